What follows belongs to an exercise in optimizing a design on an open flow for small area and a short achievable clock period; a production flow would make more cautious choices. Only simulation tests tie the RTL to the original design; equivalence was not proved. Order is by start time. A run may have started before the one above it ended, and the first run may already hold edits. The series may have gaps, and a smaller design here may also do less where the tests do not look. Power and IR drop assume default switching activity.

### flow/design.v
module alu(
        input   wire    [31:0]  A,
        input   wire    [31:0]  B,       
        input   wire    [31:0]  imm,     
        input   wire            alu_src,
        input   wire            alu_sub,
        input   wire            sel_sum,
        input   wire            sel_and,
        input   wire            sel_or,
        input   wire            sel_slt,
        input   wire            sel_shl,
        input   wire            sel_shr,
        output  wire    [31:0]  Y
    );
    wire [31:0] b_op = alu_src ? imm : (alu_sub ? ~B : B);
    wire        cin  = ~alu_src & alu_sub;
    wire [32:0] sum  = {1'b0, A} + {1'b0, b_op} + {32'b0, cin};
    wire        ltu  = ~sum[32];
    wire [4:0]  sh = imm[4:0];
    reg  [31:0] a_rev, s_rev;
    integer k;
    always @(*)
        for (k = 0; k < 32; k = k + 1)
            a_rev[k] = A[31-k];
    wire [31:0] s_in  = sel_shr ? a_rev : A;
    wire [31:0] s_out = s_in << sh;
    always @(*)
        for (k = 0; k < 32; k = k + 1)
            s_rev[k] = s_out[31-k];
    assign Y = ({32{sel_sum}} & sum[31:0])
             | ({32{sel_and}} & (A & B))
             | ({32{sel_or}}  & (A | B))
             | {31'b0, sel_slt & ltu}
             | ({32{sel_shl}} & s_out)
             | ({32{sel_shr}} & s_rev);
endmodule  
module cu(
        input   wire    [5:0]   op,
        input   wire    [5:0]   funct,
        output  wire            reg_write,
        output  wire            reg_dst,
        output  wire            is_beq,
        output  wire            is_sw,
        output  wire            sel_sum,
        output  wire            sel_and,
        output  wire            sel_or,
        output  wire            sel_slt,
        output  wire            sel_shl,
        output  wire            sel_shr,
        output  wire            sel_mem,
        output  wire            alu_sub,
        output  wire            alu_src
    );
    wire r_type = (op == 6'b000000);
    wire addi   = (op == 6'b001000);
    wire sll    = (op == 6'b000010);
    wire srl    = (op == 6'b000011);
    wire lw     = (op == 6'b100011);
    wire f_add  = (funct == 6'b100000);
    wire f_sub  = (funct == 6'b100010);
    wire f_and  = (funct == 6'b100100);
    wire f_or   = (funct == 6'b100101);
    wire f_slt  = (funct == 6'b101010);
    assign is_beq    = (op == 6'b000100);
    assign is_sw     = (op == 6'b101011);
    assign reg_write = r_type | addi | sll | srl | lw;
    assign reg_dst   = r_type;
    assign sel_sum   = addi | (r_type & (f_add | f_sub));
    assign sel_and   = r_type & f_and;
    assign sel_or    = r_type & f_or;
    assign sel_slt   = r_type & f_slt;
    assign sel_shl   = sll;
    assign sel_shr   = srl;
    assign sel_mem   = lw;
    assign alu_sub   = f_sub | f_slt;
    assign alu_src   = ~r_type;
endmodule  
module rdsel(
        input   wire    [4:0]   addr,
        input   wire    [31:1]  valid,
        output  wire    [31:1]  sel
    );
    genvar i;
    generate
        for (i = 1; i < 32; i = i + 1) begin : g
            assign sel[i] = valid[i] & (addr == i);
        end
    endgenerate
endmodule  
module rdmux(
        input   wire    [991:0] d,
        input   wire    [31:1]  sel,
        output  reg     [31:0]  y
    );
    integer k;
    always @(*)
    begin
        y = 32'h0;
        for (k = 1; k < 32; k = k + 1)
            y = y | (d[32*(k-1) +: 32] & {32{sel[k]}});
    end
endmodule  
module wrdec(
        input   wire            we,
        input   wire    [4:0]   addr,
        output  wire    [31:1]  wsel
    );
    genvar i;
    generate
        for (i = 1; i < 32; i = i + 1) begin : g
            assign wsel[i] = we & (addr == i);
        end
    endgenerate
endmodule  
module terminal(
        input   wire            clk,
        input   wire            reset_n,
        input   wire            we,
        input   wire    [7:0]   data_write,
        output  reg     [7:0]   terminal_bus
);
    always @(posedge clk or negedge reset_n)
    begin
        if (!reset_n)
            terminal_bus <= 8'h0;
        else if (we)
            terminal_bus <= data_write;
    end
endmodule  
module agen(
        input   wire    [31:0]  ra,
        input   wire    [15:0]  imm,
        output  wire    [7:0]   addr,
        output  wire            hi_zero,
        output  wire            hi_one
    );
    wire [8:0]  lo = {1'b0, ra[7:0]} + {1'b0, imm[7:0]};
    assign addr = lo[7:0];
    wire        c8 = lo[8];
    wire [23:0] hx = ra[31:8];
    wire [23:0] hy = {{16{imm[15]}}, imm[15:8]};
    wire [23:0] hp = hx ^ hy;
    wire [23:0] ho = hx | hy;
    wire        hi_upper = &(hp[23:2] ~^ ho[22:1]);
    assign hi_zero = hi_upper & (hp[1] == ho[0]) & (hp[0] == c8);
    assign hi_one  = hi_upper & (hp[1] == (hx[0] & hy[0])) & (hp[0] != c8);
endmodule  
module crt4004(
	input   wire            clk,
	input   wire            reset_n,
    output  wire    [7:0]   terminal_bus,
    output  wire    [7:0]   imem_addr,
    input   wire    [31:0]  imem_data,
    output  wire            dmem_we,
    output  wire    [7:0]   dmem_addr,
    output  wire    [31:0]  dmem_wdata,
    input   wire    [31:0]  dmem_rdata
);
    reg  [7:0]  pc;
    assign imem_addr = pc;
    wire [31:0] instr = imem_data;
    wire [4:0]  rs    = instr[25:21];
    wire [4:0]  rt    = instr[20:16];
    wire [4:0]  rd    = instr[15:11];
    wire [15:0] imm   = instr[15:0];
    wire [31:0] simm  = {{16{imm[15]}}, imm};
    wire reg_write, reg_dst, is_beq, is_sw;
    wire sel_sum, sel_and, sel_or, sel_slt, sel_shl, sel_shr, sel_mem;
    wire alu_sub, alu_src;
    cu u_cu (
        .op         (instr[31:26]),
        .funct      (instr[5:0]),
        .reg_write  (reg_write),
        .reg_dst    (reg_dst),
        .is_beq     (is_beq),
        .is_sw      (is_sw),
        .sel_sum    (sel_sum),
        .sel_and    (sel_and),
        .sel_or     (sel_or),
        .sel_slt    (sel_slt),
        .sel_shl    (sel_shl),
        .sel_shr    (sel_shr),
        .sel_mem    (sel_mem),
        .alu_sub    (alu_sub),
        .alu_src    (alu_src)
    );
    wire [31:0] wd;
    wire [31:1] wsel;
    reg  [31:1] valid;
    wire [991:0] rf;
    wrdec u_wrdec (
        .we     (reg_write),
        .addr   (reg_dst ? rd : rt),
        .wsel   (wsel)
    );
    genvar i;
    generate
        for (i = 1; i < 32; i = i + 1) begin : g_reg
            reg [31:0] q;
            always @(posedge clk)
                if (wsel[i])
                    q <= wd;
            assign rf[32*(i-1) +: 32] = q;
        end
    endgenerate
    always @(posedge clk or negedge reset_n)
    begin
        if (!reset_n)
            valid <= 31'b0;
        else
            valid <= valid | wsel;
    end
    wire [31:1] sel_a, sel_b;
    wire [31:0] ra, rb;
    rdsel u_sel_a (.addr(rs), .valid(valid), .sel(sel_a));
    rdsel u_sel_b (.addr(rt), .valid(valid), .sel(sel_b));
    rdmux u_rd_a  (.d(rf), .sel(sel_a), .y(ra));
    rdmux u_rd_b  (.d(rf), .sel(sel_b), .y(rb));
    wire [31:0] alu_y;
    alu u_alu (
        .A          (ra),
        .B          (rb),
        .imm        (simm),
        .alu_src    (alu_src),
        .alu_sub    (alu_sub),
        .sel_sum    (sel_sum),
        .sel_and    (sel_and),
        .sel_or     (sel_or),
        .sel_slt    (sel_slt),
        .sel_shl    (sel_shl),
        .sel_shr    (sel_shr),
        .Y          (alu_y)
    );
    assign wd = sel_mem ? dmem_rdata : alu_y;
    wire hi_zero, hi_one;
    agen u_agen (
        .ra         (ra),
        .imm        (imm),
        .addr       (dmem_addr),
        .hi_zero    (hi_zero),
        .hi_one     (hi_one)
    );
    assign dmem_we    = reset_n & is_sw & hi_zero;
    assign dmem_wdata = rb;
    terminal u_terminal (
        .clk            (clk),
        .reset_n        (reset_n),
        .we             (is_sw & hi_one),
        .data_write     (rb[7:0]),
        .terminal_bus   (terminal_bus)
    );
    wire [7:0] pc1  = pc + 8'd1;
    wire [7:0] pcbr = pc1 + imm[7:0];
    wire       taken = is_beq & (ra == rb);
    always @(posedge clk or negedge reset_n)
    begin
        if (!reset_n)
            pc <= 8'h0;
        else
            pc <= taken ? pcbr : pc1;
    end
endmodule  
### flow/run.sh
#!/bin/bash
# synth_recipe.tcl (not shown) runs the flow's synth.tcl, then flattens the netlist and writes it again
# the make line also repeats each setting of config.mk as NAME=value (left out here)
make -C /OpenROAD-flow-scripts/flow DESIGN_CONFIG=/design/flow/config.mk WORK_HOME=/design/flow/orfs CLKGATE_MAP_FILE= SYNTH_SCRIPT=/design/flow/synth_recipe.tcl finish
### flow/config.mk
export PLATFORM = sky130hd
export DESIGN_NAME = crt4004
export DESIGN_NICKNAME = crt4004
export VERILOG_FILES = /design/flow/design.v
export SDC_FILE = /design/flow/constraint.sdc
export NUM_CORES = 8
export LEC_CHECK = 0
export CAP_MARGIN = 20
export CORE_MARGIN = 2
export CORE_UTILIZATION = 40
export SETUP_SLACK_MARGIN = 5
export SLEW_MARGIN = 20
export SYNTH_HIERARCHICAL = 1
### flow/constraint.sdc
create_clock -name core_clock -period 15.0 [get_ports {clk}]
set_input_delay 3.0000 -clock core_clock [delete_from_list [all_inputs] [get_ports {clk}]]
set_output_delay 3.0000 -clock core_clock [all_outputs]
set_load 0.01 [all_outputs]
==> results of run 1 <==
## area by class of cell
cell class                 instances  share of cell area
inverter                          56            0.003631
multi-input combinational       2418              0.3272
sequential                      1039              0.5348
timing repair buffer             245             0.03968
tap                             1650             0.03566
clock buffer                     123             0.04690
clock inverter                    68             0.01202
antenna                            1          0.00004322
## cells by family after synthesis
group / share of synthesized area
AO/OA/AOI/OAI: 0.2021
flip-flops: 0.6096
AND/OR/NAND/NOR: 0.08415
buffers and inverters: 0.02614
multiplexers: 0.03641
XOR/XNOR: 0.02224
adder cells (fa/ha/maj): 0.01931
## repair_timing
item,in CTS,in global routing
pin swaps,11,10
buffers inserted,5,3
gates resized for setup,71,34
endpoints found under the setup margin,39,129
hold endpoints to repair,0,0
## state kept, by name, indices dropped and copies added, names as in the netlist
signal and count:
g.q 992, pc 8, u_terminal.terminal_bus 8, valid 31
## per-module statistics from Yosys, one instance, submodules excluded
module | flops+latches | cells inside
crt4004 | 1031 | 1213
alu | 0 | 771
rdmux | 0 | 733
agen | 0 | 126
terminal | 8 | 17
rdsel | 0 | 47
wrdec | 0 | 46
cu | 0 | 30
## critical path, cell delays in order
cell and delay (ns):
clkdlybuf4s15_2 0.25, and3b_2 0.28, and3_1 0.20, buf_8 0.20, a222oi_1 0.40, nand3_1 0.19, or4_4 0.58, ha_2 0.22
fa_2 0.38, a211oi_2 0.23, o21ai_1 0.12, a221oi_2 0.26, xnor2_1 0.12, nor3_2 0.18, and3_1 0.18, clkdlybuf4s15_1 0.24
## how the worst max path moves through the flow
stage	end	slack (ns)	cells after the start	from
floorplan	dmem_we	5.62	15	imem_data[22]
global placement	dmem_we	3.91	16	imem_data[23]
detailed placement	dmem_we	3.82	16	imem_data[23]
CTS	dmem_we	4.95	16	imem_data[23]
global route	dmem_we	4.81	17	imem_data[23]
finish	dmem_we	4.93	16	imem_data[23]
## per-layer routing
layer  global-route usage  part of all wire  routed length (um)
met4               0.1488             0.055               11050
met2               0.4551              0.44               88610
met1               0.3935              0.38               75800
met5                    0           0.00028                  57
met3              0.07324              0.13               25120
## power by group
| part | internal (mW) | total, mW | switching, mW |
|---|---|---|---|
| Sequential | 3.17 | 3.19 | 0.0217 |
| Clock | 1.50 | 2.64 | 1.14 |
| Combinational | 0.260 | 0.669 | 0.409 |
## per-stage QoR
stage	utilization	cells	cell area (um2)
2_1_floorplan	-	3763	50790
3_3_place_gp	0.4298	5400	54110
3_5_place_dp	0.4298	5400	54110
4_1_cts	0.4588	5596	57760
5_1_grt	0.4598	5599	57890
6_report	0.4599	5600	57900
## placed cells by master (no fill, tap or decap), drive strengths merged, types with 18 or more instances in the layout
cell type	netlist	routed
edfxtp	992	992
a22oi	780	780
nand4	145	145
nand3	145	145
buf	51	124
clkbuf	199	123
nand2	112	112
clkdlybuf4s50	0	108
o21ai	100	100
xnor2	98	98
nor2	95	95
a222oi	82	82
a221oi	78	78
mux2	76	76
and3	73	73
ha	72	72
a22o	70	70
or4	66	66
mux2i	61	61
inv	56	58
clkinv	0	52
a21oi	48	48
dfrtp	47	47
a21o	42	42
or2	35	35
xor2	31	31
nor2b	18	18
nor3	18	18
==> run_results.csv, run 1 <==
group,metric,value,unit
outcome,outcome,"no timing/DRC/antenna violations",
drt,avgRoutedWirePerCell,35.83,um
timing,clock.fmax,0.09930,GHz
synthesis,mappedNetlistArea,50790,um2
placed_design,routabilityCongestion,0.9737,
global_routing,grt_pass1_wl,277700,um
synthesis,synth.distinct_cells,88,
synthesis,synthMostInstantiatedCell,"edfxtp_1",
floorplanning,core_area,125900,um2
final_layout,area_growth,13.99,%
synthesis,yosys_warnings,10,
critical_path,endpoint_kind,"output port",
clock_network,cts_max_level,3,
power_and_ir_drop,cellPowerDensity,112.3,nW/um2
floorplanning,die-area,129800,um2
synthesis,synth_area_per_cell,13.50,um2
global_routing,antenna_found_initial,13,
synthesis,synth.top_cells.by_count,"992 x edfxtp_1, 780 x a22oi_1, 199 x clkbuf_1, 145 x nand4_1, 144 x nand3_1",
drt,drc,0,
timing,period_share,0.6714,
critical_path,required,12.00,ns
critical_path,crit_arrival,7.07,ns
critical_path,critical_path_peak_fanout,32,
critical_path,setup.worst_path.start_class,"input pin",
timing,hold_slack,0.4885,ns
synthesis,netlist_top_cells_area,"edfxtp_1 59%, a22oi_1 12%, dfrtp_1 2.3%",
critical_path,reg2reg_slack,8.10,ns
floorplanning,io_pins,123,
global_routing,grt_max_degree,67,
synthesis,synth.largest_area_cell,"edfxtp_1",
drt,routed_wl,200600,um
drt,vias,39310,
placed_design,io_buffers,122,
timing,fin_tns_setup,0,ns
critical_path,reg2regPathDepth,19,
synthesis,synth_nets,3905,
global_routing,grt_util_all_layers,0.2972,
synthesis,synthArstFlopShare,0.04524,
clock_network,path_clk_slew,0.06,ns
final_layout,seq_area,30960,um2
synthesis,synth_seq_cells,1039,
clock_network,clk_latency,0.72,ns
critical_path,r2r-start,"valid[1]$_DFF_PN0_",
placed_design,place_ws,3.823,ns
timing,rsz0062_at_grt,"yes",
timing,slew_headroom,0.3099,
clock_network,cts_sinks,1039,
clock_network,hold_buffers,0,
critical_path,rr_endpoint,"g_reg[11].q[28]$_DFFE_PP_",
synthesis,synth_edf_count,992,
synthesis,synthCells,3763,
floorplanning,start_util,0.4034,
floorplanning,die_height,360.3,um
hold_path,min_to,"valid[30]$_DFF_PN0_",
hold_path,hold_path_depth,1,
power_and_ir_drop,total_power,6.501,mW
timing,timing.final.ws_setup,4.929,ns
timing,fin_skew,0.03571,ns
synthesis,ys.flop_type,"edfxtp_1",
timing,setup_violations,0,
timing,final_hold_viol_count,0,
placed_design,dp_hpwl,123700,um
timing,tightest_slew,1.022,ns
synthesis,yosysSeqAreaShare,0.6096,
power_and_ir_drop,ir_worst_vdd,0.00009429,V
drt,first_pass_iters,8,
final_layout,layout-drive-gt1-share,0.1509,
drt,vias_per_cell,7.020,
clock_network,cts_buffer_depth,3,
clock_network,cts_buffers,102,
floorplanning,rows,130,
power_and_ir_drop,p_leak,19.84,nW
final_layout,fin_nets,4004,
hold_path,min_from,"valid[30]$_DFF_PN0_",
global_routing,grt_overflow,0,
final_layout,fill_cells,11099,
synthesis,post-synth-top-area-fraction,0.5865,
floorplanning,die_w,360.3,um
drt,first_iter_violations,6756,
clock_network,cts_tree,"built",
global_routing,grt_pass1_vias,37235,
final_layout,multi_input_area,18950,um2
drt,drtAntennaViolNets,0,
timing,slew_viol_final,0,
hold_path,hold_path_class,"reg -> reg",
flow_run,maxCapViolCount,0,
timing,min_period,10.07,ns
clock_network,cts-root-buf,"clkbuf_16",
critical_path,crit_type,"in -> out",
==> run 2, diff against run 1 <==
--- a/flow/config.mk
+++ b/flow/config.mk
@@ -7,7 +7,9 @@
 export LEC_CHECK = 0
 export CAP_MARGIN = 20
 export CORE_MARGIN = 2
-export CORE_UTILIZATION = 40
+export CORE_UTILIZATION = 65
+export CTS_CLUSTER_DIAMETER = 80
+export CTS_CLUSTER_SIZE = 25
 export SETUP_SLACK_MARGIN = 5
 export SLEW_MARGIN = 20
 export SYNTH_HIERARCHICAL = 1
==> run_results.csv, run 2 <==
group,metric,value,unit
synthesis,synth.top_cells.by_count,"992 x edfxtp_1, 780 x a22oi_1, 199 x clkbuf_1, 145 x nand4_1, 144 x nand3_1",
synthesis,synth_nets,3905,
timing,slew_headroom,0.2528,
critical_path,critical_path_peak_fanout,32,
timing,fin_skew,0.04301,ns
drt,first_iter_violations,8233,
flow_run,maxCapViolCount,0,
synthesis,synthCells,3763,
critical_path,required,15.26,ns
clock_network,cts-root-buf,"clkbuf_16",
placed_design,place_ws,3.844,ns
synthesis,synth_area_per_cell,13.50,um2
global_routing,grt_pass1_wl,277700,um
timing,fin_tns_setup,0,ns
floorplanning,rows,102,
clock_network,cts_buffers,50,
final_layout,seq_area,30960,um2
drt,drtAntennaViolNets,0,
clock_network,cts_sinks,1039,
hold_path,hold_path_depth,1,
critical_path,slowest_delay,0.84,ns
clock_network,clk_latency,0.65,ns
critical_path,critPathTopFamily,"compound AO/OA/AOI/OAI gates",
synthesis,yosysSeqAreaShare,0.6096,
power_and_ir_drop,cellPowerDensity,98.34,nW/um2
critical_path,endpoint_kind,"flop",
critical_path,rr_endpoint,"g_reg[2].q[30]$_DFFE_PP_",
synthesis,ys.flop_type,"edfxtp_1",
clock_network,cts_buffer_depth,3,
synthesis,synth.distinct_cells,88,
final_layout,largest_register,"g.q",
placed_design,dp_hpwl,124300,um
timing,setup_violations,0,
floorplanning,core_area,77470,um2
synthesis,synth_seq_cells,1039,
drt,drc,0,
final_layout,instances_no_fill,4887,
hold_path,min_to,"valid[5]$_DFF_PN0_",
drt,vias,40704,
timing,period_share,0.6670,
drt,avgRoutedWirePerCell,40.26,um
drt,vias_per_cell,8.329,
critical_path,r2r-start,"valid[2]$_DFF_PN0_",
final_layout,largestRegisters,"g.q (992), valid (31)",
synthesis,post-synth-top-area-fraction,0.5865,
global_routing,grt_pass1_vias,39263,
critical_path,setup.worst_path.start_class,"input pin",
timing,rsz0062_at_grt,"no",
critical_path,crit_path_top_delay_cell,"or4_1",
global_routing,grt_max_degree,67,
global_routing,grt_util_all_layers,0.4796,
timing,min_period,10.00,ns
placed_design,post-place-cells,4791,
timing,hold_slack,0.4887,ns
hold_path,min_from,"valid[5]$_DFF_PN0_",
global_routing,grt_overflow,0,
final_layout,final_common_cell,"edfxtp_1",
final_layout,fin_nets,3955,
final_layout,fill_cells,5068,
floorplanning,die_w,283.5,um
floorplanning,io_pins,123,
timing,tightest_slew,1.121,ns
timing,slew_viol_final,0,
synthesis,netlist_top_cells_area,"edfxtp_1 59%, a22oi_1 12%, dfrtp_1 2.3%",
final_layout,layout-drive-gt1-share,0.1275,
outcome,outcome,"no timing/DRC/antenna violations",
drt,first_pass_iters,14,
drt,routed_wl,196700,um
final_layout,layout_common_cells,"992 x edfxtp_1, 778 x a22oi_1, 145 x nand4_1, 138 x nand3_1, 111 x nand2_1",
floorplanning,start_util,0.6557,
final_layout,area_growth,8.578,%
placed_design,io_buffers,122,
clock_network,cts_max_level,2,
final_layout,largest_reg_flops,992,
power_and_ir_drop,p_leak,18.93,nW
clock_network,cts_tree,"built",
synthesis,yosys_warnings,10,
critical_path,path_cells,"dlymetal6s2s_1 -> nor2b_1 -> and3_1 -> buf_4 -> a222oi_1 -> nand3_1 -> or4_1 -> xnor2_1 -> o21ai_0 -> fa_1 -> inv_1 -> fa_1 -> nor2b_1 -> o31a_1 -> o21ai_1 -> o41ai_4 -> a31oi_2 -> o311a_1 -> a211o_1 -> a221o_1 -> mux2_2",
floorplanning,die_height,283.5,um
synthesis,mappedNetlistArea,50790,um2
timing,final_hold_viol_count,0,
synthesis,synth.largest_area_cell,"edfxtp_1",
floorplanning,die-area,80390,um2
critical_path,reg2regPathDepth,20,
critical_path,cp_num_buf_inv,3,
timing,clock.fmax,0.09995,GHz
timing,timing.final.ws_setup,4.995,ns
synthesis,synthMostInstantiatedCell,"edfxtp_1",
critical_path,reg2reg_slack,7.91,ns
critical_path,crit_arrival,10.26,ns
placed_design,routabilityCongestion,1.005,
final_layout,multi_input_area,18950,um2
power_and_ir_drop,ir_worst_vdd,0.0001126,V
critical_path,crit_type,"in -> reg",
synthesis,synth_edf_count,992,
clock_network,path_clk_slew,0.10,ns
clock_network,hold_buffers,0,
hold_path,hold_path_class,"reg -> reg",
global_routing,antenna_found_initial,19,
synthesis,synthArstFlopShare,0.04524,
power_and_ir_drop,total_power,5.423,mW
==> run 2: cell count changes in the layout (fill, tap and decap cells not counted), sizes merged <==
cell and change:
clkdlybuf4s15 -6, clkbuf -50, clkinvlp -2, diode +10, clkinv -51, buf +3
inv +6, dlymetal6s2s -1, bufinv -12
==> run 2: worst max path at each step <==
stage	start	endpoint	slack (ns)	cells past startpoint
after detailed placement	imem_data[23]	dmem_we	3.84	17
after floorplan	imem_data[22]	dmem_we	5.62	15
after global placement	imem_data[23]	dmem_we	3.89	17
final	imem_data[20]	g_reg[2].q[30]$_DFFE_PP_	5.00	21
after global routing	imem_data[23]	dmem_we	5.00	17
after CTS	imem_data[23]	dmem_we	4.93	17
==> run 2: per-module statistics from Yosys (local to each module, per instance) <==
module    flops+latches  cells
crt4004            1031   1213
alu                   0    771
rdmux                 0    733
agen                  0    126
terminal              8     17
rdsel                 0     47
wrdec                 0     46
cu                    0     30
==> run 2: metal layers <==
metal,vias to the layer above,routed length [um],global-route usage
li1,15818,-,-
met1,19587,61980,0.5956
met2,4238,84130,0.7111
met3,1035,35750,0.2091
met4,26,14590,0.2589
met5,-,287,0
==> run 2: power by group <==
part	total [mW]	switching (mW)	internal (mW)
logic	0.684	0.425	0.260
registers	3.19	0.0221	3.17
clock network	1.55	0.907	0.642
total	5.42	1.35	4.07
==> run 2: cell families (layout without fill, tap and decap cells) <==
kind of cell,Yosys count,count (layout),share of synthesized area
other,0,11,0
xor gates and xnor gates,129,129,0.02224
and+or+nand+nor,763,763,0.08415
adders and majority gates,76,76,0.01931
muxes,152,152,0.03641
DFF,1039,1039,0.6096
buffers and inverters,306,379,0.02614
AOI/OAI and AO/OA,1298,1298,0.2021
==> run 2: cell type report <==
type	count	area share
Sequential cell	1039	0.5615
Multi-Input combinational cell	2418	0.3436
Timing Repair Buffer	248	0.04088
Clock buffer	66	0.02416
Tap cell	1040	0.02360
Inverter	56	0.003812
Clock inverter	9	0.001997
Antenna cell	11	0.0004991
==> run 2: stage by stage <==
step,utilization,instance area (um2)
detailed placement,0.6889,53370
global placement,0.6881,53300
global route,0.7115,55120
finish,0.7119,55150
floorplan,-,50790
CTS,0.7107,55060
==> run 2: timing repair <==
item                                    4_1_cts  5_1_grt
pin swaps                                    10       13
endpoints found under the setup margin      101      267
setup buffers                                 7        3
gates resized for setup                      61       33
==> run 3, diff against run 2 <==
--- a/flow/design.v
+++ b/flow/design.v
@@ -1,6 +1,38 @@
+module cla32(
+        input   wire    [31:0]  a_n,
+        input   wire    [31:0]  b,
+        input   wire            cin,
+        output  wire    [32:1]  c,
+        output  wire    [31:0]  g,
+        output  wire    [31:0]  t
+    );
+    wire [31:0] a = ~a_n;
+    assign g = a & b;
+    assign t = a | b;
+    reg  [31:0] gg [0:5];
+    reg  [31:0] tt [0:5];
+    integer i, l, j;
+    always @(*) begin
+        gg[0] = g;
+        tt[0] = t;
+        gg[0][0] = g[0] | (t[0] & cin);
+        for (l = 1; l <= 5; l = l + 1)
+            for (i = 0; i < 32; i = i + 1) begin
+                j = ((i >> (l - 1)) << (l - 1)) - 1;
+                if (((i >> (l - 1)) & 1) == 1) begin
+                    gg[l][i] = gg[l-1][i] | (tt[l-1][i] & gg[l-1][j]);
+                    tt[l][i] = tt[l-1][i] & tt[l-1][j];
+                end else begin
+                    gg[l][i] = gg[l-1][i];
+                    tt[l][i] = tt[l-1][i];
+                end
+            end
+    end
+    assign c = gg[5];
+endmodule  
 module alu(
-        input   wire    [31:0]  A,
-        input   wire    [31:0]  B,       
+        input   wire    [31:0]  A_n,     
+        input   wire    [31:0]  B_n,     
         input   wire    [31:0]  imm,     
         input   wire            alu_src,
         input   wire            alu_sub,
@@ -12,27 +44,30 @@
         input   wire            sel_shr,
         output  wire    [31:0]  Y
     );
-    wire [31:0] b_op = alu_src ? imm : (alu_sub ? ~B : B);
+    wire [31:0] b_op = alu_src ? imm : (alu_sub ? B_n : ~B_n);
     wire        cin  = ~alu_src & alu_sub;
-    wire [32:0] sum  = {1'b0, A} + {1'b0, b_op} + {32'b0, cin};
-    wire        ltu  = ~sum[32];
-    wire [4:0]  sh = imm[4:0];
-    reg  [31:0] a_rev, s_rev;
+    wire [32:1] c;
+    wire [31:0] g, t;
+    cla32 u_c (.a_n(A_n), .b(b_op), .cin(cin), .c(c), .g(g), .t(t));
+    wire [31:0] sum  = ~A_n ^ b_op ^ {c[31:1], cin};
+    wire        ltu  = ~c[32];
+    wire [4:0]  n   = imm[4:0];
+    wire [4:0]  r   = sel_shr ? (5'd0 - n) : n;
+    wire [31:0] r0  = r[0] ? {A_n[30:0], A_n[31]}   : A_n;
+    wire [31:0] r1  = r[1] ? {r0[29:0], r0[31:30]} : r0;
+    wire [31:0] r2  = r[2] ? {r1[27:0], r1[31:28]} : r1;
+    wire [31:0] r3  = r[3] ? {r2[23:0], r2[31:24]} : r2;
+    wire [31:0] rot_n = r[4] ? {r3[15:0], r3[31:16]} : r3;
+    reg  [31:0] m;
     integer k;
     always @(*)
         for (k = 0; k < 32; k = k + 1)
-            a_rev[k] = A[31-k];
-    wire [31:0] s_in  = sel_shr ? a_rev : A;
-    wire [31:0] s_out = s_in << sh;
-    always @(*)
-        for (k = 0; k < 32; k = k + 1)
-            s_rev[k] = s_out[31-k];
-    assign Y = ({32{sel_sum}} & sum[31:0])
-             | ({32{sel_and}} & (A & B))
-             | ({32{sel_or}}  & (A | B))
+            m[k] = (sel_shl & (k >= n)) | (sel_shr & ((31 - k) >= n));
+    assign Y = ({32{sel_sum}} & sum)
+             | ({32{sel_and}} & g)
+             | ({32{sel_or}}  & t)
              | {31'b0, sel_slt & ltu}
-             | ({32{sel_shl}} & s_out)
-             | ({32{sel_shr}} & s_rev);
+             | (m & ~rot_n);
 endmodule  
 module cu(
         input   wire    [5:0]   op,
@@ -75,43 +110,134 @@
     assign alu_sub   = f_sub | f_slt;
     assign alu_src   = ~r_type;
 endmodule  
+module pd2(
+        input   wire    [1:0]   a,
+        output  wire    [3:0]   y
+    );
+    assign y[0] = ~a[1] & ~a[0];
+    assign y[1] = ~a[1] &  a[0];
+    assign y[2] =  a[1] & ~a[0];
+    assign y[3] =  a[1] &  a[0];
+endmodule  
+module pd3(
+        input   wire    [2:0]   a,
+        output  wire    [7:0]   y
+    );
+    genvar i;
+    generate
+        for (i = 0; i < 8; i = i + 1) begin : g
+            assign y[i] = (a == i);
+        end
+    endgenerate
+endmodule  
+module and3m(
+        input   wire            a,
+        input   wire            b,
+        input   wire            c,
+        output  wire            y
+    );
+    assign y = a & b & c;
+endmodule  
+module ao3n(
+        input   wire    [2:0]   d,
+        input   wire    [2:0]   s,
+        output  wire            y
+    );
+    assign y = ~((d[0] & s[0]) | (d[1] & s[1]) | (d[2] & s[2]));
+endmodule  
+module nand2m(
+        input   wire            a,
+        input   wire            b,
+        output  wire            y
+    );
+    assign y = ~(a & b);
+endmodule  
+module nand3m(
+        input   wire            a,
+        input   wire            b,
+        input   wire            c,
+        output  wire            y
+    );
+    assign y = ~(a & b & c);
+endmodule  
+module nand4m(
+        input   wire    [3:0]   a,
+        output  wire            y
+    );
+    assign y = ~&a;
+endmodule  
+module nor3m(
+        input   wire            a,
+        input   wire            b,
+        input   wire            c,
+        output  wire            y
+    );
+    assign y = ~(a | b | c);
+endmodule  
 module rdsel(
         input   wire    [4:0]   addr,
         input   wire    [31:1]  valid,
         output  wire    [31:1]  sel
     );
+    wire [3:0] lo;
+    wire [7:0] hi;
+    pd2 u_lo (.a(addr[1:0]), .y(lo));
+    pd3 u_hi (.a(addr[4:2]), .y(hi));
     genvar i;
     generate
         for (i = 1; i < 32; i = i + 1) begin : g
-            assign sel[i] = valid[i] & (addr == i);
+            and3m u_s (.a(lo[i % 4]), .b(hi[i / 4]), .c(valid[i]), .y(sel[i]));
         end
     endgenerate
 endmodule  
 module rdmux(
         input   wire    [991:0] d,
         input   wire    [31:1]  sel,
-        output  reg     [31:0]  y
+        output  wire    [31:0]  y_n
     );
-    integer k;
-    always @(*)
-    begin
-        y = 32'h0;
-        for (k = 1; k < 32; k = k + 1)
-            y = y | (d[32*(k-1) +: 32] & {32{sel[k]}});
-    end
+    genvar b, k;
+    generate
+        for (b = 0; b < 32; b = b + 1) begin : g_bit
+            wire [10:0] n;
+            for (k = 0; k < 10; k = k + 1) begin : g_grp
+                ao3n u_ao (
+                    .d ({d[32*(3*k+2) + b], d[32*(3*k+1) + b], d[32*(3*k) + b]}),
+                    .s (sel[3*k+3 : 3*k+1]),
+                    .y (n[k])
+                );
+            end
+            nand2m u_n31 (.a(d[32*30 + b]), .b(sel[31]), .y(n[10]));
+            wire p0, p1, p2;
+            nand4m u_p0 (.a(n[3:0]), .y(p0));
+            nand4m u_p1 (.a(n[7:4]), .y(p1));
+            nand3m u_p2 (.a(n[8]), .b(n[9]), .c(n[10]), .y(p2));
+            nor3m  u_y  (.a(p0), .b(p1), .c(p2), .y(y_n[b]));
+        end
+    endgenerate
 endmodule  
 module wrdec(
         input   wire            we,
         input   wire    [4:0]   addr,
-        output  wire    [31:1]  wsel
+        output  wire    [31:1]  wsel,
+        output  wire    [31:1]  wsel_n
     );
     genvar i;
     generate
         for (i = 1; i < 32; i = i + 1) begin : g
-            assign wsel[i] = we & (addr == i);
+            assign wsel[i]   = we & (addr == i);
+            assign wsel_n[i] = ~(we & (addr == i));
         end
     endgenerate
 endmodule  
+module wrbit(
+        input   wire            q,
+        input   wire            d,
+        input   wire            we,
+        input   wire            we_n,
+        output  wire            y
+    );
+    assign y = (q | we) & (d | we_n);
+endmodule  
 module terminal(
         input   wire            clk,
         input   wire            reset_n,
@@ -127,23 +253,144 @@
             terminal_bus <= data_write;
     end
 endmodule  
+module nor2bm(input wire a_n, input wire b, output wire y);    
+    assign y = ~a_n & b;
+endmodule
+module nand2bm(input wire a_n, input wire b, output wire y);   
+    assign y = ~a_n | b;
+endmodule
+module a21oim(input wire a1, input wire a2, input wire b1, output wire y);
+    assign y = ~((a1 & a2) | b1);
+endmodule
+module a21om(input wire a1, input wire a2, input wire b1, output wire y);
+    assign y = (a1 & a2) | b1;
+endmodule
+module o21aim(input wire a1, input wire a2, input wire b1, output wire y);
+    assign y = ~((a1 | a2) & b1);
+endmodule
+module nor2m(input wire a, input wire b, output wire y);
+    assign y = ~(a | b);
+endmodule
+module invm(input wire a, output wire y);
+    assign y = ~a;
+endmodule
+module xnor2m(input wire a, input wire b, output wire y);
+    assign y = ~(a ^ b);
+endmodule
+module mux2m(input wire a0, input wire a1, input wire s, output wire y);
+    assign y = s ? a1 : a0;
+endmodule
+module pfx8(
+        input   wire    [7:0]   a_n,
+        input   wire    [7:0]   b,
+        output  wire    [8:1]   cn
+    );
+    wire [7:0] g0, t0;                   
+    wire [7:0] g1n, t1n;                 
+    wire [7:0] g2, t2;                   
+    wire       g1_1;
+    wire [3:2] g2n;
+    genvar i;
+    generate
+        for (i = 0; i < 8; i = i + 1) begin : l0
+            nor2bm  u_g (.a_n(a_n[i]), .b(b[i]), .y(g0[i]));
+            nand2bm u_t (.a_n(a_n[i]), .b(b[i]), .y(t0[i]));
+        end
+        invm u_g1n0 (.a(g0[0]), .y(g1n[0]));
+        for (i = 1; i < 8; i = i + 1) begin : l1
+            a21oim u_g (.a1(t0[i]), .a2(g0[i-1]), .b1(g0[i]), .y(g1n[i]));
+            if (i >= 2) begin : t
+                nand2m u_t (.a(t0[i]), .b(t0[i-1]), .y(t1n[i]));
+            end
+        end
+        a21om u_g1_1 (.a1(t0[1]), .a2(g0[0]), .b1(g0[1]), .y(g1_1));
+        for (i = 2; i < 8; i = i + 1) begin : l2
+            o21aim u_g (.a1(t1n[i]), .a2(g1n[i-2]), .b1(g1n[i]), .y(g2[i]));
+            if (i >= 4) begin : t
+                nor2m u_t (.a(t1n[i]), .b(t1n[i-2]), .y(t2[i]));
+            end
+        end
+        for (i = 4; i < 8; i = i + 1) begin : l3
+            a21oim u_g (.a1(t2[i]), .a2(i == 4 ? g0[0] : (i == 5 ? g1_1 : g2[i-4])), .b1(g2[i]), .y(cn[i+1]));
+        end
+        invm u_c3 (.a(g2[2]), .y(cn[3]));
+        invm u_c4 (.a(g2[3]), .y(cn[4]));
+    endgenerate
+    assign cn[1] = g1n[0];
+    assign cn[2] = g1n[1];
+endmodule  
+module eqm(
+        input   wire            x_n,     
+        input   wire            y,       
+        input   wire            xl_n,    
+        input   wire            yl,      
+        output  wire            e
+    );
+    assign e = (~x_n ^ y) == (~xl_n | yl);
+endmodule
+module eq1m(
+        input   wire            x_n,
+        input   wire            y,
+        input   wire            xl_n,
+        input   wire            yl,
+        output  wire            e
+    );
+    assign e = (~x_n ^ y) == (~xl_n & yl);
+endmodule
+module xor2m(input wire a, input wire b, output wire y);
+    assign y = a ^ b;
+endmodule
 module agen(
-        input   wire    [31:0]  ra,
+        input   wire    [31:0]  ra_n,    
         input   wire    [15:0]  imm,
+        input   wire            en,      
         output  wire    [7:0]   addr,
-        output  wire            hi_zero,
-        output  wire            hi_one
+        output  wire            we_ram,
+        output  wire            we_term
     );
-    wire [8:0]  lo = {1'b0, ra[7:0]} + {1'b0, imm[7:0]};
-    assign addr = lo[7:0];
-    wire        c8 = lo[8];
-    wire [23:0] hx = ra[31:8];
-    wire [23:0] hy = {{16{imm[15]}}, imm[15:8]};
-    wire [23:0] hp = hx ^ hy;
-    wire [23:0] ho = hx | hy;
-    wire        hi_upper = &(hp[23:2] ~^ ho[22:1]);
-    assign hi_zero = hi_upper & (hp[1] == ho[0]) & (hp[0] == c8);
-    assign hi_one  = hi_upper & (hp[1] == (hx[0] & hy[0])) & (hp[0] != c8);
+    wire [8:1] cn;
+    pfx8 u_c (.a_n(ra_n[7:0]), .b(imm[7:0]), .cn(cn));
+    wire [7:0] p;
+    genvar i;
+    generate
+        for (i = 0; i < 8; i = i + 1) begin : g_sum
+            xnor2m u_p (.a(ra_n[i]), .b(imm[i]), .y(p[i]));     
+            if (i == 0) begin : b0
+                assign addr[0] = p[0];
+            end else begin : bi
+                xnor2m u_s (.a(p[i]), .b(cn[i]), .y(addr[i]));
+            end
+        end
+    endgenerate
+    wire [23:0] xn = ra_n[31:8];
+    wire [23:0] y  = {{16{imm[15]}}, imm[15:8]};
+    wire [23:1] e;                       
+    wire        e1o;                     
+    generate
+        for (i = 1; i < 24; i = i + 1) begin : g_e
+            eqm u_e (.x_n(xn[i]), .y(y[i]), .xl_n(xn[i-1]), .yl(y[i-1]), .e(e[i]));
+        end
+    endgenerate
+    eq1m u_e1o (.x_n(xn[1]), .y(y[1]), .xl_n(xn[0]), .yl(y[0]), .e(e1o));
+    wire [5:0] m_n;
+    nand4m u_m0 (.a(e[5:2]),   .y(m_n[0]));
+    nand4m u_m1 (.a(e[9:6]),   .y(m_n[1]));
+    nand4m u_m2 (.a(e[13:10]), .y(m_n[2]));
+    nand4m u_m3 (.a(e[17:14]), .y(m_n[3]));
+    nand4m u_m4 (.a(e[21:18]), .y(m_n[4]));
+    nand3m u_m5 (.a(e[22]), .b(e[23]), .c(en), .y(m_n[5]));
+    wire u0, u1;
+    nor3m u_u0 (.a(m_n[0]), .b(m_n[1]), .c(m_n[2]), .y(u0));
+    nor3m u_u1 (.a(m_n[3]), .b(m_n[4]), .c(m_n[5]), .y(u1));
+    wire vz_n, vo_n;                     
+    nand3m u_vz (.a(u0), .b(u1), .c(e[1]), .y(vz_n));
+    nand3m u_vo (.a(u0), .b(u1), .c(e1o),  .y(vo_n));
+    wire hp0, d_n, d;
+    xnor2m u_hp0 (.a(xn[0]), .b(y[0]), .y(hp0));    
+    xnor2m u_d_n (.a(hp0), .b(cn[8]), .y(d_n));     
+    xor2m  u_d   (.a(hp0), .b(cn[8]), .y(d));       
+    nor2m  u_wr  (.a(vz_n), .b(d_n), .y(we_ram));
+    nor2m  u_wt  (.a(vo_n), .b(d),   .y(we_term));
 endmodule  
 module crt4004(
 	input   wire            clk,
@@ -185,21 +432,26 @@
         .alu_src    (alu_src)
     );
     wire [31:0] wd;
-    wire [31:1] wsel;
+    wire [31:1] wsel, wsel_n;
     reg  [31:1] valid;
     wire [991:0] rf;
     wrdec u_wrdec (
         .we     (reg_write),
         .addr   (reg_dst ? rd : rt),
-        .wsel   (wsel)
+        .wsel   (wsel),
+        .wsel_n (wsel_n)
     );
     genvar i;
     generate
         for (i = 1; i < 32; i = i + 1) begin : g_reg
-            reg [31:0] q;
+            reg  [31:0] q;
+            wire [31:0] nxt;
+            genvar b;
+            for (b = 0; b < 32; b = b + 1) begin : g_bit
+                wrbit u_w (.q(q[b]), .d(wd[b]), .we(wsel[i]), .we_n(wsel_n[i]), .y(nxt[b]));
+            end
             always @(posedge clk)
-                if (wsel[i])
-                    q <= wd;
+                q <= nxt;
             assign rf[32*(i-1) +: 32] = q;
         end
     endgenerate
@@ -211,15 +463,15 @@
             valid <= valid | wsel;
     end
     wire [31:1] sel_a, sel_b;
-    wire [31:0] ra, rb;
+    wire [31:0] ra_n, rb_n;
     rdsel u_sel_a (.addr(rs), .valid(valid), .sel(sel_a));
     rdsel u_sel_b (.addr(rt), .valid(valid), .sel(sel_b));
-    rdmux u_rd_a  (.d(rf), .sel(sel_a), .y(ra));
-    rdmux u_rd_b  (.d(rf), .sel(sel_b), .y(rb));
+    rdmux u_rd_a  (.d(rf), .sel(sel_a), .y_n(ra_n));
+    rdmux u_rd_b  (.d(rf), .sel(sel_b), .y_n(rb_n));
     wire [31:0] alu_y;
     alu u_alu (
-        .A          (ra),
-        .B          (rb),
+        .A_n        (ra_n),
+        .B_n        (rb_n),
         .imm        (simm),
         .alu_src    (alu_src),
         .alu_sub    (alu_sub),
@@ -232,26 +484,26 @@
         .Y          (alu_y)
     );
     assign wd = sel_mem ? dmem_rdata : alu_y;
-    wire hi_zero, hi_one;
+    wire we_term;
     agen u_agen (
-        .ra         (ra),
+        .ra_n       (ra_n),
         .imm        (imm),
+        .en         (reset_n & is_sw),
         .addr       (dmem_addr),
-        .hi_zero    (hi_zero),
-        .hi_one     (hi_one)
+        .we_ram     (dmem_we),
+        .we_term    (we_term)
     );
-    assign dmem_we    = reset_n & is_sw & hi_zero;
-    assign dmem_wdata = rb;
+    assign dmem_wdata = ~rb_n;
     terminal u_terminal (
         .clk            (clk),
         .reset_n        (reset_n),
-        .we             (is_sw & hi_one),
-        .data_write     (rb[7:0]),
+        .we             (we_term),
+        .data_write     (~rb_n[7:0]),
         .terminal_bus   (terminal_bus)
     );
     wire [7:0] pc1  = pc + 8'd1;
     wire [7:0] pcbr = pc1 + imm[7:0];
-    wire       taken = is_beq & (ra == rb);
+    wire       taken = is_beq & (ra_n == rb_n);
     always @(posedge clk or negedge reset_n)
     begin
         if (!reset_n)
==> flow/flow/run.sh (new file) <==
#!/bin/bash
set -euo pipefail
sed -E 's/SETUP_SLACK_MARGIN=[0-9.]+/SETUP_SLACK_MARGIN=6.5/' standard.sh > standard_margin.sh
grep -q 'SETUP_SLACK_MARGIN=6.5' standard_margin.sh
bash standard_margin.sh > orfs_flow.log 2>&1
==> flow/standard.sh (new file) <==
#!/bin/bash
# synth_recipe.tcl (not shown) runs the flow's synth.tcl, then flattens the netlist and writes it again
# the make line also repeats each setting of config.mk as NAME=value (left out here)
make -C /OpenROAD-flow-scripts/flow DESIGN_CONFIG=/design/flow/config.mk WORK_HOME=/design/flow/orfs CLKGATE_MAP_FILE= SYNTH_SCRIPT=/design/flow/synth_recipe.tcl "${@:-finish}"
--- a/flow/config.mk
+++ b/flow/config.mk
@@ -13,3 +13,4 @@
 export SETUP_SLACK_MARGIN = 5
 export SLEW_MARGIN = 20
 export SYNTH_HIERARCHICAL = 1
+export TNS_END_PERCENT = 0
removed: flow/run.sh
==> run_results.csv, run 3 <==
group,metric,value,unit
outcome,outcome,"no timing/DRC/antenna violations",
clock_network,cts-root-buf,"clkbuf_16",
flow_run,maxCapViolCount,0,
floorplanning,die_height,275.9,um
synthesis,yosys_warnings,12,
final_layout,multi_input_area,27080,um2
clock_network,hold_buffers,0,
floorplanning,die_w,275.9,um
timing,tightest_slew,1.239,ns
floorplanning,io_pins,123,
synthesis,synthMostInstantiatedCell,"o22a_1",
global_routing,grt_util_all_layers,0.5616,
floorplanning,rows,99,
critical_path,setup.worst_path.start_class,"input pin",
timing,final_hold_viol_count,0,
synthesis,yosysSeqAreaShare,0.4379,
synthesis,synth.top_cells.by_count,"994 x o22a_1, 992 x dfxtp_1, 671 x a222oi_1, 172 x nand2_1, 148 x nand4_1",
synthesis,netlist_top_cells_area,"dfxtp_1 41%, o22a_1 18%, a222oi_1 14%",
timing,setup_violations,0,
final_layout,area_growth,14.47,%
drt,first_iter_violations,13839,
drt,vias,50708,
global_routing,grt_pass1_vias,45751,
placed_design,routabilityCongestion,1.024,
power_and_ir_drop,ir_worst_vdd,0.0001236,V
global_routing,grt_use_met1,0.6643,
power_and_ir_drop,cellPowerDensity,107.0,nW/um2
power_and_ir_drop,p_leak,20.09,nW
synthesis,post-synth-top-area-fraction,0.4134,
hold_path,hold_path_class,"reg -> reg",
drt,avgRoutedWirePerCell,39.56,um
global_routing,grt_max_degree,52,
drt,drtAntennaViolNets,0,
synthesis,synth_top_family_by_area,"compound AO/OA/AOI/OAI gates",
global_routing,antenna_found_initial,13,
synthesis,synth_fa_ha_area_frac,0.006876,
critical_path,endpoint_kind,"output port",
timing,slew_viol_final,0,
timing,slew_headroom,0.1719,
synthesis,synthSimpleGateAreaFrac,0.1077,
timing,fin_skew,0.07714,ns
synthesis,synth_edf_count,0,
synthesis,synth_area_per_cell,11.10,um2
synthesis,ys.flop_type,"dfxtp_1",
final_layout,layout_common_cells,"994 x o22a_1, 992 x dfxtp_1, 671 x a222oi_1, 194 x buf_4, 172 x nand2_1",
critical_path,critical_path_peak_fanout,20,
drt,vias_per_cell,8.954,
clock_network,path_clk_slew,0.10,ns
synthesis,synth_seq_cells,1039,
drt,routed_wl,224000,um
timing,rsz0062_at_grt,"yes",
synthesis,synthArstFlopShare,0.04524,
placed_design,io_buffers,122,
final_layout,fin_nets,4763,
global_routing,top_usage_layer,"met2",
final_layout,layout-drive-gt1-share,0.1429,
timing,min_period,9.863,ns
final_layout,largestRegisters,"g.q (992), valid (31)",
timing,fin_tns_setup,0,ns
global_routing,grt_use_met2,0.7792,
clock_network,cts_buffer_depth,3,
clock_network,cts_sinks,1039,
synthesis,synth.largest_area_cell,"dfxtp_1",
final_layout,final_common_cell,"o22a_1",
clock_network,cts_buffers,49,
synthesis,synth.distinct_cells,88,
clock_network,cts_tree,"built",
floorplanning,core_area,73080,um2
final_layout,largest_register,"g.q",
clock_network,cts_max_level,2,
global_routing,grtUsageMet3,0.2880,
drt,first_pass_iters,30,
final_layout,seq_area,21040,um2
synthesis,muxShareOfSynthArea,0.04308,
clock_network,clk_latency,0.72,ns
floorplanning,start_util,0.6573,
synthesis,synth_compound_area_frac,0.3515,
synthesis,synthCells,4328,
final_layout,fill_cells,5170,
final_layout,largest_reg_flops,992,
timing,clock.fmax,0.1014,GHz
critical_path,crit_type,"in -> out",
global_routing,grt_overflow,0,
final_layout,final_util,0.7524,
drt,drc,0,
timing,period_share,0.6575,
synthesis,synth_nets,4409,
synthesis,mappedNetlistArea,48040,um2
critical_path,crit_arrival,6.86,ns
critical_path,required,12.00,ns
synthesis,synth-xor-area-share,0.03774,
placed_design,dp_hpwl,127100,um
floorplanning,die-area,76090,um2
global_routing,grt_pass1_wl,313400,um
run 3: where the power goes:
part	internal (mW)	switching, mW
Clock	0.628	0.940
Sequential	3.14	0.306
Combinational	0.470	0.400
Total	4.24	1.65
run 3: layout make-up:
class / count / share of cell area
Sequential cell: 1039 / 0.3825
Clock inverter: 9 / 0.002822
Antenna cell: 7 / 0.0003186
Timing Repair Buffer: 377 / 0.07072
Clock buffer: 57 / 0.02285
Inverter: 94 / 0.006417
Tap cell: 959 / 0.02182
Multi-Input combinational cell: 3121 / 0.4925
run 3: critical path: stages:
cell	delay, ns
buf_12	0.11
buf_4	0.13
nor3_2	0.60
and3_4	0.53
buf_4	0.41
a222oi_1	0.13
nand4_1	0.47
nor3_4	0.05
buf_6	0.15
xor2_1	0.15
xnor2_1	0.22
nand4_1	0.18
nor3_4	0.30
nand3_1	0.13
nor2_1	0.09
buf_2	0.16
run 3: modules after synthesis (local to each module, per instance), excerpt:
module	flip-flops and latches	cells inside	cell area (um2)
a21oim	0	1	8.758
ao3n	0	1	10.01
nor2bm	0	1	13.76
alu	0	567	4609
nor3m	0	1	10.01
pd3	0	8	65.06
terminal	8	17	331.6
nor2m	0	1	3.754
eq1m	0	3	23.77
wrdec	0	96	491.7
invm	0	1	3.754
nand3m	0	1	5.005
and3m	0	1	6.256
run 3: logic make-up (layout without fill, tap and decap cells):
family	Yosys count	count (layout)
multiplexers	122	125
adder cells (fa/ha/maj)	28	28
other	0	7
XOR/XNOR	207	207
buffers and inverters	173	537
flip-flops	1039	1039
AND/OR/NAND/NOR	875	877
AO/OA/AOI/OAI	1884	1884
run 3: worst paths after layout:
path                                startpoint                                endpoint  slack (ns)  depth (start not counted)
max                              imem_data[24]                                 dmem_we        5.14                         16
min                        valid[17]$_DFF_PN0_                     valid[17]$_DFF_PN0_        0.50                          1
min reg2reg                valid[17]$_DFF_PN0_                     valid[17]$_DFF_PN0_        0.50                          1
max reg2reg                 valid[1]$_DFF_PN0_                  g_reg[8].q[31]$_DFF_P_        7.85                         22
max in group asynchronous              reset_n  u_terminal.terminal_bus[1]$_DFFE_PN0P_       11.99                          2
min in group asynchronous              reset_n  u_terminal.terminal_bus[3]$_DFFE_PN0P_        2.44                          2
run 3: metal layers:
| layer | vias to the layer above | share of wire | wire length, um |
|---|---|---|---|
| met5 | - | 0.0019 | 434 |
| met1 | 24066 | 0.32 | 70590 |
| met3 | 1638 | 0.19 | 43140 |
| met4 | 14 | 0.10 | 23240 |
| li1 | 19632 | - | - |
| met2 | 5358 | 0.39 | 86620 |
run 3: what timing repair did:
action	in CTS	in global routing
resized for setup	161	25
endpoints found under the setup margin	940	940
setup buffers	78	25
pin swaps	101	25
gates cloned	12	3
run 3: metrics by stage:
| step | cells | power (mW) | cell area (um2) | setup slack, ns | hold WS (ns) |
|---|---|---|---|---|---|
| floorplan | 4328 | 4.014 | 48190 | 6.503 | 0.4449 |
| global placement | 5457 | 4.239 | 51440 | 4.116 | 0.4633 |
| detailed placement | 5461 | 4.296 | 51530 | 4.143 | 0.4630 |
| CTS | 5617 | 5.797 | 54340 | 5.804 | 0.4876 |
| global route | 5658 | 6.042 | 54980 | 5.304 | 0.4998 |
| finish | 5663 | 5.882 | 54990 | 5.137 | 0.4959 |
==> run 4, diff against run 3 <==
==> flow/run.sh (new file) <==
#!/bin/bash
# synth_recipe.tcl (not shown) runs the flow's synth.tcl, then flattens the netlist and writes it again
# the make line also repeats each setting of config.mk as NAME=value (left out here)
make -C /OpenROAD-flow-scripts/flow DESIGN_CONFIG=/design/flow/config.mk WORK_HOME=/design/flow/orfs CLKGATE_MAP_FILE= SYNTH_SCRIPT=/design/flow/synth_recipe.tcl finish
--- a/flow/config.mk
+++ b/flow/config.mk
@@ -13,4 +13,3 @@
 export SETUP_SLACK_MARGIN = 5
 export SLEW_MARGIN = 20
 export SYNTH_HIERARCHICAL = 1
-export TNS_END_PERCENT = 0
removed: flow/flow/run.sh
removed: flow/standard.sh
==> run_results.csv, run 4 <==
group,metric,value,unit
timing,tightest_slew,1.265,ns
clock_network,cts_max_level,2,
drt,vias,49572,
outcome,outcome,"no timing/DRC/antenna violations",
critical_path,required,12.00,ns
placed_design,io_buffers,122,
synthesis,synth.distinct_cells,88,
drt,first_iter_violations,13578,
power_and_ir_drop,cellPowerDensity,109.2,nW/um2
drt,vias_per_cell,8.885,
power_and_ir_drop,total_power,5.860,mW
global_routing,grt_pass1_vias,44960,
floorplanning,die-area,76090,um2
final_layout,largest_register,"g.q",
final_layout,fin_nets,4683,
flow_run,maxCapViolCount,0,
clock_network,cts_buffers,49,
final_layout,layout-drive-gt1-share,0.1261,
placed_design,place_ws,3.902,ns
clock_network,hold_buffers,0,
hold_path,hold_path_class,"reg -> reg",
final_layout,largest_reg_flops,992,
clock_network,path_clk_slew,0.09,ns
synthesis,synthCells,4328,
final_layout,area_growth,11.67,%
clock_network,cts_tree,"built",
synthesis,synth.top_cells.by_count,"994 x o22a_1, 992 x dfxtp_1, 671 x a222oi_1, 172 x nand2_1, 148 x nand4_1",
timing,fin_skew,0.06326,ns
synthesis,synth.largest_area_cell,"dfxtp_1",
synthesis,synth_nets,4409,
timing,final_hold_viol_count,0,
global_routing,grt_overflow,0,
timing,slew_viol_final,0,
critical_path,crit_arrival,7.13,ns
clock_network,clk_latency,0.73,ns
floorplanning,core_area,73080,um2
drt,drtAntennaViolNets,0,
floorplanning,die_w,275.9,um
placed_design,dp_hpwl,132100,um
synthesis,synth_area_per_cell,11.10,um2
drt,first_pass_iters,30,
drt,routed_wl,214900,um
synthesis,ys.flop_type,"dfxtp_1",
critical_path,endpoint_kind,"output port",
floorplanning,die_height,275.9,um
timing,rsz0062_at_grt,"no",
synthesis,synth_edf_count,0,
floorplanning,io_pins,123,
power_and_ir_drop,p_leak,19.38,nW
timing,clock.fmax,0.09874,GHz
clock_network,cts_sinks,1039,
timing,setup_violations,0,
synthesis,synth_seq_cells,1039,
global_routing,antenna_found_initial,7,
critical_path,crit_type,"in -> out",
final_layout,final_common_cell,"o22a_1",
placed_design,post-place-cells,5472,
timing,period_share,0.6752,
critical_path,critical_path_peak_fanout,22,
critical_path,setup.worst_path.start_class,"input pin",
clock_network,cts_buffer_depth,3,
synthesis,synthArstFlopShare,0.04524,
synthesis,synthMostInstantiatedCell,"o22a_1",
placed_design,routabilityCongestion,1.018,
final_layout,layout_common_cells,"994 x o22a_1, 992 x dfxtp_1, 671 x a222oi_1, 172 x nand2_1, 150 x buf_4",
synthesis,post-synth-top-area-fraction,0.4134,
drt,drc,0,
timing,timing.final.ws_setup,4.872,ns
timing,hold_slack,0.5049,ns
synthesis,yosysSeqAreaShare,0.4379,
floorplanning,start_util,0.6573,
floorplanning,rows,99,
synthesis,mappedNetlistArea,48040,um2
global_routing,grt_max_degree,67,
final_layout,instances_no_fill,5579,
final_layout,largestRegisters,"g.q (992), valid (31)",
timing,slew_headroom,0.1547,
synthesis,netlist_top_cells_area,"dfxtp_1 41%, o22a_1 18%, a222oi_1 14%",
global_routing,grt_util_all_layers,0.5404,
drt,avgRoutedWirePerCell,38.52,um
clock_network,cts-root-buf,"clkbuf_16",
global_routing,grt_pass1_wl,303000,um
timing,min_period,10.13,ns
synthesis,yosys_warnings,12,
timing,fin_tns_setup,0,ns
power_and_ir_drop,ir_worst_vdd,0.0001276,V
## run 4: area by class of cell
class / instances / area [um2]
clock buffers: 57 / 1256
well taps: 959 / 1200
repair buffers: 301 / 2844
inverters: 94 / 352.8
multi-input cells: 3117 / 26810
diodes: 3 / 7.507
flip-flops and latches: 1039 / 21040
fillers: 5482 / 19440
clock inverters: 9 / 140.1
## run 4: kinds of logic after synthesis
kind of cell	count (synthesis)	share of synthesized area
adder cells (fa/ha/maj)	28	0.006876
AO/OA/AOI/OAI	1884	0.3515
flip-flops	1039	0.4379
XOR/XNOR	207	0.03774
multiplexers	122	0.04308
AND/OR/NAND/NOR	875	0.1077
buffers and inverters	173	0.01513
## run 4: metal layers
metal  wire (um)  up-vias  track usage
met5         384        -      0.02381
met4       20770       14       0.3871
met3       39690     1416       0.2455
met2       84720     5082       0.7578
met1       69370    23627       0.6519
li1            -    19433            -
## run 4: stage by stage
stage                     instance area, um2    util
after floorplan                        48040       -
after global placement                 51360  0.7028
after detailed placement               51510  0.7049
after CTS                              53320  0.7296
after global routing                   53640  0.7339
final                                  53640  0.7340
## run 4: worst paths after layout
kind	from	end	slack, ns	depth (start not counted)
worst max-delay path	imem_data[16]	dmem_wdata[22]	4.87	9
max in group asynchronous	reset_n	valid[3]$_DFF_PN0_	11.99	2
worst min register to register	g_reg[31].q[24]$_DFF_P_	g_reg[31].q[24]$_DFF_P_	0.50	1
worst min-delay path	g_reg[31].q[24]$_DFF_P_	g_reg[31].q[24]$_DFF_P_	0.50	1
min in group asynchronous	reset_n	u_terminal.terminal_bus[2]$_DFFE_PN0P_	2.43	2
worst max register to register	valid[16]$_DFF_PN0_	g_reg[31].q[18]$_DFF_P_	7.65	21
## run 4: timing repair
item,4_1_cts,5_1_grt
cloned,0,1
endpoints found under the setup margin,8,433
buffers inserted,26,3
gates resized for setup,55,30
pin swaps,33,22
## run 4: power by group
part	switching (mW)	internal [mW]
Sequential	0.328	3.14
Clock	0.940	0.613
Combinational	0.385	0.457
## run 4: critical path, stage by stage
cell and delay [ns]:
clkdlybuf4s50_1 0.54, and2_2 0.34, and3_2 0.36, buf_4 0.32, a222oi_1 0.46, nand4_1 0.58, nor3_2 0.89, inv_1 0.09
clkdlybuf4s50_1 0.51
## run 4: modules after synthesis, one instance, submodules excluded, excerpt
| module | copies in the design | cell area (um2) | flops+latches | cells |
|---|---|---|---|---|
| nand2m | 70 | 3.754 | 0 | 1 |
| cu | 1 | 180.2 | 0 | 30 |
| eq1m | 1 | 23.77 | 0 | 3 |
| terminal | 1 | 331.6 | 8 | 17 |
| o21aim | 6 | 5.005 | 0 | 1 |
| invm | 3 | 3.754 | 0 | 1 |
| nor2m | 6 | 3.754 | 0 | 1 |
| ao3n | 640 | 10.01 | 0 | 1 |
| eqm | 23 | 23.77 | 0 | 3 |
| nor2bm | 8 | 13.76 | 0 | 1 |
==> run 5, diff against run 4 <==
==> flow/flow/run.sh (new file) <==
#!/bin/bash
set -euo pipefail
sed -E 's/SETUP_SLACK_MARGIN=[0-9.]+/SETUP_SLACK_MARGIN=6.5/' standard.sh > standard_margin.sh
grep -q 'SETUP_SLACK_MARGIN=6.5' standard_margin.sh
bash standard_margin.sh > orfs_flow.log 2>&1
==> flow/standard.sh (new file) <==
#!/bin/bash
# synth_recipe.tcl (not shown) runs the flow's synth.tcl, then flattens the netlist and writes it again
# the make line also repeats each setting of config.mk as NAME=value (left out here)
make -C /OpenROAD-flow-scripts/flow DESIGN_CONFIG=/design/flow/config.mk WORK_HOME=/design/flow/orfs CLKGATE_MAP_FILE= SYNTH_SCRIPT=/design/flow/synth_recipe.tcl "${@:-finish}"
--- a/flow/config.mk
+++ b/flow/config.mk
@@ -7,9 +7,10 @@
 export LEC_CHECK = 0
 export CAP_MARGIN = 20
 export CORE_MARGIN = 2
-export CORE_UTILIZATION = 65
+export CORE_UTILIZATION = 58
 export CTS_CLUSTER_DIAMETER = 80
 export CTS_CLUSTER_SIZE = 25
 export SETUP_SLACK_MARGIN = 5
 export SLEW_MARGIN = 20
 export SYNTH_HIERARCHICAL = 1
+export TNS_END_PERCENT = 0
removed: flow/run.sh
==> run_results.csv, run 5 <==
group,metric,value,unit
critical_path,endpoint_kind,"output port",
timing,setup_violations,0,
critical_path,path_depth,14,
critical_path,crit_path_top_delay_cell,"nor3_2",
hold_path,hold_path_class,"reg -> reg",
critical_path,setup.worst_path.start_class,"input pin",
critical_path,crit_type,"in -> out",
clock_network,clk_latency,0.69,ns
placed_design,routabilityCongestion,0.9947,
critical_path,cp_num_buf_inv,3,
power_and_ir_drop,cellPowerDensity,107.6,nW/um2
placed_design,dp_hpwl,131200,um
drt,vias,48707,
timing,fin_skew,0.05637,ns
timing,rsz0062_at_grt,"yes",
flow_run,maxCapViolCount,0,
drt,first_iter_violations,11102,
drt,first_pass_iters,14,
outcome,outcome,"no timing/DRC/antenna violations",
synthesis,synthCells,4328,
synthesis,post-synth-top-area-fraction,0.4134,
floorplanning,core_area,81980,um2
critical_path,path_cells,"buf_6 -> nor3_2 -> and3_1 -> buf_4 -> a222oi_1 -> nand4_1 -> nor3_4 -> xor2_1 -> xnor2_1 -> nand4_1 -> nor3_4 -> nand3_2 -> nor2_2 -> buf_2",
timing,min_period,9.682,ns
floorplanning,die_height,291.8,um
clock_network,cts_sinks,1039,
clock_network,cts_buffer_depth,3,
timing,clock.fmax,0.1033,GHz
timing,tightest_slew,1.264,ns
synthesis,synth.top_cells.by_count,"994 x o22a_1, 992 x dfxtp_1, 671 x a222oi_1, 172 x nand2_1, 148 x nand4_1",
critical_path,endpoint,"dmem_we",
global_routing,grt_pass1_vias,44220,
synthesis,synthMostInstantiatedCell,"o22a_1",
critical_path,critPathTopFamily,"simple AND/OR/NAND/NOR gates",
global_routing,grt_util_all_layers,0.4913,
synthesis,synth.largest_area_cell,"dfxtp_1",
critical_path,crit_arrival,6.68,ns
timing,slew_headroom,0.1557,
critical_path,reg2reg_slack,7.87,ns
floorplanning,die-area,85140,um2
synthesis,ys.flop_type,"dfxtp_1",
final_layout,largestRegisters,"g.q (992), valid (31)",
floorplanning,rows,105,
timing,slew_viol_final,0,
timing,hold_slack,0.4925,ns
final_layout,final_util,0.6696,
synthesis,synth_area_per_cell,11.10,um2
critical_path,slowest_delay,0.60,ns
placed_design,io_buffers,122,
timing,fin_tns_setup,0,ns
critical_path,rr_endpoint,"g_reg[26].q[31]$_DFF_P_",
synthesis,synth_edf_count,0,
global_routing,grt_overflow,0,
final_layout,layout-drive-gt1-share,0.1406,
synthesis,synth_seq_cells,1039,
synthesis,mappedNetlistArea,48040,um2
drt,avgRoutedWirePerCell,38.54,um
power_and_ir_drop,p_leak,19.97,nW
floorplanning,io_pins,123,
critical_path,r2r-start,"valid[13]$_DFF_PN0_",
clock_network,cts_max_level,2,
clock_network,cts-root-buf,"clkbuf_16",
timing,period_share,0.6455,
final_layout,layout_common_cells,"994 x o22a_1, 992 x dfxtp_1, 671 x a222oi_1, 181 x buf_4, 172 x nand2_1",
final_layout,fill_cells,6614,
critical_path,required,12.00,ns
critical_path,reg2regPathDepth,23,
floorplanning,die_w,291.8,um
floorplanning,start_util,0.5860,
clock_network,hold_buffers,0,
global_routing,antenna_found_initial,6,
global_routing,grt_pass1_wl,310200,um
synthesis,yosysSeqAreaShare,0.4379,
clock_network,cts_buffers,50,
final_layout,largest_reg_flops,992,
synthesis,synth_nets,4409,
drt,drtAntennaViolNets,0,
synthesis,yosys_warnings,12,
timing,final_hold_viol_count,0,
final_layout,final_common_cell,"o22a_1",
final_layout,fin_nets,4743,
clock_network,path_clk_slew,0.10,ns
drt,routed_wl,221700,um
global_routing,grt_max_degree,67,
synthesis,synthArstFlopShare,0.04524,
final_layout,largest_register,"g.q",
synthesis,netlist_top_cells_area,"dfxtp_1 41%, o22a_1 18%, a222oi_1 14%",
power_and_ir_drop,ir_worst_vdd,0.0001052,V
critical_path,critical_path_peak_fanout,32,
synthesis,synth.distinct_cells,88,
drt,drc,0,
final_layout,area_growth,14.28,%
drt,vias_per_cell,8.469,
clock_network,cts_tree,"built",
critical_path,startpoint,"imem_data[25]",
==> run 5: routing by layer <==
metal  vias up  GRT usage  share of wire
met3      1006     0.2033           0.17
met5         -   0.005672        0.00017
li1      19581          -              -
met4         6     0.3264          0.083
met2      4472     0.7001           0.40
met1     23642     0.6066           0.34
==> run 5: cells by family (layout without fill, tap and decap cells) <==
kind of cell | Yosys count | in the layout | share of synthesized area
fa+ha+maj | 28 | 28 | 0.006876
buf+inv | 173 | 520 | 0.01513
mux | 122 | 125 | 0.04308
simple gates | 875 | 877 | 0.1077
other cells | 0 | 1 | 0
xor+xnor | 207 | 207 | 0.03774
compound gates | 1884 | 1884 | 0.3515
flops | 1039 | 1039 | 0.4379
==> run 5: metrics by stage <==
stage	setup slack [ns]	instances	power (mW)	instance area [um2]
after global routing	5.415	5750	6.091	54890
after detailed placement	4.059	5574	4.299	51760
after global placement	4.116	5566	4.255	51570
after CTS	5.595	5712	5.856	54220
after floorplan	6.503	4328	4.014	48190
final	5.318	5751	5.909	54900
==> run 5: how the worst min path moves through the flow <==
stage	from	to	slack, ns	depth (start not counted)
detailed placement	valid[18]$_DFF_PN0_	valid[18]$_DFF_PN0_	0.46	1
global placement	valid[24]$_DFF_PN0_	valid[24]$_DFF_PN0_	0.46	1
finish	valid[18]$_DFF_PN0_	valid[18]$_DFF_PN0_	0.49	1
CTS	valid[18]$_DFF_PN0_	valid[18]$_DFF_PN0_	0.49	1
global route	valid[20]$_DFF_PN0_	valid[20]$_DFF_PN0_	0.52	1
floorplan	valid[1]$_DFF_PN0_	valid[1]$_DFF_PN0_	0.44	1
==> run 5: modules after synthesis (local to each module, per instance), excerpt <==
module	area, um2	flops+latches
terminal	331.6	8
a21oim	8.758	0
xnor2m	8.758	0
alu	4609	0
invm	3.754	0
nand3m	5.005	0
xor2m	8.758	0
and3m	6.256	0
nand2m	3.754	0
nand4m	6.256	0
wrbit	8.758	0
==> run 5: power breakdown <==
part	internal (mW)	switching [mW]	total, mW	leakage [nW]
registers	3.14	0.304	3.44	8.78
logic	0.463	0.387	0.850	10.5
clock network	0.668	0.948	1.62	0.730
total	4.27	1.64	5.91	20.0
==> run 5: cell type report <==
type	count	area, um2	share of cell area
multi-input combinational	3121	27030	0.4924
sequential	1039	21040	0.3832
timing repair buffer	356	3637	0.06626
clock buffer	60	1341	0.02443
tap	1070	1339	0.02439
inverter	94	352.8	0.006427
clock inverter	10	156.4	0.002849
antenna	1	2.502	0.00004559
==> run 5: timing repair <==
item,in CTS,in global routing
setup endpoints to repair,1002,940
setup buffers,60,25
gates cloned,8,5
gates resized for setup,124,53
pin swaps,73,43
==> run 6, diff against run 5 <==
--- a/flow/config.mk
+++ b/flow/config.mk
@@ -7,7 +7,7 @@
 export LEC_CHECK = 0
 export CAP_MARGIN = 20
 export CORE_MARGIN = 2
-export CORE_UTILIZATION = 58
+export CORE_UTILIZATION = 45
 export CTS_CLUSTER_DIAMETER = 80
 export CTS_CLUSTER_SIZE = 25
 export SETUP_SLACK_MARGIN = 5
==> run_results.csv, run 6 <==
group,metric,value,unit
timing,final_hold_viol_count,0,
clock_network,clk_latency,0.72,ns
synthesis,synth.distinct_cells,88,
final_layout,layout-drive-gt1-share,0.1522,
synthesis,yosys_warnings,12,
final_layout,fin_nets,4774,
placed_design,dp_hpwl,137400,um
floorplanning,die_height,330.7,um
critical_path,critical_path_peak_fanout,16,
timing,rsz0062_at_grt,"yes",
global_routing,grt_pass1_wl,320000,um
clock_network,cts_max_level,2,
floorplanning,start_util,0.4550,
synthesis,ys.flop_type,"dfxtp_1",
hold_path,hold_path_depth,1,
floorplanning,core_area,105600,um2
clock_network,cts_sinks,1039,
drt,drtAntennaViolNets,0,
global_routing,grt_overflow,0,
final_layout,largest_reg_flops,992,
critical_path,required,12.00,ns
timing,timing.final.ws_setup,5.448,ns
timing,setup_violations,0,
synthesis,synth_edf_count,0,
final_layout,layout_common_cells,"994 x o22a_1, 992 x dfxtp_1, 671 x a222oi_1, 192 x buf_4, 170 x nand2_1",
final_layout,largestRegisters,"g.q (992), valid (31)",
timing,clock.fmax,0.1047,GHz
drt,avgRoutedWirePerCell,37.74,um
global_routing,grt_pass1_vias,43431,
synthesis,yosysSeqAreaShare,0.4379,
drt,vias_per_cell,7.883,
timing,tightest_slew,1.258,ns
timing,fin_tns_setup,0,ns
synthesis,synth_nets,4409,
clock_network,path_clk_slew,0.11,ns
power_and_ir_drop,ir_worst_vdd,0.00009049,V
synthesis,synthArstFlopShare,0.04524,
timing,slew_headroom,0.1595,
placed_design,place_ws,3.991,ns
critical_path,crit_arrival,6.55,ns
timing,period_share,0.6368,
power_and_ir_drop,p_leak,20.27,nW
synthesis,synth_area_per_cell,11.10,um2
synthesis,synth_seq_cells,1039,
global_routing,grt_max_degree,67,
synthesis,synth.top_cells.by_count,"994 x o22a_1, 992 x dfxtp_1, 671 x a222oi_1, 172 x nand2_1, 148 x nand4_1",
timing,fin_skew,0.05523,ns
critical_path,reg2reg_slack,7.82,ns
drt,routed_wl,230600,um
floorplanning,rows,119,
clock_network,cts-root-buf,"clkbuf_16",
final_layout,area_growth,16.53,%
clock_network,cts_buffer_depth,3,
timing,hold_slack,0.4873,ns
drt,drc,0,
synthesis,synth.largest_area_cell,"dfxtp_1",
placed_design,routabilityCongestion,0.9910,
critical_path,setup.worst_path.start_class,"input pin",
global_routing,antenna_found_initial,4,
drt,vias,48157,
flow_run,maxCapViolCount,0,
critical_path,startpoint,"imem_data[22]",
critical_path,r2r-start,"valid[1]$_DFF_PN0_",
clock_network,cts_tree,"built",
drt,first_iter_violations,10149,
critical_path,reg2regPathDepth,23,
drt,first_pass_iters,12,
timing,slew_viol_final,0,
outcome,outcome,"no timing/DRC/antenna violations",
floorplanning,die-area,109400,um2
timing,min_period,9.552,ns
placed_design,io_buffers,122,
final_layout,final_common_cell,"o22a_1",
synthesis,mappedNetlistArea,48040,um2
global_routing,grt_util_all_layers,0.4020,
final_layout,largest_register,"g.q",
floorplanning,die_w,330.7,um
critical_path,endpoint_kind,"output port",
floorplanning,io_pins,123,
power_and_ir_drop,cellPowerDensity,106.8,nW/um2
critical_path,crit_type,"in -> out",
critical_path,rr_endpoint,"g_reg[13].q[31]$_DFF_P_",
hold_path,hold_path_class,"reg -> reg",
synthesis,synthCells,4328,
clock_network,cts_buffers,51,
synthesis,synthMostInstantiatedCell,"o22a_1",
synthesis,post-synth-top-area-fraction,0.4134,
synthesis,netlist_top_cells_area,"dfxtp_1 41%, o22a_1 18%, a222oi_1 14%",
critical_path,endpoint,"dmem_we",
run 6: routing by layer:
metal | track usage | share of wire
met1 | 0.5232 | 0.37
met2 | 0.5735 | 0.41
met3 | 0.1441 | 0.15
met4 | 0.2296 | 0.068
met5 | 0 | 0.00012
run 6: Yosys stat by module, one instance, submodules excluded, excerpt:
module  area [um2]  cells inside  copies in the design  flops+latches
a21om        7.507             1                     1              0
agen         7.507             1                     1              0
alu           4609           567                     1              0
and3m        6.256             1                    62              0
ao3n         10.01             1                   640              0
eq1m         23.77             3                     1              0
eqm          23.77             3                    23              0
nand2m       3.754             1                    70              0
nand4m       6.256             1                   133              0
pd2          26.28             4                     2              0
pd3          65.06             8                     2              0
wrbit        8.758             1                   992              0
wrdec        491.7            96                     1              0
xnor2m       8.758             1                    17              0
xor2m        8.758             1                     1              0
run 6: repair_timing:
| item | CTS | global route |
|---|---|---|
| gates cloned | 8 | 2 |
| buffers inserted | 80 | 31 |
| endpoints found under the setup margin | 971 | 971 |
| gates resized for setup | 168 | 89 |
| pin swaps | 93 | 70 |
| hold buffers | 0 | 0 |
| endpoints found under the hold margin | 0 | 0 |
run 6: power breakdown:
part | internal (mW) | switching [mW]
combinational | 0.469 | 0.388
sequential | 3.14 | 0.293
clock | 0.707 | 0.985
run 6: logic make-up after synthesis:
kind of cell,share of synthesized area
compound gates,0.3515
xor+xnor,0.03774
mux,0.04308
buf+inv,0.01513
simple gates,0.1077
fa+ha+maj,0.006876
flops,0.4379
run 6: layout make-up:
type                       count  area [um2]
fill                        9574       49590
multi-input combinational   3118       27140
sequential                  1039       21040
timing repair buffer         389        4121
tap                         1391        1740
clock buffer                  63        1384
inverter                      94       352.8
clock inverter                14       198.9
antenna                        1       2.502
run 6: worst min path at each step:
| stage | to | startpoint | slack [ns] |
|---|---|---|---|
| floorplan | valid[1]$_DFF_PN0_ | valid[1]$_DFF_PN0_ | 0.44 |
| CTS | valid[22]$_DFF_PN0_ | valid[22]$_DFF_PN0_ | 0.49 |
| finish | valid[22]$_DFF_PN0_ | valid[22]$_DFF_PN0_ | 0.49 |
| global route | valid[22]$_DFF_PN0_ | valid[22]$_DFF_PN0_ | 0.51 |
| global placement | valid[27]$_DFF_PN0_ | valid[27]$_DFF_PN0_ | 0.46 |
| detailed placement | valid[18]$_DFF_PN0_ | valid[18]$_DFF_PN0_ | 0.46 |
run 6: per-stage QoR:
step                  util  total power, mW  cell area (um2)  instances
finish              0.5303            5.980            55980       6109
global route        0.5302            6.190            55970       6108
CTS                 0.5230            5.949            55210       6067
detailed placement  0.4954            4.294            52300       5902
global placement    0.4929            4.259            52030       5891
floorplan                -            4.014            48190       4328
run 6: worst max-delay path: stages:
cell      delay [ns]
buf_8           0.11
nor2b_4         0.16
and3_4          0.21
buf_12          0.16
a222oi_1        0.61
nand4_1         0.58
nor3_4          0.46
xor2_1          0.21
xnor2_1         0.16
nand4_1         0.18
nor3_4          0.29
nand3_1         0.10
nor2_1          0.12
buf_4           0.16
==> run 7, diff against run 6 <==
--- a/flow/config.mk
+++ b/flow/config.mk
@@ -7,7 +7,7 @@
 export LEC_CHECK = 0
 export CAP_MARGIN = 20
 export CORE_MARGIN = 2
-export CORE_UTILIZATION = 45
+export CORE_UTILIZATION = 40
 export CTS_CLUSTER_DIAMETER = 80
 export CTS_CLUSTER_SIZE = 25
 export SETUP_SLACK_MARGIN = 5
==> run_results.csv, run 7 <==
group,metric,value,unit
final_layout,instances_no_fill,6308,
drt,vias_per_cell,7.641,
synthesis,synth_nets,4409,
clock_network,cts_max_level,2,
timing,slew_headroom,0.1731,
synthesis,mappedNetlistArea,48040,um2
critical_path,crit_path_top_delay_cell,"nand4_1",
synthesis,muxShareOfSynthArea,0.04308,
placed_design,io_buffers,122,
placed_design,routabilityCongestion,1.005,
timing,clock.fmax,0.1050,GHz
final_layout,layout-drive-gt1-share,0.1437,
synthesis,yosysSeqAreaShare,0.4379,
synthesis,synth-xor-area-share,0.03774,
floorplanning,core_area,119500,um2
final_layout,layout_common_cells,"994 x o22a_1, 992 x dfxtp_1, 671 x a222oi_1, 179 x buf_4, 172 x nand2_1",
final_layout,largest_register,"g.q",
timing,timing.final.ws_setup,5.473,ns
floorplanning,die_height,350.5,um
drt,avgRoutedWirePerCell,36.96,um
power_and_ir_drop,ir_worst_vdd,0.00009944,V
critical_path,endpoint_kind,"output port",
critical_path,setup.worst_path.start_class,"input pin",
critical_path,slowest_delay,0.56,ns
drt,first_pass_iters,14,
synthesis,netlist_top_cells_area,"dfxtp_1 41%, o22a_1 18%, a222oi_1 14%",
drt,drc,0,
final_layout,largest_reg_flops,992,
synthesis,yosys_warnings,12,
floorplanning,io_pins,123,
timing,fin_tns_setup,0,ns
clock_network,cts_tree,"built",
synthesis,synthCells,4328,
timing,min_period,9.527,ns
clock_network,hold_buffers,0,
clock_network,clk_latency,0.71,ns
global_routing,antenna_found_initial,8,
final_layout,final_common_cell,"o22a_1",
power_and_ir_drop,cellPowerDensity,108.7,nW/um2
synthesis,synth_edf_count,0,
global_routing,grt_pass1_vias,43811,
synthesis,synth_seq_cells,1039,
synthesis,synthSimpleGateAreaFrac,0.1077,
synthesis,post-synth-top-area-fraction,0.4134,
power_and_ir_drop,p_leak,20.04,nW
drt,first_iter_violations,10495,
synthesis,synth.distinct_cells,88,
critical_path,path_cells,"buf_12 -> and3b_2 -> and3_4 -> buf_12 -> a222oi_1 -> nand4_1 -> nor3_4 -> xor2_1 -> xnor2_1 -> nand4_1 -> nor3_4 -> nand3_2 -> nor2_2 -> buf_2",
placed_design,post-place-cells,6124,
synthesis,synthArstFlopShare,0.04524,
clock_network,cts_sinks,1039,
critical_path,required,12.00,ns
hold_path,hold_path_class,"reg -> reg",
final_layout,area_growth,16.03,%
placed_design,place_ws,4.085,ns
final_layout,fin_nets,4741,
clock_network,path_clk_slew,0.10,ns
timing,final_hold_viol_count,0,
floorplanning,rows,127,
drt,vias,48197,
timing,tightest_slew,1.237,ns
drt,routed_wl,233100,um
timing,fin_skew,0.05360,ns
clock_network,cts_buffers,54,
synthesis,synth_top_family_by_area,"compound AO/OA/AOI/OAI gates",
drt,drtAntennaViolNets,0,
synthesis,synth_compound_area_frac,0.3515,
timing,rsz0062_at_grt,"yes",
clock_network,cts_buffer_depth,3,
synthesis,ys.flop_type,"dfxtp_1",
synthesis,synth.largest_area_cell,"dfxtp_1",
global_routing,grt_overflow,0,
timing,hold_slack,0.5048,ns
global_routing,grt_pass1_wl,323700,um
outcome,outcome,"no timing/DRC/antenna violations",
final_layout,largestRegisters,"g.q (992), valid (31)",
critical_path,crit_type,"in -> out",
floorplanning,die-area,122900,um2
clock_network,cts-root-buf,"clkbuf_16",
floorplanning,start_util,0.4020,
global_routing,grt_util_all_layers,0.3613,
synthesis,synth_fa_ha_area_frac,0.006876,
timing,slew_viol_final,0,
synthesis,synth.top_cells.by_count,"994 x o22a_1, 992 x dfxtp_1, 671 x a222oi_1, 172 x nand2_1, 148 x nand4_1",
floorplanning,die_w,350.5,um
synthesis,synth_area_per_cell,11.10,um2
timing,period_share,0.6352,
timing,setup_violations,0,
flow_run,maxCapViolCount,0,
synthesis,synthMostInstantiatedCell,"o22a_1",
global_routing,grt_max_degree,67,
critical_path,crit_arrival,6.53,ns
critical_path,critical_path_peak_fanout,8,
placed_design,dp_hpwl,137200,um
[run 7: area by class of cell]
type | instances | area (um2)
Antenna cell | 5 | 12.51
Clock buffer | 65 | 1486
Clock inverter | 22 | 274.0
Fill cell | 11255 | 63760
Inverter | 94 | 352.8
Multi-Input combinational cell | 3122 | 27150
Sequential cell | 1039 | 21040
Tap cell | 1612 | 2017
Timing Repair Buffer | 349 | 3412
[run 7: repair_timing]
action	CTS	global route
gates resized for setup	174	27
endpoints found under the setup margin	1002	971
gates cloned	10	0
pin swaps	94	27
buffers inserted	68	6
[run 7: Yosys stat by module (local to each module, per instance), excerpt]
module	flip-flops and latches	cells inside	times used	area, um2
o21aim	0	1	6	5.005
nand4m	0	1	133	6.256
wrdec	0	96	1	491.7
cu	0	30	1	180.2
ao3n	0	1	640	10.01
alu	0	567	1	4609
a21oim	0	1	11	8.758
xor2m	0	1	1	8.758
nor2m	0	1	6	3.754
pd2	0	4	2	26.28
nand3m	0	1	67	5.005
agen	0	1	1	7.507
xnor2m	0	1	17	8.758
terminal	8	17	1	331.6
eq1m	0	3	1	23.77
nand2bm	0	1	7	6.256
[run 7: critical path, delay by kind of cell]
kind            cells  cell delay [ns]
buf+inv             3             0.44
simple gates        8             2.27
compound gates      1             0.45
xor+xnor            2             0.35
[run 7: kinds of logic (layout without fill, tap and decap cells)]
group / Yosys count / after routing
AO/OA/AOI/OAI: 1884 / 1884
flip-flops: 1039 / 1039
buffers and inverters: 173 / 530
XOR/XNOR: 207 / 207
AND/OR/NAND/NOR: 875 / 877
multiplexers: 122 / 126
adder cells (fa/ha/maj): 28 / 28
other: 0 / 5
[run 7: layer usage]
metal | global-route usage | wire length, um | vias up
li1 | - | - | 19590
met1 | 0.4701 | 87040 | 23911
met2 | 0.5165 | 94490 | 3915
met3 | 0.1165 | 34140 | 775
met4 | 0.2236 | 17420 | 6
met5 | 0 | 34 | -
[run 7: path summary, 6_finish.rpt]
check | from | endpoint | slack [ns] | depth (start not counted)
max in group asynchronous | reset_n | valid[7]$_DFF_PN0_ | 12.00 | 2
hold reg to reg | valid[23]$_DFF_PN0_ | valid[23]$_DFF_PN0_ | 0.50 | 1
min in group asynchronous | reset_n | u_terminal.terminal_bus[0]$_DFFE_PN0P_ | 2.43 | 2
setup reg to reg | valid[7]$_DFF_PN0_ | g_reg[15].q[31]$_DFF_P_ | 7.79 | 22
hold / removal | valid[23]$_DFF_PN0_ | valid[23]$_DFF_PN0_ | 0.50 | 1
setup / recovery | imem_data[24] | dmem_we | 5.47 | 14
[run 7: where the power goes]
part           internal (mW)  total [mW]  leakage, nW  switching (mW)
registers               3.14        3.44         8.78           0.299
clock network          0.751        1.77        0.856            1.02
logic                  0.465       0.855         10.4           0.390
total                   4.35        6.06         20.0            1.71
[run 7: metrics by stage]
stage	instance area [um2]	util	power, mW
after floorplan	48190	-	4.014
after global placement	52360	0.4382	4.264
after detailed placement	52450	0.4389	4.300
after CTS	55450	0.4641	6.034
after global routing	55730	0.4663	6.264
final	55740	0.4664	6.061
==> run 8, diff against run 7 <==
--- a/flow/config.mk
+++ b/flow/config.mk
@@ -7,7 +7,7 @@
 export LEC_CHECK = 0
 export CAP_MARGIN = 20
 export CORE_MARGIN = 2
-export CORE_UTILIZATION = 40
+export CORE_UTILIZATION = 50
 export CTS_CLUSTER_DIAMETER = 80
 export CTS_CLUSTER_SIZE = 25
 export SETUP_SLACK_MARGIN = 5
==> run_results.csv, run 8 <==
group,metric,value,unit
floorplanning,io_pins,123,
timing,period_share,0.6362,
clock_network,cts_max_level,2,
placed_design,placed_area,52170,um2
clock_network,cts-root-buf,"clkbuf_16",
critical_path,path_depth,14,
synthesis,post-synth-top-area-fraction,0.4134,
hold_path,hold_path_depth,1,
final_layout,seq_area,21040,um2
placed_design,dp_hpwl,138000,um
critical_path,required,12.00,ns
synthesis,yosys_warnings,12,
synthesis,ys.flop_type,"dfxtp_1",
timing,slew_headroom,0.2026,
critical_path,startpoint,"imem_data[22]",
synthesis,synth-xor-area-share,0.03774,
synthesis,synth_compound_area_frac,0.3515,
final_layout,largest_reg_flops,992,
critical_path,r2r-start,"valid[13]$_DFF_PN0_",
timing,fin_skew,0.04491,ns
drt,met2_wirelength,96520,um
floorplanning,core_area,95150,um2
drt,drtAntennaViolNets,0,
final_layout,area_growth,16.24,%
final_layout,largestRegisters,"g.q (992), valid (31)",
synthesis,synth_fa_ha_area_frac,0.006876,
critical_path,reg2regPathDepth,23,
critical_path,slowest_delay,0.62,ns
synthesis,yosysSeqAreaShare,0.4379,
critical_path,cp_num_buf_inv,3,
synthesis,netlist_top_cells_area,"dfxtp_1 41%, o22a_1 18%, a222oi_1 14%",
floorplanning,start_util,0.5048,
final_layout,stdcell_area,55840,um2
global_routing,grt_util_all_layers,0.4486,
clock_network,cts_sinks,1039,
final_layout,largest_register,"g.q",
final_layout,multi_input_area,27130,um2
power_and_ir_drop,p_leak,20.31,nW
floorplanning,rows,113,
drt,routed_wl,237300,um
critical_path,critical_path_peak_fanout,16,
global_routing,antenna_found_initial,10,
critical_path,crit_path_top_delay_cell,"nand4_1",
timing,final_hold_viol_count,0,
global_routing,grt_pass1_wl,323200,um
synthesis,synth.largest_area_cell,"dfxtp_1",
timing,clock.fmax,0.1048,GHz
final_layout,final_util,0.5868,
synthesis,synthMostInstantiatedCell,"o22a_1",
drt,wl_met1,84860,um
final_layout,fill_cells,8298,
global_routing,grt_pass1_vias,44126,
power_and_ir_drop,ir_worst_vdd,0.00008855,V
synthesis,mappedNetlistArea,48040,um2
drt,vias_per_cell,8.188,
synthesis,synth_seq_cells,1039,
timing,min_period,9.542,ns
synthesis,synth_nets,4409,
power_and_ir_drop,cellPowerDensity,106.8,nW/um2
timing,timing.final.ws_setup,5.458,ns
hold_path,hold_path_class,"reg -> reg",
drt,drc,0,
floorplanning,die-area,98570,um2
synthesis,synth.distinct_cells,88,
critical_path,reg2reg_slack,8.03,ns
synthesis,synth_top_family_by_area,"compound AO/OA/AOI/OAI gates",
clock_network,path_clk_slew,0.11,ns
clock_network,cts_tree,"built",
global_routing,grt_overflow,0,
synthesis,synthArstFlopShare,0.04524,
clock_network,clk_latency,0.71,ns
global_routing,grt_max_degree,52,
critical_path,endpoint_kind,"output port",
critical_path,critPathTopFamily,"simple AND/OR/NAND/NOR gates",
timing,rsz0062_at_grt,"yes",
floorplanning,die_w,314.0,um
critical_path,crit_arrival,6.54,ns
drt,avgRoutedWirePerCell,39.54,um
outcome,outcome,"no timing/DRC/antenna violations",
drt,first_pass_iters,17,
flow_run,maxCapViolCount,0,
synthesis,synth.top_cells.by_count,"994 x o22a_1, 992 x dfxtp_1, 671 x a222oi_1, 172 x nand2_1, 148 x nand4_1",
critical_path,crit_type,"in -> out",
final_layout,layout_common_cells,"994 x o22a_1, 992 x dfxtp_1, 671 x a222oi_1, 213 x buf_4, 172 x nand2_1",
synthesis,synthSimpleGateAreaFrac,0.1077,
placed_design,io_buffers,122,
critical_path,path_cells,"buf_4 -> and2_4 -> and3_4 -> buf_12 -> a222oi_1 -> nand4_1 -> nor3_4 -> xor2_1 -> xnor2_1 -> nand4_1 -> nor3_4 -> nand3_1 -> nor2_1 -> buf_2",
clock_network,hold_buffers,0,
placed_design,routabilityCongestion,0.9888,
clock_network,cts_buffers,51,
placed_design,place_ws,4.155,ns
critical_path,setup.worst_path.start_class,"input pin",
critical_path,endpoint,"dmem_we",
drt,highest-signal-layer,"met5",
drt,route.met3.wl,37770,um
timing,tightest_slew,1.193,ns
final_layout,fin_nets,4794,
synthesis,muxShareOfSynthArea,0.04308,
synthesis,synthCells,4328,
final_layout,layout-drive-gt1-share,0.1530,
synthesis,synth_area_per_cell,11.10,um2
final_layout,final_common_cell,"o22a_1",
drt,first_iter_violations,11065,
timing,slew_viol_final,0,
critical_path,rr_endpoint,"g_reg[21].q[14]$_DFF_P_",
synthesis,synth_edf_count,0,
floorplanning,die_height,314.0,um
timing,fin_tns_setup,0,ns
timing,setup_violations,0,
clock_network,cts_buffer_depth,3,
drt,vias,49147,
-- run 8: cell types whose count changed in the layout (fill, tap and decap cells not counted), moves of 7 or more --
cell	before	now
and3_1	56	48
buf_12	15	28
buf_4	179	213
clkbuf_16	57	64
-- run 8: per-module statistics from Yosys, one instance, submodules excluded, excerpt --
module | area, um2 | copies in the design
invm | 3.754 | 3
pd2 | 26.28 | 2
wrdec | 491.7 | 1
nand2bm | 6.256 | 7
crt4004 | 22450 | 1
pd3 | 65.06 | 2
-- run 8: through the flow --
stage	instances	power, mW	hold slack, ns
2_1_floorplan	4328	4.014	0.4449
3_3_place_gp	5778	4.262	0.4653
4_1_cts	5938	5.925	0.4933
3_5_place_dp	5787	4.294	0.4656
6_report	6002	5.963	0.4943
5_1_grt	5998	6.156	0.5126
-- run 8: cells by family after synthesis --
kind of cell,Yosys count
AOI/OAI and AO/OA,1884
DFF,1039
and+or+nand+nor,875
xor gates and xnor gates,207
buffers and inverters,173
muxes,122
adders and majority gates,28
-- run 8: layout make-up --
type,instances,area share
well taps,1265,0.02835
multi-input cells,3121,0.4858
clock buffers,59,0.02431
diodes,4,0.0001793
flip-flops and latches,1039,0.3767
inverters,94,0.006319
repair buffers,406,0.07520
clock inverters,14,0.003092
-- run 8: power by group --
group          switching [mW]  internal (mW)
Sequential              0.298           3.14
Clock                   0.989          0.680
Combinational           0.388          0.470
Total                    1.67           4.29
-- run 8: worst min path at each step --
stage / slack [ns] / startpoint / end
final: 0.49 / valid[27]$_DFF_PN0_ / valid[27]$_DFF_PN0_
after global routing: 0.51 / valid[21]$_DFF_PN0_ / valid[21]$_DFF_PN0_
after CTS: 0.49 / valid[3]$_DFF_PN0_ / valid[3]$_DFF_PN0_
after detailed placement: 0.47 / valid[20]$_DFF_PN0_ / valid[20]$_DFF_PN0_
after global placement: 0.47 / valid[20]$_DFF_PN0_ / valid[20]$_DFF_PN0_
after floorplan: 0.44 / valid[1]$_DFF_PN0_ / valid[1]$_DFF_PN0_
-- run 8: layer usage --
| metal | GRT usage | vias up |
|---|---|---|
| met3 | 0.1532 | 891 |
| met4 | 0.2749 | 6 |
| li1 | - | 19681 |
| met1 | 0.5746 | 24288 |
| met5 | 0 | - |
| met2 | 0.6497 | 4281 |
-- run 8: repair_timing --
item / 4_1_cts / 5_1_grt
pin swaps: 105 / 44
resized for setup: 161 / 82
endpoints found under the setup margin: 1002 / 961
gates cloned: 5 / 14
setup buffers: 73 / 41
==> run 9, diff against run 8 <==
==> flow/flow/run.sh (replaced) <==
#!/bin/bash
set -euo pipefail
sed -E 's/SETUP_SLACK_MARGIN=[0-9.]+/SETUP_SLACK_MARGIN=7.5/' standard.sh > standard_margin.sh
grep -q 'SETUP_SLACK_MARGIN=7.5' standard_margin.sh
bash standard_margin.sh > orfs_flow.log 2>&1
==> run_results.csv, run 9 <==
group,metric,value,unit
final_layout,seq_area,21040,um2
power_and_ir_drop,ir_worst_vdd,0.00008360,V
placed_design,io_buffers,122,
floorplanning,die_height,314.0,um
critical_path,startpoint,"imem_data[22]",
timing,final_hold_viol_count,0,
clock_network,cts-root-buf,"clkbuf_16",
floorplanning,core_area,95150,um2
floorplanning,start_util,0.5048,
critical_path,endpoint,"dmem_we",
clock_network,cts_tree,"built",
clock_network,cts_buffers,50,
final_layout,area_growth,15.69,%
timing,tightest_slew,1.272,ns
drt,vias_per_cell,8.224,
clock_network,cts_sinks,1039,
hold_path,hold_path_class,"reg -> reg",
timing,timing.final.ws_setup,5.472,ns
final_layout,largest_register,"g.q",
drt,first_pass_iters,13,
floorplanning,rows,113,
power_and_ir_drop,total_power,5.952,mW
timing,fin_tns_setup,0,ns
flow_run,maxCapViolCount,0,
global_routing,grt_overflow,0,
synthesis,synthCells,4328,
final_layout,layout_common_cells,"994 x o22a_1, 992 x dfxtp_1, 671 x a222oi_1, 197 x buf_4, 163 x nand2_1",
synthesis,synthMostInstantiatedCell,"o22a_1",
final_layout,final_util,0.5840,
timing,setup_violations,0,
critical_path,endpoint_kind,"output port",
timing,rsz0062_at_grt,"yes",
synthesis,synthArstFlopShare,0.04524,
power_and_ir_drop,p_clk_frac,0.275,
critical_path,required,12.00,ns
power_and_ir_drop,p_leak,20.10,nW
final_layout,final_common_cell,"o22a_1",
synthesis,synth_area_per_cell,11.10,um2
final_layout,fin_nets,4778,
final_layout,fill_cells,8281,
clock_network,cts_max_level,2,
critical_path,rr_endpoint,"g_reg[11].q[25]$_DFF_P_",
power_and_ir_drop,combPwrFrac,0.146,
critical_path,critical_path_peak_fanout,10,
global_routing,grt_util_all_layers,0.4542,
final_layout,largestRegisters,"g.q (992), valid (31)",
synthesis,synth_seq_cells,1039,
critical_path,reg2regPathDepth,22,
outcome,outcome,"no timing/DRC/antenna violations",
timing,fin_skew,0.04088,ns
global_routing,grt_pass1_wl,326900,um
timing,slew_viol_final,0,
global_routing,antenna_found_initial,7,
synthesis,synth.top_cells.by_count,"994 x o22a_1, 992 x dfxtp_1, 671 x a222oi_1, 172 x nand2_1, 148 x nand4_1",
floorplanning,die-area,98570,um2
global_routing,grt_max_degree,67,
placed_design,dp_hpwl,137500,um
synthesis,synth_edf_count,0,
synthesis,post-synth-top-area-fraction,0.4134,
placed_design,place_ws,3.967,ns
timing,clock.fmax,0.1050,GHz
critical_path,crit_type,"in -> out",
clock_network,cts_buffer_depth,3,
drt,first_iter_violations,11366,
timing,slew_headroom,0.1501,
final_layout,largest_reg_flops,992,
final_layout,multi_input_area,27630,um2
timing,period_share,0.6352,
drt,avgRoutedWirePerCell,40.11,um
floorplanning,io_pins,123,
placed_design,routabilityCongestion,0.9553,
power_and_ir_drop,p_sw,1.690,mW
power_and_ir_drop,cellPowerDensity,107.1,nW/um2
critical_path,crit_arrival,6.53,ns
power_and_ir_drop,p_sw_frac,0.2839,
critical_path,reg2reg_slack,7.77,ns
drt,routed_wl,240200,um
critical_path,r2r-start,"valid[9]$_DFF_PN0_",
critical_path,setup.worst_path.start_class,"input pin",
synthesis,synth.largest_area_cell,"dfxtp_1",
global_routing,grt_pass1_vias,44101,
drt,drtAntennaViolNets,0,
synthesis,ys.flop_type,"dfxtp_1",
synthesis,netlist_top_cells_area,"dfxtp_1 41%, o22a_1 18%, a222oi_1 14%",
power_and_ir_drop,p_seq_frac,0.580,
synthesis,synth.distinct_cells,88,
clock_network,path_clk_slew,0.10,ns
synthesis,yosys_warnings,12,
drt,drc,0,
timing,min_period,9.528,ns
power_and_ir_drop,p_int,4.262,mW
drt,vias,49254,
synthesis,yosysSeqAreaShare,0.4379,
final_layout,layout-drive-gt1-share,0.1581,
synthesis,mappedNetlistArea,48040,um2
clock_network,clk_latency,0.73,ns
synthesis,synth_nets,4409,
floorplanning,die_w,314.0,um
[run 9: kinds of logic after synthesis]
family                     synth area share
muxes                               0.04308
xor gates and xnor gates            0.03774
buffers and inverters               0.01513
adders and majority gates          0.006876
and+or+nand+nor                      0.1077
AOI/OAI and AO/OA                    0.3515
DFF                                  0.4379
[run 9: worst max-delay path, cell delays in order]
cell,delay (ns)
buf_12,0.11
nor2b_4,0.20
and3_4,0.29
a222oi_1,0.44
nand4_1,0.54
nor3_4,0.67
nor2b_4,0.26
xnor2_1,0.13
nand4_1,0.18
nor3_4,0.31
nand3_2,0.12
nor2_2,0.09
buf_2,0.15
[run 9: per-stage QoR]
| stage | instances | cell area, um2 | hold WS (ns) |
|---|---|---|---|
| 2_1_floorplan | 4328 | 48320 | 0.4449 |
| 3_3_place_gp | 5734 | 51790 | 0.4669 |
| 3_5_place_dp | 5739 | 51920 | 0.4639 |
| 4_1_cts | 5938 | 54940 | 0.4890 |
| 5_1_grt | 5984 | 55560 | 0.5163 |
| 6_report | 5989 | 55570 | 0.5079 |
[run 9: modules after synthesis (local to each module, per instance), excerpt]
| module | flops+latches | area [um2] | copies in the design |
|---|---|---|---|
| nand2bm | 0 | 6.256 | 7 |
| cla32 | 0 | 1146 | 1 |
| wrbit | 0 | 8.758 | 992 |
| crt4004 | 1031 | 22450 | 1 |
| xor2m | 0 | 8.758 | 1 |
| nand2m | 0 | 3.754 | 70 |
| o21aim | 0 | 5.005 | 6 |
| and3m | 0 | 6.256 | 62 |
| nor3m | 0 | 10.01 | 66 |
| eq1m | 0 | 23.77 | 1 |
| ao3n | 0 | 10.01 | 640 |
| agen | 0 | 7.507 | 1 |
| pd2 | 0 | 26.28 | 2 |
| alu | 0 | 4609 | 1 |
[run 9: worst min-delay path by stage]
stage / end / cells past startpoint / startpoint / slack (ns)
after floorplan: valid[11]$_DFF_PN0_ / 1 / valid[11]$_DFF_PN0_ / 0.44
after global placement: valid[23]$_DFF_PN0_ / 1 / valid[23]$_DFF_PN0_ / 0.47
after detailed placement: valid[26]$_DFF_PN0_ / 1 / valid[26]$_DFF_PN0_ / 0.46
after CTS: valid[20]$_DFF_PN0_ / 1 / valid[20]$_DFF_PN0_ / 0.49
after global routing: g_reg[14].q[17]$_DFF_P_ / 1 / g_reg[14].q[17]$_DFF_P_ / 0.52
final: valid[31]$_DFF_PN0_ / 1 / valid[31]$_DFF_PN0_ / 0.51
[run 9: layer usage]
metal / routed length (um) / global-route usage / share of wire
met3: 38290 / 0.1660 / 0.16
met4: 16520 / 0.2417 / 0.069
met1: 88920 / 0.6048 / 0.37
met2: 96480 / 0.6387 / 0.40
met5: 30 / 0 / 0.00012
[run 9: timing repair]
| action | CTS | global route |
|---|---|---|
| pin swaps | 99 | 60 |
| gates cloned | 24 | 14 |
| setup buffers | 101 | 27 |
| hold endpoints to repair | 0 | 0 |
| hold buffers | 0 | 0 |
| setup endpoints to repair | 1049 | 1041 |
| gates resized for setup | 157 | 51 |
[run 9: power groups by stage]
stage	clock, mW	sequential (mW)	combinational, mW
floorplan	0	3.42	0.599
global placement	0	3.47	0.787
detailed placement	0	3.48	0.808
CTS	1.64	3.43	0.840
global route	1.73	3.49	0.927
finish	1.63	3.45	0.866
[run 9: final cells by class]
type,instances,share of cell area
multi-input combinational,3152,0.4972
sequential,1039,0.3785
timing repair buffer,360,0.06277
tap,1265,0.02848
clock buffer,60,0.02355
inverter,94,0.006349
clock inverter,14,0.002949
antenna,5,0.0002251
==> run 10, diff against run 9 <==
==> flow/flow/run.sh (replaced) <==
#!/bin/bash
set -euo pipefail
echo 'export BUFFER_PORTS_ARGS = -buffer_cell sky130_fd_sc_hd__buf_1' >> config.mk
sed -E 's/SETUP_SLACK_MARGIN=[0-9.]+/SETUP_SLACK_MARGIN=6.5/' standard.sh > standard_margin.sh
grep -q 'SETUP_SLACK_MARGIN=6.5' standard_margin.sh
bash standard_margin.sh > orfs_flow.log 2>&1
--- a/flow/config.mk
+++ b/flow/config.mk
@@ -14,3 +14,4 @@
 export SLEW_MARGIN = 20
 export SYNTH_HIERARCHICAL = 1
 export TNS_END_PERCENT = 0
+export BUFFER_PORTS_ARGS = -buffer_cell sky130_fd_sc_hd__buf_1
==> run_results.csv, run 10 <==
group,metric,value,unit
outcome,outcome,"no timing/DRC/antenna violations",
final_layout,layout-drive-gt1-share,0.1494,
power_and_ir_drop,p_leak,19.71,nW
global_routing,grt_use_met2,0.6412,
synthesis,synth_seq_cells,1039,
drt,first_pass_iters,13,
critical_path,reg2reg_slack,7.66,ns
critical_path,required,12.00,ns
timing,slew_headroom,0.1633,
floorplanning,core_area,95150,um2
final_layout,final_common_cell,"o22a_1",
critical_path,slowest_delay,0.57,ns
critical_path,endpoint_kind,"output port",
floorplanning,die_w,314.0,um
timing,fin_tns_setup,0,ns
timing,period_share,0.6371,
flow_run,maxCapViolCount,0,
final_layout,instances_no_fill,5971,
global_routing,grt_overflow,0,
floorplanning,io_pins,123,
synthesis,netlist_top_cells_area,"dfxtp_1 41%, o22a_1 18%, a222oi_1 14%",
drt,drc,0,
critical_path,r2r-start,"valid[1]$_DFF_PN0_",
hold_path,hold_path_class,"reg -> reg",
synthesis,synth_edf_count,0,
global_routing,top_usage_layer,"met2",
synthesis,synth.distinct_cells,88,
timing,rsz0062_at_grt,"yes",
drt,vias,48270,
timing,clock.fmax,0.1046,GHz
power_and_ir_drop,cellPowerDensity,107.9,nW/um2
synthesis,synth_area_per_cell,11.10,um2
synthesis,post-synth-top-area-fraction,0.4134,
floorplanning,rows,113,
global_routing,grt_pass1_vias,43232,
placed_design,post-place-cells,5767,
synthesis,mappedNetlistArea,48040,um2
floorplanning,start_util,0.5048,
final_layout,layout_common_cells,"994 x o22a_1, 992 x dfxtp_1, 671 x a222oi_1, 198 x buf_4, 171 x nand2_1",
timing,fin_skew,0.06705,ns
synthesis,synth_top_family_by_area,"compound AO/OA/AOI/OAI gates",
timing,final_hold_viol_count,0,
synthesis,synthArstFlopShare,0.04524,
critical_path,rr_endpoint,"g_reg[12].q[25]$_DFF_P_",
critical_path,reg2regPathDepth,21,
critical_path,crit_path_top_delay_cell,"nand4_1",
timing,setup_violations,0,
drt,avgRoutedWirePerCell,38.26,um
drt,routed_wl,228400,um
global_routing,antenna_found_initial,9,
floorplanning,die_height,314.0,um
final_layout,largest_reg_flops,992,
synthesis,synth.top_cells.by_count,"994 x o22a_1, 992 x dfxtp_1, 671 x a222oi_1, 172 x nand2_1, 148 x nand4_1",
placed_design,dp_hpwl,136000,um
synthesis,ys.flop_type,"dfxtp_1",
synthesis,synth.largest_area_cell,"dfxtp_1",
placed_design,io_buffers,122,
clock_network,cts-root-buf,"clkbuf_16",
clock_network,path_clk_slew,0.10,ns
hold_path,hold_path_depth,1,
final_layout,area_growth,13.66,%
drt,vias_per_cell,8.084,
synthesis,muxShareOfSynthArea,0.04308,
timing,min_period,9.557,ns
clock_network,clk_latency,0.73,ns
clock_network,cts_max_level,2,
global_routing,grt_max_degree,67,
final_layout,largest_register,"g.q",
global_routing,grtUsageMet3,0.1496,
synthesis,synthCells,4328,
clock_network,cts_tree,"built",
critical_path,critical_path_peak_fanout,8,
synthesis,synth_compound_area_frac,0.3515,
final_layout,final_util,0.5738,
placed_design,routabilityCongestion,0.9608,
critical_path,crit_arrival,6.56,ns
synthesis,yosysSeqAreaShare,0.4379,
synthesis,synth-xor-area-share,0.03774,
clock_network,cts_buffer_depth,3,
final_layout,fin_nets,4761,
timing,slew_viol_final,0,
critical_path,path_cells,"buf_12 -> nor3b_4 -> and3_4 -> buf_12 -> buf_4 -> buf_4 -> a222oi_1 -> nand4_1 -> nor3_4 -> nor2b_1 -> xnor2_1 -> nand4_1 -> nor3_4 -> nand3_2 -> nor2_2 -> buf_2",
drt,first_iter_violations,10832,
drt,drtAntennaViolNets,0,
critical_path,setup.worst_path.start_class,"input pin",
synthesis,synthMostInstantiatedCell,"o22a_1",
synthesis,synth_fa_ha_area_frac,0.006876,
global_routing,grt_pass1_wl,318900,um
clock_network,cts_sinks,1039,
global_routing,grt_util_all_layers,0.4414,
final_layout,largestRegisters,"g.q (992), valid (31)",
synthesis,synthSimpleGateAreaFrac,0.1077,
hold_path,min_to,"g_reg[31].q[3]$_DFF_P_",
synthesis,synth_nets,4409,
power_and_ir_drop,ir_worst_vdd,0.00009621,V
synthesis,yosys_warnings,12,
hold_path,min_from,"g_reg[31].q[3]$_DFF_P_",
global_routing,grt_use_met1,0.5759,
clock_network,cts_buffers,50,
floorplanning,die-area,98570,um2
timing,tightest_slew,1.252,ns
critical_path,crit_type,"in -> out",
-- run 10: critical path: cells and delay by family --
family	cells	cell delay (ns)
and+or+nand+nor	9	2.21
buffers and inverters	5	0.71
AOI/OAI and AO/OA	1	0.47
xor gates and xnor gates	1	0.14
-- run 10: how the worst max path moves through the flow --
stage                              from                 endpoint  slack [ns]  depth (start not counted)
after floorplan           imem_data[22]                  dmem_we        6.50                         11
after global placement    imem_data[17]  g_reg[12].q[14]$_DFF_P_        4.61                         24
after detailed placement  imem_data[17]  g_reg[27].q[14]$_DFF_P_        4.53                         24
after CTS                 imem_data[23]                  dmem_we        5.64                         16
after global routing      imem_data[23]                  dmem_we        5.46                         14
final                     imem_data[23]                  dmem_we        5.44                         16
-- run 10: per-layer routing --
layer | share of wire | up-vias
li1 | - | 19632
met1 | 0.37 | 24061
met2 | 0.41 | 3867
met3 | 0.15 | 702
met4 | 0.066 | 8
met5 | 0.00021 | -
-- run 10: per-module statistics from Yosys (local to each module, per instance), a selection --
| module | copies in the design | cell area (um2) | flops+latches | cells inside |
|---|---|---|---|---|
| pd2 | 2 | 26.28 | 0 | 4 |
| nor3m | 66 | 10.01 | 0 | 1 |
| eqm | 23 | 23.77 | 0 | 3 |
| invm | 3 | 3.754 | 0 | 1 |
| eq1m | 1 | 23.77 | 0 | 3 |
| wrdec | 1 | 491.7 | 0 | 96 |
| o21aim | 6 | 5.005 | 0 | 1 |
-- run 10: kinds of logic (layout without fill, tap and decap cells) --
| kind of cell | count (synthesis) | count (layout) |
|---|---|---|
| flip-flops | 1039 | 1039 |
| AND/OR/NAND/NOR | 875 | 880 |
| buffers and inverters | 173 | 538 |
| adder cells (fa/ha/maj) | 28 | 28 |
| multiplexers | 122 | 124 |
| AO/OA/AOI/OAI | 1884 | 1884 |
| other | 0 | 6 |
| XOR/XNOR | 207 | 207 |
-- run 10: repair_timing --
action	CTS	global route
setup buffers	79	27
pin swaps	70	36
hold buffers	0	0
gates resized for setup	111	29
endpoints found under the setup margin	906	971
gates cloned	13	1
-- run 10: area by class of cell --
| class | instances | area, um2 |
|---|---|---|
| Sequential cell | 1039 | 21040 |
| Inverter | 94 | 352.8 |
| Tap cell | 1265 | 1583 |
| Fill cell | 8423 | 40560 |
| Clock buffer | 59 | 1326 |
| Clock inverter | 13 | 176.4 |
| Multi-Input combinational cell | 3123 | 27070 |
| Antenna cell | 6 | 15.01 |
| Timing Repair Buffer | 372 | 3042 |
-- run 10: power breakdown --
group	total (mW)	internal, mW	switching [mW]
combinational	0.816	0.435	0.380
clock	1.64	0.663	0.972
sequential	3.44	3.14	0.300
-- run 10: metrics by stage --
| stage | setup WS [ns] | power (mW) | hold slack, ns | cell area, um2 |
|---|---|---|---|---|
| 4_1_cts | 5.638 | 5.863 | 0.4946 | 54130 |
| 5_1_grt | 5.456 | 6.096 | 0.5163 | 54590 |
| 6_report | 5.443 | 5.889 | 0.5061 | 54600 |
| 3_5_place_dp | 4.532 | 4.260 | 0.4670 | 51220 |
| 3_3_place_gp | 4.613 | 4.227 | 0.4659 | 51120 |
| 2_1_floorplan | 6.503 | 4.014 | 0.4449 | 48190 |

-- what the ideal ports hide --
Ports are ideal in the flow. The routed layouts listed here were re-timed in OpenROAD.
Step 1, drivers: a clkbuf_16 drives clk and a buf_2 each remaining input, both assumed.
Step 2 also shifts input and output timing later by t, the mid clock arrival at the registers, as if the neighbouring blocks saw the same clock.
Three values: ideal, step 1, step 2; two values: the first two.
| run | t (ns) | slack for setup (ns) | worst setup path at the end | worst register clock-pin slew, ns |
|---|---|---|---|---|
| run 1 | 0.786 | 4.929 / 4.899 / 4.423 | input to register | 0.07 / 0.07 |
| run 2 | 0.703 | 4.995 / 5.039 / 4.337 | input to register | 0.10 / 0.10 |
| run 3 | 0.752 | 5.137 / 5.083 / 4.565 | input to register | 0.11 / 0.11 |
| run 4 | 0.766 | 4.872 / 4.847 / 4.215 | input to register | 0.11 / 0.11 |
| run 5 | 0.733 | 5.318 / 5.283 / 4.673 | input to register | 0.11 / 0.11 |
| run 6 | 0.766 | 5.448 / 5.404 / 4.746 | input to register | 0.11 / 0.11 |
| run 7 | 0.763 | 5.473 / 5.404 / 4.774 | input to register | 0.11 / 0.11 |
| run 8 | 0.768 | 5.458 / 5.419 / 4.845 | input to register | 0.11 / 0.11 |
| run 9 | 0.784 | 5.472 / 5.360 / 4.907 | input to register | 0.11 / 0.11 |
| run 10 | 0.776 | 5.443 / 5.355 / 4.580 | input to register | 0.10 / 0.10 |
After both steps setup and hold are still met in every run listed. The setup slack of run 10, which loses most, moves by -0.088 ns with the drivers and by -0.863 ns with both steps.
